Background: an optimization exercise with open tools, aiming at a short achievable clock period and few clock cycles. Do not read the settings as production practice.
In this exercise RTL edits were held to simulation tests only and were not proved equivalent to the original.
Runs are listed by start time; runs that overlapped did not see each other's results, and the first one shown may already differ from the original design.
Some runs may be left out. An edit can pass the tests and still lose a function that they never use.

<file path="config.mk">
export PLATFORM = sky130hd
export DESIGN_NAME = MIPS
export DESIGN_NICKNAME = MIPS
export VERILOG_FILES = /design/flow/design.v
export SDC_FILE = /design/flow/constraint.sdc
export NUM_CORES = 4
export LEC_CHECK = 0
export CAP_MARGIN = 20
export CORE_MARGIN = 2
export CORE_UTILIZATION = 40
export SLEW_MARGIN = 20
</file>
<file path="constraint.sdc">
create_clock -name core_clock -period 110.0 [get_ports {clk}]
set_input_delay 22.0000 -clock core_clock [delete_from_list [all_inputs] [get_ports {clk}]]
set_output_delay 22.0000 -clock core_clock [all_outputs]
set_load 0.01 [all_outputs]
</file>
<file path="design.v">
`timescale 1ns / 1ps
`default_nettype none
module OR #(parameter WIDTH = 2)(
	input wire [WIDTH-1:0] in,
	output wire out
);
assign out = |in;
endmodule
module MUX #(
    parameter WIDTH  = 1,
    parameter INPUTS = 2
)(
    input wire [$clog2(INPUTS)-1:0] select,
    input wire [(WIDTH*INPUTS)-1:0] in,
    output wire [WIDTH-1:0] out
);
assign out = (in >> (select*WIDTH));
endmodule
`timescale 1ns / 1ps
module REGISTER #(parameter WIDTH = 8)(
	input wire rst,
	input wire clk,
	input wire load,
	input wire [WIDTH-1:0] D,
	output reg [WIDTH-1:0] Q
);
always @(posedge clk or posedge rst)
begin
    if (rst)
    begin
    	Q <= 0;
    end
    else if(load)
    begin
        Q <= D;
    end
end
endmodule
`timescale 1ns / 1ps
`default_nettype none
module MIPS(
    input wire clk,
    input wire rst,
    output wire [3:0] MemWrite,
    output wire MemRead,
    output wire [32-1:0] AddressBus,
    output wire [32-1:0] DataOut,
    input wire  [32-1:0] DataIn,
    output wire [32-1:0] ProgramCounter,
    input wire  [32-1:0] Instruction
);
parameter BYTE = 2'd2;
parameter HALF = 2'd1;
parameter WORD = 2'd0;
assign AddressBus                   = (BusCycle) ? alu_result : 32'b0;
assign ProgramCounter               = pc;
assign mips_instruction             = Instruction;
assign data_out_bus_select          = (MemWrite == 4'b1111) ? WORD : (MemWrite == 4'b0011 || MemWrite == 4'b1100) ? HALF : BYTE;
wire BusCycle;
wire [32-1:0] mips_instruction;
wire [ 5:0] opcode                 = mips_instruction[31:26];
wire [ 4:0] register_source        = mips_instruction[25:21];
wire [ 4:0] register_target        = mips_instruction[20:16];
wire [ 4:0] register_destination   = mips_instruction[15:11];
wire [ 4:0] shift_amount           = mips_instruction[10:6];
wire [ 5:0] funct                  = mips_instruction[5:0];
wire [15:0] immediate              = mips_instruction[15:0];
wire [25:0] jump_address           = mips_instruction[25:0];
wire [32-1:0] final_pc;
wire [32-1:0] next_pc;
wire [32-1:0] branch_pc_offset;
wire [32-1:0] branch_pc_offset_sign_extended;
wire [32-1:0] branch_pc;
wire [32-1:0] pc;
wire [6-1:0] ALUOp;
wire [1:0] RegInSelect;
wire [1:0] RegWriteDst;
wire [1:0] PCSrc;
wire ALUSrc;
wire RegWrite;
wire SignExtImm;
wire [32-1:0] alu_b;
wire [32-1:0] alu_result;
wire [32-1:0] memory_to_reg_data;
wire zero;
wire tribuffer_enable;
wire less_than_eq;
wire greater_than;
wire [32-1:0] read_data_1;
wire [32-1:0] read_data_2;
wire [$clog2(32)-1:0] write_address;
wire [32-1:0] immediate_extended;
wire [32-1:0] DataBusByteShifted;
wire [32-1:0] DataBusByte = DataBusByteShifted & 8'hFF;
wire [32-1:0] write_data;
wire [1:0] data_out_bus_select;
wire [32-1:0] data_out;
PROCESSOR_DECODER decoder(
    .opcode(opcode),
    .funct(funct),
    .alu_result(alu_result),
    .zero(zero),
    .less_than_eq(less_than_eq),
    .greater_than(greater_than),
    .BusCycle(BusCycle),
    .RegWriteDst(RegWriteDst),
    .RegInSelect(RegInSelect),
    .PCSrc(PCSrc),
    .ALUSrc(ALUSrc),
    .SignExtImm(SignExtImm),
    .RegWrite(RegWrite),
    .MemWrite(MemWrite),
    .MemRead(MemRead),
    .ALUOp(ALUOp)
);
REGISTER #(.WIDTH(32)) pc_register (
	.rst(rst),
	.clk(clk),
	.load(1'b1),
	.D(final_pc),
	.Q(pc)
);
ADDER #(.WIDTH(32)) adder (
	.a(pc),
    .b(32'h4),
	.y(next_pc)
);
MUX #(
    .WIDTH($clog2(32)),
    .INPUTS(3)
) register_destination_mux (
    .select(RegWriteDst),
    .in({ 31, register_target, register_destination }),
    .out(write_address)
);
REGFILE regfile(
	.clk(clk),
	.read_address_1(register_source),
    .read_address_2(register_target),
    .write_address(write_address),
	.write_enable(RegWrite),
	.write_data(write_data),
	.read_data_1(read_data_1),
    .read_data_2(read_data_2)
);
VALUE_EXTEND #(
    .INPUT_WIDTH(16),
    .OUTPUT_WIDTH(32)
) sign_extend_immediate (
    .sign_extend(SignExtImm),
	.a(immediate),
	.y(immediate_extended)
);
SHIFT_LEFT #(.AMOUNT(2))
branch_shift_immediate
(
	.a(immediate_extended),
    .y(branch_pc_offset)
);
VALUE_EXTEND #(
    .INPUT_WIDTH(16),
    .OUTPUT_WIDTH(32)
) branch_pc_offset_sign_extend
(
    .sign_extend(1),
	.a(branch_pc_offset),
	.y(branch_pc_offset_sign_extended)
);
ADDER #(.WIDTH(32)) branch_pc_adder (
	.a(branch_pc_offset_sign_extended),
    .b(next_pc),
	.y(branch_pc)
);
MUX #(
    .WIDTH(32),
    .INPUTS(4)
) final_pc_mux (
    .select(PCSrc),
    .in({ alu_result, branch_pc_offset, branch_pc, next_pc }),
    .out(final_pc)
);
MUX #(
    .WIDTH(32),
    .INPUTS(2)
) alu_source_mux (
    .select(ALUSrc),
    .in({immediate_extended, read_data_2}),
    .out(alu_b)
);
ALU alu(
    .clk(clk),
    .a(read_data_1),
    .b(alu_b),
    .ALUOp(ALUOp),
    .shift_amount(shift_amount),
    .result(alu_result),
    .zero(zero),
    .less_than_eq(less_than_eq),
    .greater_than(greater_than)
);
OR #(.WIDTH(4)
) mem_write_or (
    .in(MemWrite),
    .out(tribuffer_enable)
);
MUX #(
    .WIDTH(32),
    .INPUTS(3)
) data_out_bus_mux (
    .select(data_out_bus_select),
    .in({
        { read_data_2[ 7:0], read_data_2[7:0], read_data_2[ 7:0], read_data_2[7:0] },
        { read_data_2[15:8], read_data_2[7:0], read_data_2[15:8], read_data_2[7:0] },
        read_data_2
    }),
    .out(data_out)
);
assign DataOut = data_out;
SHIFT_RIGHT #(.WIDTH(32)
) shift_data_memory_by_address_offset (
	.a(DataIn),
    .b({ {(32-5){1'b0}}, AddressBus[1:0], 3'b0 }),
	.y(DataBusByteShifted)
);
MUX #(
    .WIDTH(32),
    .INPUTS(4)
) final_stage_write_data (
    .select(RegInSelect),
    .in({
        DataBusByte,
        next_pc,
        DataIn,
        alu_result
    }),
    .out(write_data)
);
endmodule
module PROCESSOR_DECODER(
    input wire [6-1:0]  opcode,
    input wire [6-1:0] funct,
    input wire [32-1:0] alu_result,
    input wire                      zero,
    input wire                      less_than_eq,
    input wire                      greater_than,
    output wire                     BusCycle,
    output reg [1:0]                RegWriteDst,
    output reg [1:0]                RegInSelect,
    output reg [1:0]                PCSrc,
    output reg                      ALUSrc,
    output reg                      SignExtImm,
    output reg                      RegWrite,
    output reg [3:0]                MemWrite,
    output reg                      MemRead,
    output reg [6-1:0]  ALUOp
);
assign BusCycle = (MemRead | (|MemWrite));
wire [6-1:0] immediate_funct;
IMMEDIATE_TO_ALU_CONVERTER imm_to_alu (
    .opcode(opcode),
    .instruction_function(funct),
    .alu_funct(immediate_funct)
);
always @(*)
begin
    case(opcode)
        6'b00_0000: begin
            RegWrite    <= 1;
            SignExtImm  <= 0;
            RegWriteDst <= 0;
            ALUSrc      <= 0;
            RegInSelect <= 0;
            case(funct)
                6'b00_1000,
                6'b00_1001: begin
                    PCSrc       <= 3;
                end
                default: begin
                    PCSrc       <= 0;
                end
            endcase
            MemWrite    <= 0;
            MemRead     <= 0;
            ALUOp       <= funct;
        end
        6'b00_1000,
        6'b00_1001,
        6'b00_1010,
        6'b00_1011,
        6'b00_1111: begin
            RegWrite    <= 1;
            SignExtImm  <= 1;
            RegWriteDst <= 1;
            ALUSrc      <= 1;
            RegInSelect <= 0;
            PCSrc       <= 0;
            MemWrite    <= 0;
            MemRead     <= 0;
            ALUOp       <= immediate_funct;
        end
        6'b00_1100,
        6'b00_1101,
        6'b00_1110: begin
            RegWrite    <= 1;
            SignExtImm  <= 0;
            RegWriteDst <= 1;
            ALUSrc      <= 1;
            RegInSelect <= 0;
            PCSrc       <= 0;
            MemWrite    <= 0;
            MemRead     <= 0;
            ALUOp       <= immediate_funct;
        end
        6'b00_0100: begin
            RegWrite    <= 0;
            SignExtImm  <= 0;
            RegWriteDst <= 0;
            ALUSrc      <= 0;
            RegInSelect <= 0;
            PCSrc       <= (zero) ? 1 : 0;
            MemWrite    <= 0;
            MemRead     <= 0;
            ALUOp       <= 6'b10_0010;
        end
        6'b00_0101: begin
            RegWrite    <= 0;
            SignExtImm  <= 0;
            RegWriteDst <= 0;
            ALUSrc      <= 0;
            RegInSelect <= 0;
            PCSrc       <= (!zero) ? 1 : 0;
            MemWrite    <= 0;
            MemRead     <= 0;
            ALUOp       <= 6'b10_0010;
        end
        6'b00_0111: begin
            RegWrite    <= 0;
            SignExtImm  <= 0;
            RegWriteDst <= 0;
            ALUSrc      <= 0;
            RegInSelect <= 0;
            PCSrc       <= (greater_than) ? 1 : 0;
            MemWrite    <= 0;
            MemRead     <= 0;
            ALUOp       <= 6'b10_0010;
        end
        6'b00_0110: begin
            RegWrite    <= 0;
            SignExtImm  <= 0;
            RegWriteDst <= 0;
            ALUSrc      <= 0;
            RegInSelect <= 0;
            PCSrc       <= (less_than_eq) ? 1 : 0;
            MemWrite    <= 0;
            MemRead     <= 0;
            ALUOp       <= 6'b10_0010;
        end
        6'b00_0001,
        6'b00_0001: begin
            RegWrite    <= 1'bx; 
            SignExtImm  <= 1'bx; 
            RegWriteDst <= 1'bx; 
            ALUSrc      <= 1'bx; 
            RegInSelect <= 1'bx; 
            PCSrc       <= 1'bx; 
            MemWrite    <= 1'bx; 
            MemRead     <= 1'bx; 
            ALUOp       <= 1'bx;
        end
        6'b00_0010: begin
            RegWrite    <= 0;
            SignExtImm  <= 0;
            RegWriteDst <= 0;
            ALUSrc      <= 0;
            RegInSelect <= 0;
            PCSrc       <= 2;
            MemWrite    <= 0;
            MemRead     <= 0;
            ALUOp       <= 6'b0;
        end
        6'b00_0011: begin
            RegWrite    <= 1;
            SignExtImm  <= 0;
            RegWriteDst <= 2;
            ALUSrc      <= 0;
            RegInSelect <= 2;
            PCSrc       <= 2;
            MemWrite    <= 0;
            MemRead     <= 0;
            ALUOp       <= 6'b0;
        end
        6'b10_0001,
        6'b10_0101,
        6'b11_0000:begin
            RegWrite    <= 1'bx; 
            SignExtImm  <= 1'bx; 
            RegWriteDst <= 1'bx; 
            ALUSrc      <= 1'bx; 
            RegInSelect <= 1'bx; 
            PCSrc       <= 1'bx; 
            MemWrite    <= 1'bx; 
            MemRead     <= 1'bx; 
            ALUOp       <= 1'bx;
        end
        6'b10_0100,
        6'b10_0000: begin
            RegWrite    <= 1;
            SignExtImm  <= 0;
            RegWriteDst <= 1;
            ALUSrc      <= 1;
            RegInSelect <= 3;
            PCSrc       <= 0;
            MemWrite    <= 0;
            MemRead     <= 1;
            ALUOp       <= 6'b10_0000;
        end
        6'b10_0011: begin
            RegWrite    <= 1;
            SignExtImm  <= 0;
            RegWriteDst <= 1;
            ALUSrc      <= 1;
            RegInSelect <= 1;
            PCSrc       <= 0;
            MemWrite    <= 0;
            MemRead     <= 1;
            ALUOp       <= 6'b10_0000;
        end
        6'b10_1000: begin
            RegWrite    <= 0;
            SignExtImm  <= 0;
            RegWriteDst <= 1;
            ALUSrc      <= 1;
            RegInSelect <= 0;
            PCSrc       <= 0;
            MemWrite    <= 4'b0001 << alu_result[1:0];
            MemRead     <= 0;
            ALUOp       <= 6'b10_0000;
        end
        6'b10_1001: begin
            RegWrite    <= 0;
            SignExtImm  <= 0;
            RegWriteDst <= 1;
            ALUSrc      <= 1;
            RegInSelect <= 0;
            PCSrc       <= 0;
            MemWrite    <= 4'b0011 << (alu_result[1] << 1);
            MemRead     <= 0;
            ALUOp       <= 6'b10_0000;
        end
        6'b10_1011: begin
            RegWrite    <= 0;
            SignExtImm  <= 0;
            RegWriteDst <= 1;
            ALUSrc      <= 1;
            RegInSelect <= 0;
            PCSrc       <= 0;
            MemWrite    <= 4'b1111;
            MemRead     <= 0;
            ALUOp       <= 6'b10_0000;
        end
        default: begin  
            RegWrite    <= 1'bx; 
            SignExtImm  <= 1'bx; 
            RegWriteDst <= 1'bx; 
            ALUSrc      <= 1'bx; 
            RegInSelect <= 1'bx; 
            PCSrc       <= 1'bx; 
            MemWrite    <= 1'bx; 
            MemRead     <= 1'bx; 
            ALUOp       <= 1'bx;
        end
    endcase
end
endmodule
module IMMEDIATE_TO_ALU_CONVERTER (
    input wire [6-1:0]         opcode,
    input wire [6-1:0]        instruction_function,
    output reg [6-1:0]    alu_funct
);
always @(*)
begin
    case (opcode)
        6'b00_0000:  alu_funct <= instruction_function;
        6'b00_1000:    alu_funct <= 6'b10_0000;
        6'b00_1001:   alu_funct <= 6'b10_0000;
        6'b00_1100:    alu_funct <= 6'b10_0100;
        6'b00_0100:     alu_funct <= 6'b10_0010;
        6'b00_1111:     alu_funct <= 6'b11_1101;
        6'b00_1101:     alu_funct <= 6'b10_0101;
        6'b00_1010:    alu_funct <= 6'b10_1010;
        6'b00_1110 :   alu_funct <= 6'b10_0110;
        default:     alu_funct <= 6'b0;
    endcase
end
endmodule
module ADDER #(parameter WIDTH = 32)
(
	input  wire signed [WIDTH-1:0]	a,
    input  wire signed [WIDTH-1:0]	b,
	output wire signed [WIDTH-1:0]	y
);
assign y = a + b;
endmodule
module REGFILE #(
    parameter WIDTH = 32,
    parameter COUNT = 32
)
(
	input wire  clk,
	input wire  [$clog2(COUNT)-1:0] read_address_1,
    input wire  [$clog2(COUNT)-1:0] read_address_2,
    input wire  [$clog2(COUNT)-1:0] write_address,
	input wire  write_enable,
	input wire  [WIDTH-1:0] write_data,
	output wire [WIDTH-1:0] read_data_1,
    output wire [WIDTH-1:0] read_data_2
);
reg		[31:0]	register_file [0:COUNT-1];
assign read_data_1 = (read_address_1 != 0) ? register_file[read_address_1] : 0;
assign read_data_2 = (read_address_2 != 0) ? register_file[read_address_2] : 0;
always @(posedge clk)
begin
    if (write_enable)
    begin
        register_file[write_address] <= write_data;
    end
end
endmodule
module ALU(
    input wire                              clk,
	input wire 	[32-1:0]	    a,
    input wire 	[32-1:0]       b,
	input wire 	[6-1:0]   ALUOp,
    input wire  [4:0]                       shift_amount,
	output reg	[32-1:0]       result,
	output wire			                    zero,
    output wire			                    less_than_eq,
    output wire			                    greater_than
);
wire signed [32-1:0] signed_a;
wire signed [32-1:0] signed_b;
assign signed_a = a;
assign signed_b = b;
assign zero         = (result == 32'b0);
assign less_than_eq = (signed_a <= 0);
assign greater_than = (signed_a > 0);
reg	[32-1:0] high_result;
reg	[32-1:0]  low_result;
always @(*)
begin
    case(ALUOp)
        6'b10_0000:       result <=  (signed_a + signed_b);
        6'b10_0001:      result <=  (a + b);
        6'b10_0100:       result <=  (a & b);
        6'b10_0001:       result <= 32'hxxxxxxxx;  
        6'b10_0000:       result <= 32'hxxxxxxxx;  
        6'b00_1001:      result <=  a;
        6'b00_1000:        result <=  a;
        6'b01_0000:      result <=  high_result;
        6'b01_0010:      result <=  low_result;
        6'b10_0111:       result <= ~(a | b);
        6'b10_0101:        result <=  (a | b);
        6'b00_0000:       result <=  (b << shift_amount);
        6'b00_0100:      result <=  (a << b);
        6'b10_1010:       result <=  (signed_a < signed_b) ? 32'b1 : 32'b0;
        6'b10_1011:      result <=  (a < b) ? 32'b1 : 32'b0;
        6'b00_0011:       result <=  (b >>> shift_amount);
        6'b00_0111:      result <=  (a >>> b);
        6'b00_0010:       result <=  (b >> shift_amount);
        6'b00_0110:      result <=  (a >> b);
        6'b10_0010:       result <=  (signed_a - signed_b);
        6'b10_0011:      result <=  (a - b);
        6'b10_0110:       result <=  (a ^ b);
        6'b11_1101:     result <= (b << 32/2);
        default:                result <= 32'hxxxxxxxx;
        6'b01_1000, 6'b01_1001,
        6'b01_1010, 6'b01_1011:
                                result <= 0;
    endcase
end
wire [63:0] product = $signed(signed_a) * $signed(signed_b);
wire [32-1:0] abs_a = signed_a[32-1] ? -a : a;
wire [32-1:0] abs_b = signed_b[32-1] ? -b : b;
wire [32-1:0] abs_q = abs_a / abs_b;
wire [32-1:0] abs_r = abs_a % abs_b;
wire [32-1:0] quotient  = (b == 0) ? {32{1'b1}} :
                                       (a[32-1] ^ b[32-1]) ? -abs_q : abs_q;
wire [32-1:0] remainder = (b == 0) ? a :
                                       a[32-1] ? -abs_r : abs_r;
always @(posedge clk)
begin
    case(ALUOp)
        6'b01_1000, 6'b01_1001:
            { high_result, low_result } <= product;
        6'b01_1010, 6'b01_1011:
        begin
            high_result <= remainder;
            low_result  <= quotient;
        end
        default: ;
    endcase
end
endmodule
module VALUE_EXTEND #(
    parameter INPUT_WIDTH = 16,
    parameter OUTPUT_WIDTH = 32
)
(
    input  wire                     sign_extend,
	input  wire [INPUT_WIDTH-1:0]   a,
	output wire [OUTPUT_WIDTH-1:0]  y
);
wire [OUTPUT_WIDTH-1:0] sign_extended_value = { { (OUTPUT_WIDTH-INPUT_WIDTH){ a[INPUT_WIDTH-1] } }, a };
wire [OUTPUT_WIDTH-1:0] zero_extended_value = { { (OUTPUT_WIDTH-INPUT_WIDTH){ 1'b0 } }, a };
assign y = (sign_extend) ? sign_extended_value : zero_extended_value;
endmodule
module SHIFT_LEFT #(parameter AMOUNT = 2)
(
	input wire [32-1:0]	a,
	output wire	[32-1:0]	y
);
assign y = (a << AMOUNT);
endmodule
module SHIFT_RIGHT #(parameter WIDTH = 32)
(
	input wire  [WIDTH-1:0]	a,
    input wire  [WIDTH-1:0] b,
	output wire	[WIDTH-1:0]	y
);
assign y = (a >> b);
endmodule
module MULT #(parameter WIDTH = 32)(
    input wire              sign,
    input  wire [WIDTH-1:0] a,
    input  wire [WIDTH-1:0] b,
    output wire [(WIDTH*2)-1:0] out
);
wire [WIDTH-1:0] signed_a = a;
wire [WIDTH-1:0] signed_b = b;
wire [(WIDTH*2)-1:0] signed_product   = signed_a * signed_b;
wire [(WIDTH*2)-1:0] unsigned_product =        a * b;
assign out = (sign) ? signed_product : unsigned_product;
endmodule
module DIV #(parameter WIDTH = 32)(
    input  wire [WIDTH-1:0] a,
    input  wire [WIDTH-1:0] b,
    output wire [WIDTH-1:0] quotient,
    output wire [WIDTH-1:0] modulus
);
assign quotient = a / b;
assign modulus  = a % b;
endmodule
</file>
<file path="run.sh">
#!/bin/bash
# synth_recipe.tcl (not shown) runs the flow's synth.tcl, then flattens the netlist and writes it again
# the make line also repeats each setting of config.mk as NAME=value (left out here)
make -C /OpenROAD-flow-scripts/flow DESIGN_CONFIG=/design/flow/config.mk WORK_HOME=/design/flow/orfs CLKGATE_MAP_FILE= SYNTH_SCRIPT=/design/flow/synth_recipe.tcl finish
</file>
==> results of run 1 <==
-- worst max-delay path, delay by kind of cell --
kind                     cells  cell delay (ps)
AO/OA/AOI/OAI              221            45670
XOR/XNOR                     3              520
adder cells (fa/ha/maj)     31             9980
buffers and inverters       43             7910
multiplexers                 4              910
AND/OR/NAND/NOR            100            19580
-- layout make-up --
type | instances | share of cell area
clock buffer | 135 | 0.0192
sequential | 1120 | 0.213
tap | 4578 | 0.0365
clock inverter | 89 | 0.00673
inverter | 1518 | 0.0363
multi-input combinational | 11131 | 0.627
timing repair buffer | 1134 | 0.0605
antenna | 44 | 0.000701
-- flip-flops by register name, summed over array words and instances (netlist names) --
signal and cells:
regfile.register_file 1024, pc_register.Q 32, alu.low_result 32, alu.high_result 32
-- worst paths after layout --
kind                                                   start            endpoint  slack, ps  depth (start not counted)
worst min-delay path                        pc_register.Q[1]    pc_register.Q[1]        850                          2
worst min register to register              pc_register.Q[1]    pc_register.Q[1]        850                          2
worst max register to register  regfile.register_file[12][4]  alu.low_result[19]      24950                        399
max in group asynchronous                                rst   pc_register.Q[27]      87710                          3
min in group asynchronous                                rst    pc_register.Q[8]      21890                          3
worst max-delay path                         Instruction[19]  alu.low_result[19]       3570                        402
-- synthesized netlist by cell type, types with 163 or more instances --
master                     instances  share of area
sky130_fd_sc_hd__mux4_2          526          0.086
sky130_fd_sc_hd__inv_1          1489          0.040
sky130_fd_sc_hd__xnor2_1         442          0.028
sky130_fd_sc_hd__mux2i_1         410          0.030
sky130_fd_sc_hd__nor3_1          341          0.012
sky130_fd_sc_hd__edfxtp_1       1088           0.24
sky130_fd_sc_hd__nor2_1         1236          0.033
sky130_fd_sc_hd__o21a_1          202          0.011
sky130_fd_sc_hd__o21ai_0         574          0.021
sky130_fd_sc_hd__xor2_1          163          0.010
sky130_fd_sc_hd__a21o_1          198          0.011
sky130_fd_sc_hd__a21oi_1         734          0.027
sky130_fd_sc_hd__clkbuf_1        525          0.014
sky130_fd_sc_hd__buf_1           199         0.0054
sky130_fd_sc_hd__nand2_1        1774          0.048
sky130_fd_sc_hd__fa_1           1087           0.16
sky130_fd_sc_hd__ha_1            876          0.079
sky130_fd_sc_hd__nand3_1         241         0.0087
-- metrics by stage --
step | TNS, ps | area (um^2)
floorplan | 0 | 139000
global placement | -74720 | 151000
detailed placement | -110170 | 151000
CTS | 0 | 156000
global route | -7320 | 157000
finish | 0 | 157000
-- logic make-up after synthesis --
kind of cell / Yosys count
buffers and inverters: 2362
xor gates and xnor gates: 605
and+or+nand+nor: 4436
AOI/OAI and AO/OA: 3093
DFF: 1120
muxes: 1033
adders and majority gates: 1963
-- timing repair --
| item | CTS | global route |
|---|---|---|
| pin swaps | 4 | 46 |
| endpoints found under the setup margin | 62 | 64 |
| buffers inserted | 3 | 41 |
| cloned | 0 | 3 |
| gates resized for setup | 35 | 245 |
-- layer usage --
| layer | share of wire | GRT usage |
|---|---|---|
| met1 | 0.38 | 0.512 |
| met2 | 0.42 | 0.577 |
| met3 | 0.12 | 0.107 |
| met4 | 0.081 | 0.262 |
| met5 | 0.00047 | 0 |
==> Flow_metrics.wiki, run 1 <==
{| class="wikitable"
! Metric !! Value
|-
| CP Max Fanout || 27
|-
| Combined area of all synthesized cells || 0.139 mm^2
|-
| Half-perimeter wire length after detailed placement || 533000 um
|-
| DRC violation count after routing || 0
|-
| Most frequent cells in the layout || sky130_fd_sc_hd__nand2_1, sky130_fd_sc_hd__inv_1, sky130_fd_sc_hd__nor2_1
|-
| Fraction of the core area covered by cells at the end of the flow || 0.455
|-
| Residual antenna-violating net count after detailed routing || 0
|-
| Basic-gate share of the synthesized area counting and, or, nand and nor cells || 0.144
|-
| Dpl ws || -2640 ps
|-
| CP required || 110540 ps
|-
| Sequential-to-total area share from yosys stat || 0.242
|-
| CTS buffer count || 118
|-
| I/O pin cnt || 167
|-
| Combinational family with the most area after synthesis || adder cells
|-
| Setup crit end kind || register
|-
| Min-delay worst type || reg2reg
|-
| Most common cell after layout, fill and taps aside || sky130_fd_sc_hd__nand2_1
|-
| Hold Buf Count CTS || 0
|-
| GR Overflow Total || 0
|-
| Wire length per cell after detailed routing || 35.8 um
|-
| Final layout net count || 17.1k
|-
| Setup skew after layout || 90.9 ps
|-
| Reg clk slew, reported paths || 70 ps
|-
| Number of global-route vias before repair || 122k
|-
| Post-DR vias/cell || 6.53
|-
| Fraction of synthesized cell area in xor and xnor cells || 0.0383
|-
| Instance count after placement with tap cells included || 19.4k
|-
| Fillcell total || 33.1k
|-
| Fraction of final layout cells with drive strength greater than 1 || 0.158
|-
| Post-Layout Cell Count || 19.7k
|-
| Area occupied by multi-input gates || 0.0985 mm^2
|-
| Area Growth Syn to Fin || 13.4%
|-
| Maximum number of pins on one net before global-route repair || 81
|-
| Total of warnings raised by yosys || 8
|-
| Actual slew at the worst max-slew pin || 1430 ps
|-
| Top FF cell, synth || sky130_fd_sc_hd__edfxtp_1
|-
| Total global-route track usage || 0.394
|-
| Outcome || finished clean
|-
| Floorplan Core Area || 0.345 mm^2
|-
| Clock network latency to the later pin of the worst-skew pair || 840 ps
|-
| Critical path arrival || 106960 ps
|-
| Number of endpoints with negative hold slack in the final report || 0
|-
| Area of the die || 0.351 mm^2
|-
| Most common cell on crit path || sky130_fd_sc_hd__o21a_1
|-
| Clock buffer depth || 3
|-
| Post-synthesis instance total || 14.6k
|-
| Number of sinks handled by clock tree synthesis || 1120
|-
| Share of the synthesized area in compound gates (AO/OA/AOI/OAI) || 0.150
|-
| Clock tree root driver cell || sky130_fd_sc_hd__clkbuf_16
|-
| Max Clock Freq || 0.00940 GHz
|-
| Max-slew headroom || 0.0454
|-
| Clock tree from TritonCTS || built
|-
| Number of flops mapped to enable cells by yosys || 1088
|-
| Effective utilization at floorplan || 0.401
|-
| Start-to-end type of the worst setup path || in2reg
|-
| First-pass iteration count of the detailed router || 9
|-
| Netlist cell types || 125
|-
| Slowest cell on the critical path || sky130_fd_sc_hd__o21ai_0
|-
| Wirelength, routed || 706000 um
|-
| Standard-cell row count || 216
|-
| Antenna violations before repair || 82
|-
| Die Y-Extent || 592 um
|-
| Post-synthesis async set-or-reset flop share || 0.0286
|-
| Hold Slack || 847 ps
|-
| Crit path launch type || primary input
|-
| Total of endpoints with negative setup slack in the final report || 0
|-
| Number of violations of the max-capacitance limit || 0
|-
| Final estimated routing congestion in global placement || 1.13
|-
| Min setup slack post-route || 3570 ps
|-
| Fraction of the mapped netlist area in adder cells || 0.236
|-
| Horizontal die dimension || 592 um
|-
| Number of buffer cells added on primary ports || 166
|-
| Iteration-0 DRC count of the detailed router || 18.5k
|-
| Post-route clock period utilization || 0.968
|-
| Worst path max stage delay || 740 ps
|-
| Syn Area/Cell || 9.48 um^2
|-
| Total area of sequential cells || 0.0335 mm^2
|-
| Post-synthesis register bit count || 1120
|-
| Wire length of the first global-routing pass || 970000 um
|-
| Final critical-path required period || 106430 ps
|-
| Clock H-tree levels || 3
|-
| Total vias in the final route || 129k
|-
| Max Transition Viols Final || 0
|-
| Mux cell area share after synthesis || 0.123
|}
Power of run 1 is left out: the tool's default activity adds up to more than one toggle a clock period on the data nets, which glitch-free logic cannot reach.
--- run 2: outline of the changes from run 1 ---
design.v: 652 -> 2474 lines; modules unchanged: 3
  MULS32: new, 1883 lines, shown in part
  MIPS: edited, 198 -> 500 lines
  FETCH_NEXT: new, 51 lines
  removed: PROCESSOR_DECODER, IMMEDIATE_TO_ALU_CONVERTER, ADDER, REGFILE, ALU, VALUE_EXTEND, SHIFT_LEFT, SHIFT_RIGHT, MULT, DIV
==> module MULS32 as of run 2, first 5 of 1883 lines <==
module MULS32(
    input  wire [31:0] a,
    input  wire [31:0] b,
    output wire [63:0] p
);
==> module MIPS as of run 2 <==
module MIPS(
    input wire clk,
    input wire rst,
    output wire [3:0] MemWrite,
    output wire MemRead,
    output wire [31:0] AddressBus,
    output wire [31:0] DataOut,
    input wire  [31:0] DataIn,
    output wire [31:0] ProgramCounter,
    input wire  [31:0] Instruction
);
function [34:0] ks_add34;            
    input [33:0] a;
    input [33:0] b;
    input        cin;
    reg   [33:0] g, p, gg, pp;
    integer i, d;
    begin
        g  = a & b;
        p  = a ^ b;
        gg = g;
        pp = p;
        gg[0] = g[0] | (p[0] & cin);
        for (d = 1; d < 34; d = d * 2)
            for (i = 33; i >= d; i = i - 1) begin
                gg[i] = gg[i] | (pp[i] & gg[i-d]);
                pp[i] = pp[i] & pp[i-d];
            end
        ks_add34 = {gg[33], p ^ {gg[32:0], cin}};
    end
endfunction
reg  [31:0] pc;          
reg  [31:0] pc_n;        
reg         x_v;
reg  [31:0] ir;
reg  [31:0] x_pc;
reg  [31:0] rf [1:31];
reg  [31:0] bus_addr;
reg         bus_rd;
reg  [3:0]  bus_we;
reg  [31:0] bus_dout;
reg         m_v;         
reg  [4:0]  m_rd;
reg         m_lb;
reg  [1:0]  m_off;
reg         w_v;         
reg  [4:0]  w_rd;
reg         w_lb;
reg  [1:0]  w_off;
reg  [31:0] w_data;
reg  [31:0] hi, lo;
localparam NE = 4;
reg  [NE-1:0] jr_v, j_v;
reg  [31:0]   jr_tag [0:NE-1];
reg  [31:0]   j_tag  [0:NE-1];
reg  [15:0]   j_tgt  [0:NE-1];
reg  [NE-1:0] jal_v;
reg  [31:0]   jal_tag [0:NE-1];
reg  [15:0]   jal_tgt [0:NE-1];
localparam NB = 8;
reg  [NB-1:0] br_v;
reg  [31:0]   br_tag [0:NB-1];
reg  [1:0]    br_op  [0:NB-1];
reg  [4:0]    br_rs  [0:NB-1];
reg  [4:0]    br_rt  [0:NB-1];
reg  [31:0]   brt_tgt [0:NB-1];
localparam RS = 6;                       
localparam NC = (16 + RS - 1) / RS;      
localparam QW = 2 * RS * NC;             
reg         div_busy;
reg  [3:0]  div_cnt;
reg  [QW-1:0] div_q;
reg  [31:0] div_r, div_d, div_a;
reg  [33:0] div_d3;
reg         div_sq, div_sr, div_z;
assign ProgramCounter = pc;
assign AddressBus     = bus_addr;
assign MemRead        = bus_rd;
assign MemWrite       = bus_we;
assign DataOut        = bus_dout;
wire [31:0] pci = ~pc_n;
function jr_hit;
    input [31:0] a;
    integer e;
    begin
        jr_hit = 1'b0;
        for (e = 0; e < NE; e = e + 1)
            if (jr_v[e] && jr_tag[e] == a)
                jr_hit = 1'b1;
    end
endfunction
function [31:0] j_fold;              
    input [31:0] a;
    integer e;
    begin
        j_fold = a;
        for (e = 0; e < NE; e = e + 1)
            if (j_v[e] && j_tag[e] == a)
                j_fold = {14'b0, j_tgt[e], 2'b00};
    end
endfunction
function jal_hit;
    input [31:0] a;
    integer e;
    begin
        jal_hit = 1'b0;
        for (e = 0; e < NE; e = e + 1)
            if (jal_v[e] && jal_tag[e] == a)
                jal_hit = 1'b1;
    end
endfunction
function [15:0] jal_target;
    input [31:0] a;
    integer e;
    begin
        jal_target = 16'd0;
        for (e = 0; e < NE; e = e + 1)
            if (jal_v[e] && jal_tag[e] == a)
                jal_target = jal_tgt[e];
    end
endfunction
function br_hit;
    input [31:0] a;
    integer e;
    begin
        br_hit = 1'b0;
        for (e = 0; e < NB; e = e + 1)
            if (br_v[e] && br_tag[e] == a)
                br_hit = 1'b1;
    end
endfunction
function [43:0] br_info;             
    input [31:0] a;
    integer e;
    begin
        br_info = 44'd0;
        for (e = 0; e < NB; e = e + 1)
            if (br_v[e] && br_tag[e] == a)
                br_info = {br_op[e], br_rs[e], br_rt[e], brt_tgt[e]};
    end
endfunction
wire [5:0]  op   = ir[31:26];
wire [4:0]  rs_a = ir[25:21];
wire [4:0]  rt_a = ir[20:16];
wire [4:0]  rd_a = ir[15:11];
wire [4:0]  sh   = ir[10:6];
wire [5:0]  fn   = ir[5:0];
wire [15:0] imm  = ir[15:0];
wire is_r    = (op == 6'h00);
wire is_j    = (op == 6'h02) | (op == 6'h03);
wire is_jal  = (op == 6'h03);
wire is_br   = (op[5:2] == 4'b0001);
wire is_ld   = (op == 6'h23) | (op == 6'h20) | (op == 6'h24);
wire is_st   = (op == 6'h2b) | (op == 6'h29) | (op == 6'h28);
wire is_imm  = (op[5:3] == 3'b001);
wire r_jr    = is_r & (fn[5:1] == 5'b00100);
wire r_mul   = is_r & (fn[5:1] == 5'b01100);
wire r_div   = is_r & (fn[5:1] == 5'b01101);
wire r_mf    = is_r & ((fn == 6'h10) | (fn == 6'h12));
wire use_rs  = ~is_j;
wire use_rt  = is_r | is_st | (op == 6'h04) | (op == 6'h05);
wire [31:0] ld_val = w_lb ? {24'b0, w_data[{w_off, 3'b000} +: 8]} : w_data;
wire [31:0] rf_a = (rs_a == 5'd0) ? 32'd0 : rf[rs_a];
wire [31:0] rf_b = (rt_a == 5'd0) ? 32'd0 : rf[rt_a];
wire [31:0] A = (w_v && w_rd == rs_a) ? ld_val : rf_a;
wire [31:0] B = (w_v && w_rd == rt_a) ? ld_val : rf_b;
wire lu_stall = m_v & ((use_rs & (rs_a == m_rd)) | (use_rt & (rt_a == m_rd)));
wire mf_stall = r_mf & div_busy;
wire stall    = x_v & (lu_stall | mf_stall);
wire x_go     = x_v & ~stall;
wire [31:0] simm = {{16{imm[15]}}, imm};
wire [31:0] zimm = {16'b0, imm};
wire [31:0] sum_ab  = A + B;
wire [31:0] dif_ab  = A - B;
wire [31:0] sum_ai  = A + simm;
wire        slt_ab  = ($signed(A) < $signed(B));
wire        sltu_ab = (A < B);
wire        slt_ai  = ($signed(A) < $signed(simm));
wire [31:0] sll_c = B << sh;
wire [31:0] srl_c = B >> sh;
wire        vbig  = |B[31:5];
wire [31:0] sll_v = vbig ? 32'd0 : (A << B[4:0]);
wire [31:0] srl_v = vbig ? 32'd0 : (A >> B[4:0]);
reg [31:0] r_res;
always @(*) begin
    case (fn)
        6'h20, 6'h21: r_res = sum_ab;
        6'h22, 6'h23: r_res = dif_ab;
        6'h24:        r_res = A & B;
        6'h25:        r_res = A | B;
        6'h26:        r_res = A ^ B;
        6'h27:        r_res = ~(A | B);
        6'h2a:        r_res = {31'b0, slt_ab};
        6'h2b:        r_res = {31'b0, sltu_ab};
        6'h00:        r_res = sll_c;
        6'h02, 6'h03: r_res = srl_c;
        6'h04:        r_res = sll_v;
        6'h06, 6'h07: r_res = srl_v;
        6'h08, 6'h09: r_res = A;
        6'h10:        r_res = hi;
        6'h12:        r_res = lo;
        default:      r_res = 32'd0;
    endcase
end
reg [31:0] i_res;
always @(*) begin
    case (op[2:0])
        3'b000, 3'b001: i_res = sum_ai;
        3'b010:         i_res = {31'b0, slt_ai};
        3'b100:         i_res = A & zimm;
        3'b101:         i_res = A | zimm;
        3'b110:         i_res = A ^ zimm;
        3'b111:         i_res = {imm, 16'b0};
        default:        i_res = 32'd0;
    endcase
end
wire [31:0] x_pc4 = x_pc + 32'd4;
wire [4:0]  x_dst = is_r ? rd_a : is_jal ? 5'd31 : rt_a;
wire        x_wr  = is_r | is_imm | is_jal;
wire [31:0] x_res = is_r ? r_res : is_jal ? x_pc4 : i_res;
wire        x_we  = x_go & x_wr & (x_dst != 5'd0);
wire        x_ldw = x_v & is_ld;
wire [63:0] product;
MULS32 mul (.a(A), .b(B), .p(product));
reg br_t;
always @(*) begin
    case (op[1:0])
        2'b00: br_t = (A == B);
        2'b01: br_t = (A != B);
        2'b10: br_t = A[31] | (A == 32'd0);
        2'b11: br_t = ~A[31] & (A != 32'd0);
    endcase
end
wire [31:0] br_tgt = x_pc4 + {{16{imm[13]}}, imm[13:0], 2'b00};
wire        r31_unk = ((x_ldw & (rt_a == 5'd31)) | (m_v & (m_rd == 5'd31))) &
                      ~(x_wr & (x_dst == 5'd31));
wire [31:0] r31_aft = (x_wr & (x_dst == 5'd31)) ? x_res :
                      (w_v & (w_rd == 5'd31)) ? ld_val : rf[31];
wire [43:0] xb      = br_info(x_pc4);
wire [1:0]  xb_op   = xb[43:42];
wire [4:0]  xb_rs   = xb[41:37];
wire [4:0]  xb_rt   = xb[36:32];
wire [31:0] xb_tgt  = xb[31:0];
function post_unk;
    input [4:0] r;
    begin
        post_unk = (r != 5'd0) & ~(x_wr & (x_dst == r)) &
                   ((x_ldw & (rt_a == r)) | (m_v & (m_rd == r)));
    end
endfunction
function [31:0] post_val;
    input [4:0] r;
    begin
        post_val = (r == 5'd0) ? 32'd0 :
                   (x_wr & (x_dst == r)) ? x_res :
                   (w_v & (w_rd == r)) ? ld_val : rf[r];
    end
endfunction
wire [31:0] xb_a    = post_val(xb_rs);
wire [31:0] xb_b    = post_val(xb_rt);
wire        xb_unk  = post_unk(xb_rs) | post_unk(xb_rt);
reg         xb_t;
always @(*) begin
    case (xb_op)
        2'b00: xb_t = (xb_a == xb_b);
        2'b01: xb_t = (xb_a != xb_b);
        2'b10: xb_t = xb_a[31] | (xb_a == 32'd0);
        2'b11: xb_t = ~xb_a[31] & (xb_a != 32'd0);
    endcase
end
wire        xh_jr   = jr_hit(x_pc4);
wire        xh_jal  = jal_hit(x_pc4);
wire        xh_br   = br_hit(x_pc4);
wire [31:0] x_pc8   = x_pc + 32'd8;
wire [31:0] x_seq   = xh_jr  ? (r31_unk ? x_pc4 : j_fold(r31_aft)) :
                      xh_jal ? {14'b0, jal_target(x_pc4), 2'b00} :
                      xh_br  ? (xb_unk ? x_pc4 : xb_t ? xb_tgt : x_pc8) :
                               j_fold(x_pc4);
wire [31:0] x_npc  = is_j ? {14'b0, imm, 2'b00} :
                     r_jr ? j_fold(A) :
                     (is_br & br_t) ? br_tgt : x_seq;
wire redirect = x_go & (x_npc != pci);
wire jal_fold = x_go & xh_jal & ~is_j & ~r_jr & ~(is_br & br_t);
wire [31:0] x_addr = A + zimm;
wire [3:0]  st_mask = (op == 6'h2b) ? 4'b1111 :
                      (op == 6'h29) ? 4'b0011 :
                      (4'b0001 << x_addr[1:0]);
wire [31:0] st_data = (op == 6'h2b) ? B :
                      (op == 6'h29) ? {B[15:0], B[15:0]} :
                      {4{B[7:0]}};
wire        xz    = (x_res == 32'd0);
wire        lz    = (ld_val == 32'd0);
reg  [31:0] fz, fle, fgt;
integer j;
always @(*) begin
    fz[0] = 1'b1; fle[0] = 1'b1; fgt[0] = 1'b0;
    for (j = 1; j < 32; j = j + 1) begin
        if (x_v & x_wr & (x_dst == j)) begin
            fz[j] = xz; fle[j] = x_res[31] | xz; fgt[j] = ~(x_res[31] | xz);
        end else if ((x_ldw & (rt_a == j)) | (m_v & (m_rd == j))) begin
            fz[j] = 1'b0; fle[j] = 1'b0; fgt[j] = 1'b1;
        end else if (w_v & (w_rd == j)) begin
            fz[j] = lz; fle[j] = ld_val[31] | lz; fgt[j] = ~(ld_val[31] | lz);
        end else begin
            fz[j]  = (rf[j] == 32'd0);
            fle[j] = rf[j][31] | (rf[j] == 32'd0);
            fgt[j] = ~(rf[j][31] | (rf[j] == 32'd0));
        end
    end
end
wire [31:0] pc4  = pci + 32'd4;
wire [31:0] rf31 = rf[31];
wire [43:0] fb    = br_info(pc4);
wire [4:0]  fb_rs = fb[41:37];
wire [4:0]  fb_rt = fb[36:32];
reg         fb_t;
always @(*) begin
    case (fb[43:42])
        2'b00: fb_t = (fb_rs == fb_rt) | ((fb_rt == 5'd0) & fz[fb_rs]);
        2'b01: fb_t = (fb_rs != fb_rt) & ~((fb_rt == 5'd0) & fz[fb_rs]);
        2'b10: fb_t = fle[fb_rs];
        2'b11: fb_t = fgt[fb_rs];
    endcase
end
wire [31:0] pc8  = pci + 32'd8;
wire [31:0] f_seq_pc = jr_hit(pc4)  ? j_fold(rf31) :
                       jal_hit(pc4) ? {14'b0, jal_target(pc4), 2'b00} :
                       br_hit(pc4)  ? (fb_t ? fb[31:0] : pc8) :
                                      j_fold(pc4);
wire [31:0] f_jr_pc  = j_fold(rf31);
wire        hold   = redirect | stall;
wire [31:0] pc_nxt;
FETCH_NEXT fetch_next (
    .fi(Instruction),
    .pc4(pc4),
    .seq_pc(f_seq_pc),
    .jr_pc(f_jr_pc),
    .fz(fz),
    .fle(fle),
    .fgt(fgt),
    .hold(hold),
    .hold_pc(redirect ? x_npc : pci),
    .pc_nxt(pc_nxt)
);
always @(posedge clk or posedge rst) begin
    if (rst) begin
        pc   <= 32'd0;
        pc_n <= 32'hFFFF_FFFF;
        x_v  <= 1'b0;
    end else begin
        pc   <= pc_nxt;
        pc_n <= ~pc_nxt;
        x_v  <= ~redirect & (x_v | ~stall);
    end
end
always @(posedge clk) begin
    if (!stall) begin
        ir   <= Instruction;
        x_pc <= pci;
    end
end
integer k;
always @(posedge clk) begin
    for (k = 1; k < 32; k = k + 1) begin
        if (jal_fold && k == 31)
            rf[k] <= x_pc8;
        else if (x_we && x_dst == k)
            rf[k] <= x_res;
        else if (w_v && w_rd == k)
            rf[k] <= ld_val;
    end
end
wire learn_jr = x_go & is_r & (fn == 6'h08) & (rs_a == 5'd31) & (rt_a == 5'd0) & (rd_a == 5'd0);
wire learn_j  = x_go & (op == 6'h02);
wire learn_jal = x_go & is_jal;
wire learn_br  = x_go & is_br;
wire [1:0] x_ix = x_pc[3:2];
wire [2:0] x_ib = x_pc[4:2];
always @(posedge clk or posedge rst) begin
    if (rst) begin
        jr_v  <= {NE{1'b0}};
        j_v   <= {NE{1'b0}};
        jal_v <= {NE{1'b0}};
        br_v  <= {NB{1'b0}};
    end else begin
        if (learn_jr) jr_v[x_ix] <= 1'b1;
        if (learn_j)  j_v[x_ix]  <= 1'b1;
        if (learn_jal) jal_v[x_ix] <= 1'b1;
        if (learn_br)  br_v[x_ib]  <= 1'b1;
    end
end
always @(posedge clk) begin
    if (learn_jr) jr_tag[x_ix] <= x_pc;
    if (learn_j) begin
        j_tag[x_ix] <= x_pc;
        j_tgt[x_ix] <= imm;
    end
    if (learn_jal) begin
        jal_tag[x_ix] <= x_pc;
        jal_tgt[x_ix] <= imm;
    end
    if (learn_br) begin
        br_tag[x_ib] <= x_pc;
        br_op[x_ib]  <= op[1:0];
        br_rs[x_ib]  <= rs_a;
        br_rt[x_ib]  <= rt_a;
        brt_tgt[x_ib] <= br_tgt;
    end
end
always @(posedge clk or posedge rst) begin
    if (rst) begin
        bus_rd <= 1'b0;
        bus_we <= 4'b0;
        m_v    <= 1'b0;
        w_v    <= 1'b0;
    end else begin
        bus_rd <= x_go & is_ld;
        bus_we <= (x_go & is_st) ? st_mask : 4'b0;
        m_v    <= x_go & is_ld & (rt_a != 5'd0) & ~(jal_fold & (rt_a == 5'd31));
        w_v    <= m_v & ~(x_we & (x_dst == m_rd)) & ~(jal_fold & (m_rd == 5'd31));
    end
end
always @(posedge clk) begin
    bus_addr <= x_addr;
    bus_dout <= st_data;
    if (x_go & is_ld) begin
        m_rd  <= rt_a;
        m_lb  <= (op != 6'h23);
        m_off <= x_addr[1:0];
    end
    w_rd     <= m_rd;
    w_lb     <= m_lb;
    w_off    <= m_off;
    w_data   <= DataIn;
end
reg [QW-1:0] dq;
reg [31:0] dr;
reg [33:0] dx;
reg [34:0] d1, d2, d3;
integer s;
always @(*) begin
    dq = div_q;
    dr = div_r;
    for (s = 0; s < RS; s = s + 1) begin
        dx = {dr, dq[QW-1:QW-2]};
        d1 = ks_add34(dx, ~{2'b00, div_d}, 1'b1);
        d2 = ks_add34(dx, ~{1'b0, div_d, 1'b0}, 1'b1);
        d3 = ks_add34(dx, ~div_d3, 1'b1);
        if (d3[34]) begin
            dr = d3[31:0]; dq = {dq[QW-3:0], 2'b11};
        end else if (d2[34]) begin
            dr = d2[31:0]; dq = {dq[QW-3:0], 2'b10};
        end else if (d1[34]) begin
            dr = d1[31:0]; dq = {dq[QW-3:0], 2'b01};
        end else begin
            dr = dx[31:0]; dq = {dq[QW-3:0], 2'b00};
        end
    end
end
wire div_last = div_busy & (div_cnt == NC - 1);
wire x_md = x_go & (r_mul | r_div);
wire [31:0] abs_b = B[31] ? -B : B;
always @(posedge clk or posedge rst) begin
    if (rst) begin
        div_busy <= 1'b0;
        div_cnt  <= 4'd0;
    end else begin
        if (x_md) begin
            div_busy <= r_div;
            div_cnt  <= 4'd0;
        end else if (div_busy) begin
            div_cnt <= div_cnt + 4'd1;
            if (div_last)
                div_busy <= 1'b0;
        end
    end
end
always @(posedge clk) begin
    if (x_go & r_div) begin
        div_q  <= {{(QW-32){1'b0}}, (A[31] ? -A : A)};
        div_r  <= 32'd0;
        div_d  <= abs_b;
        div_d3 <= {2'b00, abs_b} + {1'b0, abs_b, 1'b0};
        div_a  <= A;
        div_sq <= A[31] ^ B[31];
        div_sr <= A[31];
        div_z  <= (B == 32'd0);
    end else if (div_busy) begin
        div_q <= dq;
        div_r <= dr;
    end
    if (x_go & r_mul) begin
        hi <= product[63:32];
        lo <= product[31:0];
    end else if (div_last) begin
        lo <= div_z ? 32'hFFFF_FFFF : div_sq ? -dq[31:0] : dq[31:0];
        hi <= div_z ? div_a : div_sr ? -dr : dr;
    end
end
endmodule
==> module FETCH_NEXT as of run 2 <==
module FETCH_NEXT (
    input  wire [31:0] fi,
    input  wire [31:0] pc4,
    input  wire [31:0] seq_pc,
    input  wire [31:0] jr_pc,
    input  wire [31:0] fz,
    input  wire [31:0] fle,
    input  wire [31:0] fgt,
    input  wire        hold,
    input  wire [31:0] hold_pc,
    output wire [31:0] pc_nxt
);
function [13:0] ks_add14;
    input [13:0] a;
    input [13:0] b;
    reg   [13:0] g, p, gg, pp;
    integer i, d;
    begin
        g  = a & b;
        p  = a ^ b;
        gg = g;
        pp = p;
        for (d = 1; d < 14; d = d * 2)
            for (i = 13; i >= d; i = i - 1) begin
                gg[i] = gg[i] | (pp[i] & gg[i-d]);
                pp[i] = pp[i] & pp[i-d];
            end
        ks_add14 = p ^ {gg[12:0], 1'b0};
    end
endfunction
wire [5:0]  fop  = fi[31:26];
wire [4:0]  frs  = fi[25:21];
wire [4:0]  frt  = fi[20:16];
wire f_j    = (fop[5:1] == 5'b00001);
wire f_jr   = (fop == 6'h00) & (fi[5:1] == 5'b00100);
wire f_br   = (fop[5:2] == 4'b0001);
wire f_eq   = (frs == frt);
wire f_rt0  = (frt == 5'd0);
wire f_z    = f_rt0 & fz[frs];
wire f_bt   = f_br & (((fop[1:0] == 2'b00) & (f_eq | f_z)) |
                      ((fop[1:0] == 2'b01) & ~f_eq & ~f_z) |
                      ((fop[1:0] == 2'b10) & fle[frs]) |
                      ((fop[1:0] == 2'b11) & fgt[frs]));
wire f_seq  = ~(f_j | f_jr | f_bt);
wire [31:0] f_btgt = {pc4[31:16], ks_add14(pc4[15:2], fi[13:0]), pc4[1:0]};
wire [31:0] f_npc = ({32{f_j}}   & {14'b0, fi[15:0], 2'b00}) |
                    ({32{f_jr}}  & jr_pc) |
                    ({32{f_bt}}  & f_btgt) |
                    ({32{f_seq}} & seq_pc);
assign pc_nxt = hold ? hold_pc : f_npc;
endmodule
removed: run.sh
==> flow/run.sh (new file) <==
#!/bin/bash
# Own layout flow: the standard synthesis unchanged, then the standard
# layout steps with two changes:
#  - a larger setup slack margin, so that the resizer's timing repair works
#    on the paths of the design (with the design's 110 ns clock the slack is
#    never negative and repair does nothing). The constraints (SDC) are
#    the standard flow's, unchanged.
#  - every port still gets its buffer, but a plain buffer cell instead of the
#    delay cell buffer_ports picks by default.
set -euo pipefail
MARGIN=${MARGIN:-87}
bash standard.sh synth > synth.log 2>&1
bash standard.sh SETUP_SLACK_MARGIN=$MARGIN \
    "BUFFER_PORTS_ARGS=-inputs -outputs -buffer_cell sky130_fd_sc_hd__buf_4" \
    finish > layout.log 2>&1
==> standard.sh (new file) <==
#!/bin/bash
# synth_recipe.tcl (not shown) runs the flow's synth.tcl, then flattens the netlist and writes it again
# the make line also repeats each setting of config.mk as NAME=value (left out here)
make -C /OpenROAD-flow-scripts/flow DESIGN_CONFIG=/design/flow/config.mk WORK_HOME=/design/flow/orfs CLKGATE_MAP_FILE= SYNTH_SCRIPT=/design/flow/synth_recipe.tcl "${@:-finish}"
--- a/config.mk
+++ b/config.mk
@@ -9,3 +9,4 @@
 export CORE_MARGIN = 2
 export CORE_UTILIZATION = 40
 export SLEW_MARGIN = 20
+export SYNTH_HIERARCHICAL = 1
==> Flow_metrics.wiki, run 2 <==
{| class="wikitable"
! Metric !! Value
|-
| Outcome || did not finish
|-
| Last stage reached || global routing
|-
| Tool error message || [ERROR GRT-0116] Global routing finished with congestion. Check the congestion regions in the DRC Viewer.
|-
| CTS buffer count || 331 (+180%)
|-
| Syn Area/Cell || 8.61 um^2 (-9.1%)
|-
| Half-perimeter wire length after detailed placement || 1650000 um (+210%)
|-
| Top post-synthesis cells by count || sky130_fd_sc_hd__nand2_1, sky130_fd_sc_hd__edfxtp_1, sky130_fd_sc_hd__o21ai_0, sky130_fd_sc_hd__nor2_1, sky130_fd_sc_hd__xnor2_1
|-
| Sequential-to-total area share from yosys stat || 0.292 (+0.0506)
|-
| I/O pin cnt || 167 (unchanged)
|-
| Top FF cell, synth || sky130_fd_sc_hd__edfxtp_1
|-
| Largest area contributor in the netlist || sky130_fd_sc_hd__edfxtp_1
|-
| Largest cells by area after synthesis || sky130_fd_sc_hd__edfxtp_1, sky130_fd_sc_hd__fa_1, sky130_fd_sc_hd__xnor2_1
|-
| Clock tree root driver cell || sky130_fd_sc_hd__clkbuf_16
|-
| Post-synth top area share || 0.272 (+0.0362)
|-
| Clock H-tree levels || 5 (+2)
|-
| Horizontal die dimension || 811 um (+37%)
|-
| Hold Buf Count CTS || 0 (unchanged)
|-
| Post-synthesis async set-or-reset flop share || 0.0373 (+0.00874)
|-
| Post-synthesis register bit count || 2600 (+130%)
|-
| Standard-cell row count || 296 (+37%)
|-
| Cell area reported after detailed placement || 0.282 mm^2 (+86%)
|-
| Post-synthesis instance total || 30.3k (+110%)
|-
| Number of buffer cells added on primary ports || 166 (unchanged)
|-
| Die Y-Extent || 811 um (+37%)
|-
| Final estimated routing congestion in global placement || 1.37 (+21%)
|-
| Effective utilization at floorplan || 0.401 (+0.000460)
|-
| Total of warnings raised by yosys || 42 (+34)
|-
| Clock buffer depth || 4 (+1)
|-
| Number of flops mapped to enable cells by yosys || 2363 (+120%)
|-
| Cell with the most instances after synthesis || sky130_fd_sc_hd__nand2_1
|-
| Number of sinks handled by clock tree synthesis || 2600 (+130%)
|-
| Netlist cell types || 132 (+5.6%)
|-
| Combined area of all synthesized cells || 0.261 mm^2 (+88%)
|-
| Maximum number of pins on one net before global-route repair || 82
|}
-- run 2: cell types whose count changed after synthesis, moves of 683 or more --
cell,change
sky130_fd_sc_hd__a21oi_1,+995
sky130_fd_sc_hd__a22oi_1,+683
sky130_fd_sc_hd__and2_1,+843
sky130_fd_sc_hd__clkbuf_1,+1244
sky130_fd_sc_hd__edfxtp_1,+1275
sky130_fd_sc_hd__nand2_1,+1144
sky130_fd_sc_hd__nor2_1,+780
sky130_fd_sc_hd__o21ai_0,+1656
sky130_fd_sc_hd__xnor2_1,+1354
-- run 2: how the worst max path moves through the flow --
stage | from | end | slack, ps | cells after the start
2_1_floorplan | Instruction[21] | pc[10] | 85720 | 10
3_3_place_gp | div_d[25] | lo[28] | 77010 | 117
3_5_place_dp | div_d3[2] | lo[28] | 77800 | 116
4_1_cts | div_d[1] | lo[25] | 85610 | 123
-- run 2: Yosys stat by module (local to each module, per instance) --
module | flops+latches | cells inside | times used
MIPS | 2600 | 26459 | 1
MULS32 | 0 | 3506 | 1
FETCH_NEXT | 0 | 317 | 1
-- run 2: stage by stage --
step	cells	setup WS [ps]	hold WS, ps	util
after global placement	38511	77010	356	0.433
after floorplan	30283	85720	323	-
after detailed placement	38522	77800	339	0.433
after CTS	39562	85610	366	0.465
-- run 2: cells by family after synthesis --
group	after synthesis	share of synthesized area
AND/OR/NAND/NOR	10069	0.192
AO/OA/AOI/OAI	8303	0.212
buffers and inverters	3986	0.0598
flip-flops	2600	0.292
XOR/XNOR	2501	0.0861
adder cells (fa/ha/maj)	1869	0.116
multiplexers	952	0.0420
other	2	0.0000288
-- run 2: repair_timing --
action,CTS
endpoints found under the setup margin,299
gates cloned,27
buffers inserted,403
gates resized for setup,1165
pin swaps,297
Testbench counts for the RTL of run 2, summed over its fixed seeds: cycles 219,970.
==> inputs of run 3 (changes only) <==
--- a/design.v
+++ b/design.v
@@ -1952,8 +1952,7 @@
         ks_add34 = {gg[33], p ^ {gg[32:0], cin}};
     end
 endfunction
-reg  [31:0] pc;          
-reg  [31:0] pc_n;        
+reg  [31:0] pc;
 reg         x_v;
 reg  [31:0] ir;
 reg  [31:0] x_pc;
@@ -1977,16 +1976,6 @@
 reg  [31:0]   jr_tag [0:NE-1];
 reg  [31:0]   j_tag  [0:NE-1];
 reg  [15:0]   j_tgt  [0:NE-1];
-reg  [NE-1:0] jal_v;
-reg  [31:0]   jal_tag [0:NE-1];
-reg  [15:0]   jal_tgt [0:NE-1];
-localparam NB = 8;
-reg  [NB-1:0] br_v;
-reg  [31:0]   br_tag [0:NB-1];
-reg  [1:0]    br_op  [0:NB-1];
-reg  [4:0]    br_rs  [0:NB-1];
-reg  [4:0]    br_rt  [0:NB-1];
-reg  [31:0]   brt_tgt [0:NB-1];
 localparam RS = 6;                       
 localparam NC = (16 + RS - 1) / RS;      
 localparam QW = 2 * RS * NC;             
@@ -2001,7 +1990,7 @@
 assign MemRead        = bus_rd;
 assign MemWrite       = bus_we;
 assign DataOut        = bus_dout;
-wire [31:0] pci = ~pc_n;
+wire [31:0] pci = pc;
 function jr_hit;
     input [31:0] a;
     integer e;
@@ -2022,46 +2011,6 @@
                 j_fold = {14'b0, j_tgt[e], 2'b00};
     end
 endfunction
-function jal_hit;
-    input [31:0] a;
-    integer e;
-    begin
-        jal_hit = 1'b0;
-        for (e = 0; e < NE; e = e + 1)
-            if (jal_v[e] && jal_tag[e] == a)
-                jal_hit = 1'b1;
-    end
-endfunction
-function [15:0] jal_target;
-    input [31:0] a;
-    integer e;
-    begin
-        jal_target = 16'd0;
-        for (e = 0; e < NE; e = e + 1)
-            if (jal_v[e] && jal_tag[e] == a)
-                jal_target = jal_tgt[e];
-    end
-endfunction
-function br_hit;
-    input [31:0] a;
-    integer e;
-    begin
-        br_hit = 1'b0;
-        for (e = 0; e < NB; e = e + 1)
-            if (br_v[e] && br_tag[e] == a)
-                br_hit = 1'b1;
-    end
-endfunction
-function [43:0] br_info;             
-    input [31:0] a;
-    integer e;
-    begin
-        br_info = 44'd0;
-        for (e = 0; e < NB; e = e + 1)
-            if (br_v[e] && br_tag[e] == a)
-                br_info = {br_op[e], br_rs[e], br_rt[e], brt_tgt[e]};
-    end
-endfunction
 wire [5:0]  op   = ir[31:26];
 wire [4:0]  rs_a = ir[25:21];
 wire [4:0]  rt_a = ir[20:16];
@@ -2159,51 +2108,12 @@
                       ~(x_wr & (x_dst == 5'd31));
 wire [31:0] r31_aft = (x_wr & (x_dst == 5'd31)) ? x_res :
                       (w_v & (w_rd == 5'd31)) ? ld_val : rf[31];
-wire [43:0] xb      = br_info(x_pc4);
-wire [1:0]  xb_op   = xb[43:42];
-wire [4:0]  xb_rs   = xb[41:37];
-wire [4:0]  xb_rt   = xb[36:32];
-wire [31:0] xb_tgt  = xb[31:0];
-function post_unk;
-    input [4:0] r;
-    begin
-        post_unk = (r != 5'd0) & ~(x_wr & (x_dst == r)) &
-                   ((x_ldw & (rt_a == r)) | (m_v & (m_rd == r)));
-    end
-endfunction
-function [31:0] post_val;
-    input [4:0] r;
-    begin
-        post_val = (r == 5'd0) ? 32'd0 :
-                   (x_wr & (x_dst == r)) ? x_res :
-                   (w_v & (w_rd == r)) ? ld_val : rf[r];
-    end
-endfunction
-wire [31:0] xb_a    = post_val(xb_rs);
-wire [31:0] xb_b    = post_val(xb_rt);
-wire        xb_unk  = post_unk(xb_rs) | post_unk(xb_rt);
-reg         xb_t;
-always @(*) begin
-    case (xb_op)
-        2'b00: xb_t = (xb_a == xb_b);
-        2'b01: xb_t = (xb_a != xb_b);
-        2'b10: xb_t = xb_a[31] | (xb_a == 32'd0);
-        2'b11: xb_t = ~xb_a[31] & (xb_a != 32'd0);
-    endcase
-end
-wire        xh_jr   = jr_hit(x_pc4);
-wire        xh_jal  = jal_hit(x_pc4);
-wire        xh_br   = br_hit(x_pc4);
-wire [31:0] x_pc8   = x_pc + 32'd8;
-wire [31:0] x_seq   = xh_jr  ? (r31_unk ? x_pc4 : j_fold(r31_aft)) :
-                      xh_jal ? {14'b0, jal_target(x_pc4), 2'b00} :
-                      xh_br  ? (xb_unk ? x_pc4 : xb_t ? xb_tgt : x_pc8) :
-                               j_fold(x_pc4);
+wire [31:0] x_seq   = jr_hit(x_pc4) ? (r31_unk ? x_pc4 : j_fold(r31_aft)) :
+                                      j_fold(x_pc4);
 wire [31:0] x_npc  = is_j ? {14'b0, imm, 2'b00} :
                      r_jr ? j_fold(A) :
                      (is_br & br_t) ? br_tgt : x_seq;
 wire redirect = x_go & (x_npc != pci);
-wire jal_fold = x_go & xh_jal & ~is_j & ~r_jr & ~(is_br & br_t);
 wire [31:0] x_addr = A + zimm;
 wire [3:0]  st_mask = (op == 6'h2b) ? 4'b1111 :
                       (op == 6'h29) ? 4'b0011 :
@@ -2212,44 +2122,9 @@
                       (op == 6'h29) ? {B[15:0], B[15:0]} :
                       {4{B[7:0]}};
 wire        xz    = (x_res == 32'd0);
-wire        lz    = (ld_val == 32'd0);
-reg  [31:0] fz, fle, fgt;
-integer j;
-always @(*) begin
-    fz[0] = 1'b1; fle[0] = 1'b1; fgt[0] = 1'b0;
-    for (j = 1; j < 32; j = j + 1) begin
-        if (x_v & x_wr & (x_dst == j)) begin
-            fz[j] = xz; fle[j] = x_res[31] | xz; fgt[j] = ~(x_res[31] | xz);
-        end else if ((x_ldw & (rt_a == j)) | (m_v & (m_rd == j))) begin
-            fz[j] = 1'b0; fle[j] = 1'b0; fgt[j] = 1'b1;
-        end else if (w_v & (w_rd == j)) begin
-            fz[j] = lz; fle[j] = ld_val[31] | lz; fgt[j] = ~(ld_val[31] | lz);
-        end else begin
-            fz[j]  = (rf[j] == 32'd0);
-            fle[j] = rf[j][31] | (rf[j] == 32'd0);
-            fgt[j] = ~(rf[j][31] | (rf[j] == 32'd0));
-        end
-    end
-end
 wire [31:0] pc4  = pci + 32'd4;
 wire [31:0] rf31 = rf[31];
-wire [43:0] fb    = br_info(pc4);
-wire [4:0]  fb_rs = fb[41:37];
-wire [4:0]  fb_rt = fb[36:32];
-reg         fb_t;
-always @(*) begin
-    case (fb[43:42])
-        2'b00: fb_t = (fb_rs == fb_rt) | ((fb_rt == 5'd0) & fz[fb_rs]);
-        2'b01: fb_t = (fb_rs != fb_rt) & ~((fb_rt == 5'd0) & fz[fb_rs]);
-        2'b10: fb_t = fle[fb_rs];
-        2'b11: fb_t = fgt[fb_rs];
-    endcase
-end
-wire [31:0] pc8  = pci + 32'd8;
-wire [31:0] f_seq_pc = jr_hit(pc4)  ? j_fold(rf31) :
-                       jal_hit(pc4) ? {14'b0, jal_target(pc4), 2'b00} :
-                       br_hit(pc4)  ? (fb_t ? fb[31:0] : pc8) :
-                                      j_fold(pc4);
+wire [31:0] f_seq_pc = jr_hit(pc4) ? j_fold(rf31) : j_fold(pc4);
 wire [31:0] f_jr_pc  = j_fold(rf31);
 wire        hold   = redirect | stall;
 wire [31:0] pc_nxt;
@@ -2258,9 +2133,10 @@
     .pc4(pc4),
     .seq_pc(f_seq_pc),
     .jr_pc(f_jr_pc),
-    .fz(fz),
-    .fle(fle),
-    .fgt(fgt),
+    .xk(x_v & x_wr & (x_dst != 5'd0)),
+    .xd(x_dst),
+    .xz(xz),
+    .xle(x_res[31] | xz),
     .hold(hold),
     .hold_pc(redirect ? x_npc : pci),
     .pc_nxt(pc_nxt)
@@ -2268,11 +2144,9 @@
 always @(posedge clk or posedge rst) begin
     if (rst) begin
         pc   <= 32'd0;
-        pc_n <= 32'hFFFF_FFFF;
         x_v  <= 1'b0;
     end else begin
         pc   <= pc_nxt;
-        pc_n <= ~pc_nxt;
         x_v  <= ~redirect & (x_v | ~stall);
     end
 end
@@ -2285,9 +2159,7 @@
 integer k;
 always @(posedge clk) begin
     for (k = 1; k < 32; k = k + 1) begin
-        if (jal_fold && k == 31)
-            rf[k] <= x_pc8;
-        else if (x_we && x_dst == k)
+        if (x_we && x_dst == k)
             rf[k] <= x_res;
         else if (w_v && w_rd == k)
             rf[k] <= ld_val;
@@ -2295,21 +2167,14 @@
 end
 wire learn_jr = x_go & is_r & (fn == 6'h08) & (rs_a == 5'd31) & (rt_a == 5'd0) & (rd_a == 5'd0);
 wire learn_j  = x_go & (op == 6'h02);
-wire learn_jal = x_go & is_jal;
-wire learn_br  = x_go & is_br;
 wire [1:0] x_ix = x_pc[3:2];
-wire [2:0] x_ib = x_pc[4:2];
 always @(posedge clk or posedge rst) begin
     if (rst) begin
-        jr_v  <= {NE{1'b0}};
-        j_v   <= {NE{1'b0}};
-        jal_v <= {NE{1'b0}};
-        br_v  <= {NB{1'b0}};
+        jr_v <= {NE{1'b0}};
+        j_v  <= {NE{1'b0}};
     end else begin
         if (learn_jr) jr_v[x_ix] <= 1'b1;
         if (learn_j)  j_v[x_ix]  <= 1'b1;
-        if (learn_jal) jal_v[x_ix] <= 1'b1;
-        if (learn_br)  br_v[x_ib]  <= 1'b1;
     end
 end
 always @(posedge clk) begin
@@ -2318,17 +2183,6 @@
         j_tag[x_ix] <= x_pc;
         j_tgt[x_ix] <= imm;
     end
-    if (learn_jal) begin
-        jal_tag[x_ix] <= x_pc;
-        jal_tgt[x_ix] <= imm;
-    end
-    if (learn_br) begin
-        br_tag[x_ib] <= x_pc;
-        br_op[x_ib]  <= op[1:0];
-        br_rs[x_ib]  <= rs_a;
-        br_rt[x_ib]  <= rt_a;
-        brt_tgt[x_ib] <= br_tgt;
-    end
 end
 always @(posedge clk or posedge rst) begin
     if (rst) begin
@@ -2339,8 +2193,8 @@
     end else begin
         bus_rd <= x_go & is_ld;
         bus_we <= (x_go & is_st) ? st_mask : 4'b0;
-        m_v    <= x_go & is_ld & (rt_a != 5'd0) & ~(jal_fold & (rt_a == 5'd31));
-        w_v    <= m_v & ~(x_we & (x_dst == m_rd)) & ~(jal_fold & (m_rd == 5'd31));
+        m_v    <= x_go & is_ld & (rt_a != 5'd0);
+        w_v    <= m_v & ~(x_we & (x_dst == m_rd));
     end
 end
 always @(posedge clk) begin
@@ -2356,30 +2210,23 @@
     w_off    <= m_off;
     w_data   <= DataIn;
 end
-reg [QW-1:0] dq;
-reg [31:0] dr;
-reg [33:0] dx;
-reg [34:0] d1, d2, d3;
-integer s;
-always @(*) begin
-    dq = div_q;
-    dr = div_r;
-    for (s = 0; s < RS; s = s + 1) begin
-        dx = {dr, dq[QW-1:QW-2]};
-        d1 = ks_add34(dx, ~{2'b00, div_d}, 1'b1);
-        d2 = ks_add34(dx, ~{1'b0, div_d, 1'b0}, 1'b1);
-        d3 = ks_add34(dx, ~div_d3, 1'b1);
-        if (d3[34]) begin
-            dr = d3[31:0]; dq = {dq[QW-3:0], 2'b11};
-        end else if (d2[34]) begin
-            dr = d2[31:0]; dq = {dq[QW-3:0], 2'b10};
-        end else if (d1[34]) begin
-            dr = d1[31:0]; dq = {dq[QW-3:0], 2'b01};
-        end else begin
-            dr = dx[31:0]; dq = {dq[QW-3:0], 2'b00};
-        end
-    end
-end
+wire [QW-1:0] dqs [0:RS];
+wire [31:0]   drs [0:RS];
+assign dqs[0] = div_q;
+assign drs[0] = div_r;
+genvar gs;
+generate
+    for (gs = 0; gs < RS; gs = gs + 1) begin : dstep
+        DIV4STEP step (
+            .d(div_d), .d3(div_d3),
+            .r(drs[gs]), .qin(dqs[gs][QW-1:QW-2]),
+            .r_out(drs[gs+1]), .q(dqs[gs+1][1:0])
+        );
+        assign dqs[gs+1][QW-1:2] = dqs[gs][QW-3:0];
+    end
+endgenerate
+wire [QW-1:0] dq = dqs[RS];
+wire [31:0]   dr = drs[RS];
 wire div_last = div_busy & (div_cnt == NC - 1);
 wire x_md = x_go & (r_mul | r_div);
 wire [31:0] abs_b = B[31] ? -B : B;
@@ -2421,14 +2268,50 @@
     end
 end
 endmodule
+module DIV4STEP (
+    input  wire [31:0] d,
+    input  wire [33:0] d3,
+    input  wire [31:0] r,
+    input  wire [1:0]  qin,
+    output wire [31:0] r_out,
+    output wire [1:0]  q
+);
+function [34:0] ks_add34;            
+    input [33:0] a;
+    input [33:0] b;
+    input        cin;
+    reg   [33:0] g, p, gg, pp;
+    integer i, k;
+    begin
+        g  = a & b;
+        p  = a ^ b;
+        gg = g;
+        pp = p;
+        gg[0] = g[0] | (p[0] & cin);
+        for (k = 1; k < 34; k = k * 2)
+            for (i = 33; i >= k; i = i - 1) begin
+                gg[i] = gg[i] | (pp[i] & gg[i-k]);
+                pp[i] = pp[i] & pp[i-k];
+            end
+        ks_add34 = {gg[33], p ^ {gg[32:0], cin}};
+    end
+endfunction
+wire [33:0] x  = {r, qin};
+wire [34:0] s1 = ks_add34(x, ~{2'b00, d}, 1'b1);
+wire [34:0] s2 = ks_add34(x, ~{1'b0, d, 1'b0}, 1'b1);
+wire [34:0] s3 = ks_add34(x, ~d3, 1'b1);
+assign q     = s3[34] ? 2'b11 : s2[34] ? 2'b10 : s1[34] ? 2'b01 : 2'b00;
+assign r_out = s3[34] ? s3[31:0] : s2[34] ? s2[31:0] : s1[34] ? s1[31:0] : x[31:0];
+endmodule
 module FETCH_NEXT (
     input  wire [31:0] fi,
     input  wire [31:0] pc4,
     input  wire [31:0] seq_pc,
     input  wire [31:0] jr_pc,
-    input  wire [31:0] fz,
-    input  wire [31:0] fle,
-    input  wire [31:0] fgt,
+    input  wire        xk,       
+    input  wire [4:0]  xd,       
+    input  wire        xz,
+    input  wire        xle,
     input  wire        hold,
     input  wire [31:0] hold_pc,
     output wire [31:0] pc_nxt
@@ -2459,11 +2342,16 @@
 wire f_br   = (fop[5:2] == 4'b0001);
 wire f_eq   = (frs == frt);
 wire f_rt0  = (frt == 5'd0);
-wire f_z    = f_rt0 & fz[frs];
+wire hx     = xk & (frs == xd);
+wire f_rs0  = (frs == 5'd0);
+wire z_rs   = hx ? xz  : f_rs0;
+wire le_rs  = hx ? xle : f_rs0;
+wire gt_rs  = hx ? ~xle : ~f_rs0;
+wire f_z    = f_rt0 & z_rs;
 wire f_bt   = f_br & (((fop[1:0] == 2'b00) & (f_eq | f_z)) |
                       ((fop[1:0] == 2'b01) & ~f_eq & ~f_z) |
-                      ((fop[1:0] == 2'b10) & fle[frs]) |
-                      ((fop[1:0] == 2'b11) & fgt[frs]));
+                      ((fop[1:0] == 2'b10) & le_rs) |
+                      ((fop[1:0] == 2'b11) & gt_rs));
 wire f_seq  = ~(f_j | f_jr | f_bt);
 wire [31:0] f_btgt = {pc4[31:16], ks_add14(pc4[15:2], fi[13:0]), pc4[1:0]};
 wire [31:0] f_npc = ({32{f_j}}   & {14'b0, fi[15:0], 2'b00}) |
--- a/config.mk
+++ b/config.mk
@@ -7,6 +7,7 @@
 export LEC_CHECK = 0
 export CAP_MARGIN = 20
 export CORE_MARGIN = 2
-export CORE_UTILIZATION = 40
+export CORE_UTILIZATION = 30
+export PLACE_DENSITY = 0.5
 export SLEW_MARGIN = 20
 export SYNTH_HIERARCHICAL = 1
==> Flow_metrics.wiki, run 3 <==
{| class="wikitable"
! Metric !! Value
|-
| Top post-synthesis cells by count || sky130_fd_sc_hd__nand2_1, sky130_fd_sc_hd__o21ai_0, sky130_fd_sc_hd__inv_1, sky130_fd_sc_hd__edfxtp_1, sky130_fd_sc_hd__clkbuf_1
|-
| Most common cell after layout, fill and taps aside || sky130_fd_sc_hd__nand2_1
|-
| Critical path arrival || 1750 ps
|-
| Horizontal die dimension || 827 um (+1.9%)
|-
| GR Overflow Total || 0
|-
| Setup crit end kind || output port
|-
| Layout check faults || antenna violations
|-
| Final estimated routing congestion in global placement || 1.09 (-20%)
|-
| Largest area contributor in the netlist || sky130_fd_sc_hd__edfxtp_1
|-
| Outcome || complete, but fails checks
|-
| Min-delay worst type || reg2reg
|-
| Max Transition Viols Final || 0
|-
| Post-synth top area share || 0.234 (-0.0386)
|-
| Number of flops mapped to enable cells by yosys || 1579 (-33%)
|-
| Register ranked first by flip-flop count || rf
|-
| Post-synthesis async set-or-reset flop share || 0.0299 (-0.00740)
|-
| Largest cells by area after synthesis || sky130_fd_sc_hd__edfxtp_1, sky130_fd_sc_hd__fa_1, sky130_fd_sc_hd__ha_1
|-
| Sequential-to-total area share from yosys stat || 0.254 (-0.0384)
|-
| Instance count after placement with tap cells included || 32.8k (-15%)
|-
| Fillcell total || 70.3k
|-
| Setup skew after layout || 278 ps
|-
| Final critical-path required period || 23750 ps
|-
| Slowest cell on the critical path || sky130_fd_sc_hd__dfrtp_2
|-
| Reg clk slew, reported paths || 70 ps
|-
| Cell with the most instances after synthesis || sky130_fd_sc_hd__nand2_1
|-
| CTS buffer count || 228 (-31%)
|-
| Area Growth Syn to Fin || 14.0%
|-
| Max Clock Freq || 0.0421 GHz
|-
| Largest registers ranked by flip-flop count || rf x992, j_tag x128, jr_tag x128
|-
| Combined area of all synthesized cells || 0.203 mm^2 (-22%)
|-
| Dpl ws || 83800 ps (+6010 ps)
|-
| Hold Slack || 316 ps
|-
| Area of the die || 0.683 mm^2
|-
| Wire length per cell after detailed routing || 43.3 um
|-
| Clock tree from TritonCTS || built
|-
| Antenna violations before repair || 239
|-
| Worst path max stage delay || 410 ps
|-
| Most frequent cells in the layout || sky130_fd_sc_hd__nand2_1, sky130_fd_sc_hd__o21ai_0, sky130_fd_sc_hd__inv_1
|-
| Residual antenna-violating net count after detailed routing || 1
|-
| Standard-cell row count || 302 (+2.0%)
|-
| Fraction of final layout cells with drive strength greater than 1 || 0.125
|-
| DRC violation count after routing || 0
|-
| Final layout net count || 26.2k
|-
| First-pass iteration count of the detailed router || 15
|-
| Half-perimeter wire length after detailed placement || 1040000 um (-37%)
|-
| Wire length of the first global-routing pass || 1900000 um
|-
| Total of endpoints with negative setup slack in the final report || 0
|-
| Post-synthesis register bit count || 1772 (-32%)
|-
| CP Max Fanout || 3
|-
| Post-Layout Cell Count || 33.6k
|-
| Min setup slack post-route || 86250 ps
|-
| Max-slew headroom || 0.0621
|-
| Post-synthesis instance total || 24.4k (-20%)
|-
| Floorplan Core Area || 0.675 mm^2
|-
| Number of endpoints with negative hold slack in the final report || 0
|-
| Max reg flops || 992
|-
| Post-DR vias/cell || 6.60
|-
| Total of warnings raised by yosys || 44 (+4.8%)
|-
| Total global-route track usage || 0.407
|-
| Netlist cell types || 132 (unchanged)
|-
| Number of violations of the max-capacitance limit || 0
|-
| Clock buffer depth || 4 (unchanged)
|-
| I/O pin cnt || 167 (unchanged)
|-
| Setup TNS || 0 ps
|-
| Buf/Inv on CP || 2
|-
| Hold Buf Count CTS || 0 (unchanged)
|-
| Top cell family by delay on the critical path || flip-flops
|-
| Clock H-tree levels || 4 (-1)
|-
| List of cells traversed by the critical path || buf_12 -> buf_6
|-
| Crit path launch type || register
|-
| Die Y-Extent || 827 um (+1.9%)
|-
| Iteration-0 DRC count of the detailed router || 37.5k
|-
| RSZ-0062 raised after global routing || true
|-
| Number of global-route vias before repair || 203k
|-
| Number of buffer cells added on primary ports || 166 (unchanged)
|-
| Clock tree root driver cell || sky130_fd_sc_hd__clkbuf_16
|-
| Number of sinks handled by clock tree synthesis || 1772 (-32%)
|-
| Total vias in the final route || 221k
|-
| Start-to-end type of the worst setup path || reg2out
|-
| CP required || 88000 ps
|-
| Maximum number of pins on one net before global-route repair || 92
|-
| Actual slew at the worst max-slew pin || 1410 ps
|-
| Syn Area/Cell || 8.34 um^2 (-3.2%)
|-
| Clock network latency to the later pin of the worst-skew pair || 1170 ps
|-
| Top FF cell, synth || sky130_fd_sc_hd__edfxtp_1
|-
| Post-route clock period utilization || 0.216
|-
| Effective utilization at floorplan || 0.301 (-0.101)
|-
| Wirelength, routed || 1450000 um
|}
## run 3: changes by cell type after synthesis, sizes merged, moves of 279 or more
cell,previous run,this run
a21oi,1734,1356
buf,582,303
o21ai,2267,1824
xnor2,1804,1022
and3,494,952
edfxtp,2363,1579
nand2,2920,2592
nor4,607,244
a22o,328,41
nand3,890,579
a22oi,767,287
nor2,2018,1440
## run 3: worst paths after layout
kind                                          end      from  cells after the start  slack, ps
worst max-delay path            ProgramCounter[2]     pc[2]                      2      86250
worst min-delay path                     w_off[0]  m_off[0]                      0        320
worst max register to register             hi[30]  div_d[0]                     86      87550
worst min register to register           w_off[0]  m_off[0]                      0        320
max in group asynchronous                  pc[25]       rst                      4      87450
min in group asynchronous              div_cnt[1]       rst                      2      21040
## run 3: kinds of logic after synthesis
logic type	after synthesis	share of synthesized area
mux	472	0.0260
compound gates	6516	0.214
buf+inv	3579	0.0686
xor+xnor	1729	0.0786
fa+ha+maj	1882	0.150
flops	1772	0.254
simple gates	8410	0.209
## run 3: cell type report
| cell class | instances | area (um^2) | area share |
|---|---|---|---|
| tap | 8968 | 11200 | 0.0485 |
| antenna | 190 | 475 | 0.00205 |
| multi-input combinational | 19011 | 141000 | 0.610 |
| clock buffer | 287 | 6140 | 0.0265 |
| sequential | 1772 | 51700 | 0.223 |
| timing repair buffer | 1492 | 12800 | 0.0551 |
| inverter | 1721 | 6470 | 0.0280 |
| clock inverter | 130 | 1530 | 0.00661 |
## run 3: through the flow
step,util,instance area (um^2)
2_1_floorplan,-,203000
3_3_place_gp,0.325,219000
3_5_place_dp,0.325,220000
4_1_cts,0.340,230000
5_1_grt,0.342,231000
6_report,0.343,232000
## run 3: routing by layer
layer,global-route usage,vias up,wire (um)
met4,0.323,100,144000
met5,0.00322,-,784
met2,0.568,18877,576000
met3,0.156,5458,193000
li1,-,87651,-
met1,0.497,109397,539000
## run 3: per-module statistics from Yosys, one instance, submodules excluded
module | flops+latches | cell area, um^2 | cells inside | copies in the design
DIV4STEP | 0 | 6180 | 891 | 6
MIPS | 1772 | 132000 | 15184 | 1
FETCH_NEXT | 0 | 2000 | 305 | 1
MULS32 | 0 | 31800 | 3525 | 1
## run 3: repair_timing
item	4_1_cts	5_1_grt
gates cloned	7	6
endpoints found under the setup margin	220	182
resized for setup	378	170
pin swaps	42	61
buffers inserted	83	50
Testbench counts for the RTL of run 3, summed over its fixed seeds: cycles 233,147.
Power of run 3 is left out for the same reason.

-- what the ideal ports hide --
How much do the figures lean on ideal ports? The routed layouts below were timed once more, with nothing changed but the port constraints.
Step 1 sets driving cells, clkbuf_16 on the clock port and buf_2 on the other inputs (assumed; they add their load-dependent delay and slew).
Step 2 also shifts input and output timing later by t, the mid clock arrival at the registers, as if the neighbouring blocks saw the same clock.
Slacks: ideal / step 1 / step 2; pairs: ideal / step 1.
run	t (ns)	setup WS [ns]	worst data-port slew with drivers (ns)
run 1	0.897	3.572 / 3.596 / 2.698	0.18
run 3	1.188	86.252 / 86.094 / 85.313	0.08
The setup slack of run 3, which loses most, moves by -0.158 ns with the drivers and by -0.939 ns with both steps.
